This is an optimization exercise on Yosys and OpenROAD, whose aim is small area, a short achievable clock period and few clock cycles, not a production implementation. Function was checked by simulation only, so behaviour that the tests miss may differ from the original. The runs stand in the order in which they began. Some may have run side by side, so a run need not build on the results above it, and the first need not be the original design. Some runs may be left out. An edit can pass the tests and still lose a function that they never use.

==> design.v <==
module MM(
  input wire clk,
  input wire [31:0] in_temp_key,
  input wire [31:0] in_text,
  input wire [31:0] in_answer,
  input wire [31:0] in_N,
  output reg [31:0] MM_temp_key,
  output reg [31:0] MM_text,
  output reg [31:0] MM_answer
);
wire [31:0] op_b = (in_temp_key % 2 == 0) ? in_text : in_answer;
wire [63:0] prod = in_text * op_b;
reg  [32:0] rem;
reg  [33:0] diff;
reg  [31:0] red;
integer k;
always@* begin
  rem = 33'd0;
  for(k = 63; k >= 0; k = k - 1) begin
    rem  = {rem[31:0], prod[k]};
    diff = {1'b0, rem} - {2'b00, in_N};
    if(!diff[33])
      rem = diff[32:0];
  end
  red = rem[31:0];
end
always@ (posedge clk) begin
  if(in_temp_key % 2 == 0) begin
    MM_text <= red;
    MM_answer <= in_answer;
    MM_temp_key <= in_temp_key/2;
  end
  else begin
    MM_text   <= in_text;
    MM_answer <= red;
    MM_temp_key <= in_temp_key-1;
  end
end
endmodule
module SBPRSA (
  input wire clk,
  input wire rst_n,
  input wire exe,
  input wire [31:0]data,
  input wire [31:0] MM_temp_key,
  input wire [31:0] MM_text,
  input wire [31:0] MM_answer,
  output reg en,
  output reg [7:0] addr,
  output reg [31:0]result,
  output reg [1:0]status,
  output reg o_en,
  output reg [31:0] in_temp_key,
  output reg [31:0] in_text,
  output reg [31:0] in_answer,
  output reg [31:0] in_N
);
  reg       [ 3:0] state, state_next;
  parameter [ 3:0] IDLE       = 4'b0000;
  parameter [ 3:0] LOAD_KEY   = 4'b0001;
  parameter [ 3:0] CATCH_KEY  = 4'b0010;
  parameter [ 3:0] GET_KEY    = 4'b0011;
  parameter [ 3:0] LOAD_DATA  = 4'b0100;
  parameter [ 3:0] CATCH_DATA = 4'b0101;
  parameter [ 3:0] CALC       = 4'b0110;
  parameter [ 3:0] CALC2      = 4'b1010;
  parameter [ 3:0] OUT        = 4'b0111;
  parameter [ 3:0] OUT2       = 4'b1000;
  parameter [ 3:0] FINISH     = 4'b1001;
  reg [7:0] i,i_next;
  reg [31:0] kkk,kkk_next;
  reg [31:0] nnn,nnn_next;
  reg [31:0] text,text_next;
  reg [31:0] answer,answer_next;
  reg [31:0] key,key_next;
  reg [31:0] temp_key,temp_key_next;
  reg [31:0] N,N_next;
always@ (posedge clk or negedge rst_n) begin
  if(!rst_n)begin
    state <= IDLE;
    en    <= 1'b0;
  end
  else begin
    state <= state_next;
    en    <= 1'b1;
  end
end
always@ (posedge clk) begin
    i     <= i_next;
    key   <= key_next;
    N     <= N_next;
    kkk   <= kkk_next;
    nnn   <= nnn_next;
    text   <= text_next;
    answer <= answer_next;
    temp_key <= temp_key_next;
end
always@* begin
  case(state)
      IDLE:begin
        if(exe)
          state_next = LOAD_KEY;
        else
          state_next = IDLE;
      end
      LOAD_KEY:begin
          state_next = CATCH_KEY;
      end
      CATCH_KEY:begin
          state_next = GET_KEY;
      end
      GET_KEY:begin
        if(i != 191)
            state_next = LOAD_KEY;
        else
            state_next = LOAD_DATA;
      end
      LOAD_DATA:begin
          state_next = CATCH_DATA;
      end
      CATCH_DATA:begin
          state_next = CALC;
      end
      CALC:begin
          state_next = CALC2;
      end
      CALC2:begin
        if(temp_key > 0)
          state_next = CALC;
        else
          state_next = OUT;
      end
      OUT :begin
          state_next = OUT2;
      end
      OUT2:begin
        if(i<63)
          state_next = LOAD_DATA;
        else
          state_next = FINISH;
      end
      FINISH:begin
          state_next = FINISH;
      end
      default:begin
        state_next = IDLE;
      end
  endcase
end
always@* begin
  status        = 2'b01;
  addr          = i;
  i_next        = i;
  key_next      = key;
  temp_key_next = key;
  N_next        = N;
  o_en          = 1'b0;
  kkk_next      = 32'd0;
  nnn_next      = 32'd0;
  text_next     = 32'd0;
  answer_next   = 32'd1;
  result        = 32'd0;
  in_text       = 32'd0;
  in_N          = 32'd0;
  in_answer     = 32'd0;
  in_temp_key   = 32'd0;
  case(state)
      IDLE:begin
        status   = 2'b00;
        addr     = 8'd0;
        i_next   = 8'd127;
        key_next = 32'd0;
        temp_key_next = 32'd0;
        N_next   = 32'd0;
      end
      LOAD_KEY:begin
        temp_key_next = 32'd0;
      end
      CATCH_KEY:begin
        temp_key_next = 32'd0;
        if(i == 127)  begin
          kkk_next = data;
          nnn_next = 32'd0;
        end
        else begin
          kkk_next = 32'd0;
          nnn_next = data;
        end
      end
      GET_KEY:begin
        kkk_next = kkk;
        temp_key_next = 32'd0;
        nnn_next = nnn;
        if(i != 191)
          i_next = 8'd191;
        else
          i_next = 8'd0;
        if(i == 127)
          key_next = kkk;
        else
          N_next   = nnn;
      end
      LOAD_DATA:begin
      end
      CATCH_DATA:begin
        text_next = data;
      end
      CALC:begin
        in_text = text;
        in_N    = N;
        in_answer = answer;
        in_temp_key = temp_key;
        text_next = text;
        answer_next = answer;
        temp_key_next = temp_key;
      end
      CALC2:begin
        in_text = text;
        in_N    = N;
        in_answer = answer;
        in_temp_key = temp_key;
        text_next = MM_text;
        answer_next = MM_answer;
        temp_key_next = MM_temp_key;
      end
      OUT:begin
        o_en     = 1'b1;
        answer_next = answer;
        result   = answer;
      end
      OUT2:begin
        i_next   = i+8'd1;
        answer_next   = answer;
      end
      FINISH:begin
        status   = 2'b11;
        addr     = 8'd0;
        i_next   = 8'd127;
        key_next = 32'd0;
        temp_key_next = 32'd0;
        N_next   = 32'd0;
      end
      default:begin
        status   = 2'b00;
        addr     = 8'd0;
        i_next   = 8'd127;
        key_next = 32'd0;
        temp_key_next = 32'd0;
        N_next   = 32'd0;
      end
  endcase
end
endmodule
module RSA (
  input  wire        clk,
  input  wire        rst_n,
  input  wire        exe,
  input  wire [31:0] data,
  output wire        en,
  output wire [7:0]  addr,
  output wire [31:0] result,
  output wire [1:0]  status,
  output wire        o_en
);
  wire [31:0] MM_temp_key;
  wire [31:0] MM_text;
  wire [31:0] MM_answer;
  wire [31:0] in_temp_key;
  wire [31:0] in_text;
  wire [31:0] in_answer;
  wire [31:0] in_N;
  SBPRSA sbprsa
  (
    .clk(clk),
    .rst_n(rst_n),
    .exe(exe),
    .data(data),
    .en(en),
    .addr(addr),
    .result(result),
    .status(status),
    .o_en(o_en),
    .MM_temp_key(MM_temp_key),
    .MM_text(MM_text),
    .MM_answer(MM_answer),
    .in_temp_key(in_temp_key),
    .in_text(in_text),
    .in_answer(in_answer),
    .in_N(in_N)
  );
  MM mm
  (
    .clk(clk),
    .MM_temp_key(MM_temp_key),
    .MM_text(MM_text),
    .MM_answer(MM_answer),
    .in_temp_key(in_temp_key),
    .in_text(in_text),
    .in_answer(in_answer),
    .in_N(in_N)
  );
endmodule
==> run.sh <==
#!/bin/bash
# synth_recipe.tcl (not shown) runs the flow's synth.tcl, then flattens the netlist and writes it again
# the make line also repeats each setting of config.mk as NAME=value (left out here)
make -C /OpenROAD-flow-scripts/flow DESIGN_CONFIG=/design/flow/config.mk WORK_HOME=/design/flow/orfs CLKGATE_MAP_FILE= SYNTH_SCRIPT=/design/flow/synth_recipe.tcl finish
==> config.mk <==
export PLATFORM = sky130hd
export DESIGN_NAME = RSA
export DESIGN_NICKNAME = RSA
export VERILOG_FILES = /design/flow/design.v
export SDC_FILE = /design/flow/constraint.sdc
export NUM_CORES = 4
export LEC_CHECK = 0
export CAP_MARGIN = 20
export CORE_MARGIN = 2
export CORE_UTILIZATION = 40
export SLEW_MARGIN = 20
==> constraint.sdc <==
create_clock -name core_clock -period 400.0 [get_ports {clk}]
set_input_delay 80.0000 -clock core_clock [delete_from_list [all_inputs] [get_ports {clk}]]
set_output_delay 80.0000 -clock core_clock [all_outputs]
set_load 0.01 [all_outputs]
==> flow_summary.ini, run 1 <==
[run_status]
status = no timing/DRC/antenna violations

[die]
core_area_sq_mm = 0.383
ios = 79
start_util_pct = 40.2
die_y_um = 624
dieArea_sq_mm = 0.390
rows = 227
die_w_um = 624

[sta]
min_period_ns = 366.29
setup_viol = 0
timing.final.crit_share_pct = 91.6
skew_ns = 0.0565
tns_ns = 0
worst_hold_slack_ns = 0.499
drv_slew = 0
fmax_ghz = 0.00273
hold_viol = 0
setup_slack_ns = 33.71
slew_headroom_pct = 10.9

[global_routing]
gr-usage-all-layers_pct = 27.9
grt_max_degree = 166
grt_pass1_wl_um = 835000
grt_pass1_vias = 133756
grt-ovfl-total = 0
antenna_found_initial = 21

[clock_tree]
clk_pin_slew_worst_paths_ns = 0.06
htreeDepth = 2
tritoncts = done
holdBufCountCts = 0
insertion_delay_ns = 0.64
root_buffer = clkbuf_16
numCtsBuffers = 38
cts_buffer_depth = 3
cts.sinks = 333

[worst_setup_path]
critPathLaunchType = register
cp_slowest_stage_delay_ns = 0.58
startpoint = sbprsa.state[2]$_DFF_PN0_
required_ns = 400.46
critical_path_class = reg2reg
end_kind = register
critPathCapture = mm.MM_text[6]$_DFF_P_
crit_family = compound AO/OA/AOI/OAI gates
crit_arrival_ns = 366.75
cp_slowest_cell = fa_1
worstPathMaxFanout = 50
critPathBufInv = 36
critPathMostFrequentCell = a21boi_0
crit_cells = 699

[layout]
regArea_sq_mm = 0.00902
final_common_cell = ha_1
final_layout_size_suffix_gt1_share_pct = 11.9
multi_input_area_sq_mm = 0.136
area_growth_pct = 7.84
mostFrequentLayoutCells = 2,281 x ha_1, 2,089 x inv_1, 1,721 x nor2_1
finalNonFillerCells = 24627
fillers = 38529
final_nets = 22820

[placed_design]
dp_cells = 24425
port_buffers = 78
hpwl_um = 450000
dp_slack_ns = 1.84
gp_congestion = 0.978

[drt]
ant_nets = 0
via_count = 141751
route.detailed.drc = 0
first_pass_iters = 8
vias_per_cell = 5.76
wirelength_um = 572000
first_iter_violations = 10914
post_drt_wl_per_cell_um = 23.2

[flow_run]
drv_cap = 0

[yosys]
ys_ff_latch = 333
seq_area_frac_synth_pct = 5.85
ys_warn_count = 2
synth.avg_cell_area_sq_um = 7.91
synth_edf_count = 232
async_reset_ff_share_pct = 1.50
syn_inst = 19467
synthFlopType = edfxtp_1
ys_types = 154
synthesis.area_sq_mm = 0.154

[worst_hold_path]
hold_path_depth = 1
hp-class = reg2reg
worstHoldStart = sbprsa.nnn[4]$_SDFFCE_PP0N_
whs_endpoint = sbprsa.N[4]$_SDFFCE_PN0P_
-- layer usage --
layer,GRT usage [%],share of wire (%)
met4,13.0,5.6
met5,0,0.0045
met3,4.55,7.8
met1,36.1,42
met2,45.4,45
-- per-stage QoR --
stage / utilization (%) / cell area, sq um
final: 43.4 / 166000
after global routing: 43.4 / 166000
after CTS: 42.7 / 163000
after detailed placement: 42.3 / 162000
after global placement: 42.3 / 162000
after floorplan: - / 154000
-- area by class of cell --
cell class | count | share of cell area (%)
Multi-Input combinational cell | 16467 | 82.1
Tap cell | 5038 | 3.80
Clock buffer | 52 | 0.635
Antenna cell | 16 | 0.0241
Timing Repair Buffer | 612 | 3.15
Clock inverter | 17 | 0.129
Sequential cell | 333 | 5.43
Inverter | 2092 | 4.73
-- cell families after synthesis --
group | synth area share, %
AO/OA/AOI/OAI | 20.4
multiplexers | 12.6
AND/OR/NAND/NOR | 14.1
adder cells (fa/ha/maj) | 31.0
other | 0.00488
buffers and inverters | 6.94
XOR/XNOR | 9.09
flip-flops | 5.85
-- cell usage after synthesis (30+ instances only) --
library cell,count,share of area [%]
a211oi_1,102,0.50
a21boi_0,236,1.2
a21o_1,770,3.8
a21oi_1,1412,4.6
a22o_1,71,0.40
a31oi_1,72,0.29
and2_1,356,1.4
and3_1,110,0.45
buf_1,63,0.15
buf_2,78,0.25
buf_4,40,0.20
buf_6,30,0.22
clkbuf_1,370,0.90
dfxtp_1,96,1.2
edfxtp_1,232,4.5
fa_1,959,12
ha_1,2282,19
inv_1,2091,5.1
mux2_1,30,0.22
mux2_2,1173,8.6
mux2_4,60,0.59
mux2i_1,476,3.1
nand2_1,1714,4.2
nand2b_1,192,0.78
nand3_1,138,0.45
nor2_1,1735,4.2
nor2b_1,164,0.67
nor3_1,179,0.58
o211ai_1,60,0.29
o21a_1,153,0.75
o21ai_0,1402,4.6
o21bai_1,175,0.85
o31ai_1,42,0.20
or3_1,65,0.26
xnor2_1,868,4.9
xor2_1,729,4.1
-- sequential cells by signal, indices dropped and copies added (netlist names) --
signal,cells
sbprsa.temp_key,32
sbprsa.text,32
sbprsa.answer,32
sbprsa.i,8
mm.MM_temp_key,32
sbprsa.state,4
sbprsa.N,32
sbprsa.en,1
sbprsa.kkk,32
sbprsa.nnn,32
mm.MM_answer,32
sbprsa.key,32
mm.MM_text,32
-- timing repair --
| item | CTS | global route |
|---|---|---|
| gates cloned | 0 | 15 |
| endpoints found under the hold margin | 0 | 0 |
| setup buffers | 0 | 102 |
| endpoints found under the setup margin | 61 | 64 |
| pin swaps | 0 | 43 |
| resized for setup | 2 | 586 |
Testbench counts, summed over its fixed seeds: cycles 126,504.
Power of run 1 is not shown: the default activity estimate is doubtful for this run.
==> run 2: changes to the inputs <==
==> design.v (replaced) <==
module MM (
  input  wire [31:0] A,
  input  wire [31:0] B,
  input  wire [31:0] N,
  input  wire        force_sub,
  output wire [31:0] res
);
  wire [32:0] BN = {1'b0, B} + {1'b0, N};
  wire [32:0] Bx = {1'b0, B};
  wire [32:0] Nx = {1'b0, N[31:1], 1'b1};
  wire [31:0] S [0:32];
  wire [32:0] C [0:32];
  assign S[0] = 32'd0;
  assign C[0] = 33'd0;
  genvar i;
  generate
    for (i = 0; i < 32; i = i + 1) begin : row
      wire        q    = S[i][0] ^ C[i][0] ^ (A[i] & B[0]);
      wire        s_bn = A[i] & q;
      wire        s_b  = A[i] & ~q;
      wire        s_n  = ~A[i] & q;
      wire [32:0] sel  = ({33{s_bn}} & BN) | ({33{s_b}} & Bx) | ({33{s_n}} & Nx);
      wire [32:0] s3   = {1'b0, S[i]};
      wire [32:0] sum  = s3 ^ C[i] ^ sel;
      wire [32:0] cy   = (s3 & C[i]) | (s3 & sel) | (C[i] & sel);
      assign S[i+1] = sum[32:1];
      assign C[i+1] = {cy[32:1], s3[0] | C[i][0] | sel[0]};
    end
  endgenerate
  wire [32:0] T = {1'b0, S[32]} + C[32];
  wire [33:0] D = {1'b0, T} - {2'b00, N};
  assign res = (force_sub | ~D[33]) ? D[31:0] : T[31:0];
endmodule
module RSA (
  input  wire        clk,
  input  wire        rst_n,
  input  wire        exe,
  input  wire [31:0] data,
  output reg         en,
  output reg  [7:0]  addr,
  output wire [31:0] result,
  output reg  [1:0]  status,
  output reg         o_en
);
  localparam [3:0] IDLE = 4'd0,  LDN  = 4'd1,  LDK   = 4'd2,  FSUB = 4'd3,
                   SNI  = 4'd4,  DBL  = 4'd5,  SQR2  = 4'd6,  CIN  = 4'd7,
                   SQ   = 4'd8,  MUL  = 4'd9,  COUT  = 4'd10, LAST = 4'd11,
                   DONE = 4'd12;
  reg [3:0]  state;
  reg [5:0]  cnt;       
  reg [31:0] N;
  reg [31:0] key;
  reg [31:0] R2;        
  reg [31:0] base;      
  reg [31:0] acc;
  assign result = acc;
  reg [4:0] msb;
  integer k;
  always @* begin
    msb = 5'd0;
    for (k = 1; k < 32; k = k + 1)
      if (key[k]) msb = k[4:0];
  end
  wire key0 = (key == 32'd0);
  wire kbit = key[cnt[4:0]];
  reg  [31:0] opA;
  reg  [31:0] opB;
  always @* begin
    case (state)
      CIN:     opA = key0 ? 32'd1 : base;
      MUL:     opA = base;
      COUT:    opA = 32'd1;
      DBL:     opA = {acc[30:0], 1'b0};
      FSUB:    opA = 32'd0;
      default: opA = acc;
    endcase
    opB = (state == CIN) ? R2 : acc;
  end
  wire [31:0] mres;
  MM mm (.A(opA), .B(opB), .N(N), .force_sub(state == FSUB), .res(mres));
  always @(posedge clk or negedge rst_n) begin
    if (!rst_n) begin
      state  <= IDLE;
      en     <= 1'b0;
      addr   <= 8'd191;
      status <= 2'b00;
      o_en   <= 1'b0;
    end else begin
      en   <= 1'b1;
      o_en <= (state == COUT);
      case (state)
        IDLE: if (exe) begin state <= LDN; status <= 2'b01; end
        LDN:  begin state <= LDK; addr <= 8'd127; end
        LDK:  begin state <= FSUB; addr <= 8'd0; end
        FSUB: state <= N[31] ? DBL : SNI;
        SNI:  if (cnt == 6'd0) state <= DBL;
        DBL:  state <= SQR2;
        SQR2: if (cnt == 6'd0) begin state <= CIN; addr <= addr + 8'd1; end
        CIN:  state <= (msb == 5'd0) ? COUT : SQ;
        SQ:   if (kbit) state <= MUL;
              else if (cnt == 6'd0) state <= COUT;
        MUL:  state <= (cnt == 6'd0) ? COUT : SQ;
        COUT: begin
                addr  <= addr + 8'd1;
                state <= (addr == 8'd64) ? LAST : CIN;
              end
        LAST: begin state <= DONE; status <= 2'b11; end
        default: ;
      endcase
    end
  end
  always @(posedge clk) begin
    case (state)
      LDK:  N   <= data;
      FSUB: begin key <= data; cnt <= 6'd39; end
      SNI:  cnt <= cnt - 6'd1;
      DBL:  cnt <= 6'd4;
      SQR2: cnt <= cnt - 6'd1;
      CIN:  cnt <= {1'b0, msb - 5'd1};
      SQ:   if (!kbit) cnt <= cnt - 6'd1;
      MUL:  cnt <= cnt - 6'd1;
      default: ;
    endcase
    if (state == FSUB || state == SNI || state == DBL || state == SQR2 ||
        state == CIN || state == SQ || state == MUL || state == COUT)
      acc <= mres;
    if (state == SQR2)
      R2 <= mres;
    if (state == CIN)
      base <= mres;
    else if ((state == SQR2 && cnt == 6'd0) || state == COUT)
      base <= data;
  end
endmodule
==> run 2 against run 1 <==
Against the previous run:
- worst hold slack got worse by 0.012 ns
- wire length is 62% lower
- utilization is 1.2 points lower
- largest cell class unchanged
- via count is 64% lower
- setup slack better by 280 ns
- global-route usage increased by 2.7 points
- final cell count down 67%
- first-iteration DRC count down 42%
- sequential share of layout area up 3.9 points
- fmax rose to 4.5 times the previous value
- flip-flop and latch count shrank 151
- critical path type is now reg2out
- count of clock-buffer cells in the layout decreased by 34
==> flow_summary.ini, run 2 <==
[yosys]
synth_area_leaders = fa_1 34%, a21oi_1 11%, edfxtp_1 9.0%, a22oi_1 5.6%, o21ai_0 5.1%
syn_inst = 6680
ys_warn_count = 2
yosysMostFrequentCell = a21oi_1
async_reset_ff_share_pct = 8.79
ys_ff_latch = 182
synth_top_area_cell = fa_1
yosys-top-cells-count = 1,235 x a21oi_1, 933 x fa_1, 629 x clkbuf_1
ys_types = 94
synth_edf_count = 166
yosysTopAreaCellShare_pct = 33.9
synthesis.area_sq_mm = 0.0552
seq_area_frac_synth_pct = 9.78
synth.avg_cell_area_sq_um = 8.26
synthFlopType = edfxtp_1

[worst_setup_path]
worstPathMaxFanout = 4
required_ns = 320.00
critPathLaunchType = register
cp_slowest_stage_delay_ns = 0.67
critPathBufInv = 1
end_kind = primary output
critical_path_class = reg2out
rrSetupSlack_ns = 334.58
cp_slowest_cell = clkdlybuf4s50_1
path_cells = clkdlybuf4s50_1
crit_arrival_ns = 1.64
crit_family = buffers and inverters

[global_routing]
grt-ovfl-total = 0
grt_max_degree = 72
antenna_found_initial = 5
gr-usage-all-layers_pct = 30.6
grt_pass1_vias = 50514
grt_pass1_wl_um = 332000

[clock_tree]
cts_setup_buffers = 0
tritoncts = done
cts_buffer_depth = 2
cts_resized = 0
clk_pin_slew_worst_paths_ns = 0.07
htreeDepth = 4
insertion_delay_ns = 0.45
cts.sinks = 182
numCtsBuffers = 17
root_buffer = clkbuf_16
holdBufCountCts = 0

[die]
core_area_sq_mm = 0.137
start_util_pct = 40.2
ios = 79
rows = 136
die_y_um = 375
dieArea_sq_mm = 0.141
die_w_um = 375

[sta]
drv_slew = 0
tightest_slew_ns = 1.17
timing.final.crit_share_pct = 20.4
setup_viol = 0
skew_ns = 0.0102
min_period_ns = 81.64
rsz0062_at_grt = false
fmax_ghz = 0.0122
slew_headroom_pct = 21.7
hold_viol = 0
tns_ns = 0

[drt]
ant_nets = 0
first_pass_iters = 8
first_iter_violations = 6297
post_drt_wl_per_cell_um = 27.1
route.detailed.drc = 0
wirelength_um = 218000
via_count = 51308
vias_per_cell = 6.38

[layout]
fillers = 13615
final_layout_size_suffix_gt1_share_pct = 8.71
mostFrequentLayoutCells = 1,225 x a21oi_1, 933 x fa_1, 581 x nor2_1
area_growth_pct = 4.78
final_common_cell = a21oi_1
final_nets = 7367

[placed_design]
port_buffers = 78
gp_congestion = 0.975
hpwl_um = 168000

[run_status]
status = no timing/DRC/antenna violations

[worst_hold_path]
hp-class = reg2reg

[flow_run]
drv_cap = 0
## run 2: metal layers
metal | vias to the layer above | global-route usage [%] | wire, um
met5 | - | 0.789 | 207
met4 | 10 | 11.9 | 9990
met3 | 472 | 5.86 | 21300
met2 | 2855 | 49.0 | 99600
met1 | 25496 | 40.7 | 86500
li1 | 22475 | - | -
## run 2: cells by family (layout without fill, tap and decap cells)
kind of cell,count (synthesis),after routing,synth area share (%)
other,1,4,0.00680
and+or+nand+nor,1469,1469,11.3
adders and majority gates,1100,1100,37.6
xor gates and xnor gates,120,120,1.91
AOI/OAI and AO/OA,2577,2577,27.2
muxes,220,220,4.87
buffers and inverters,1011,576,7.27
DFF,182,182,9.78
## run 2: cell type report
cell class | instances | area [sq um] | area share (%)
inverters | 230 | 866 | 1.50
flip-flops and latches | 182 | 5390 | 9.33
diodes | 3 | 7.51 | 0.0130
repair buffers | 314 | 2560 | 4.44
multi-input cells | 5487 | 46100 | 79.8
clock inverters | 14 | 171 | 0.297
clock buffers | 18 | 429 | 0.743
well taps | 1794 | 2240 | 3.88
## run 2: tightest hold or removal path, stage by stage, from the launching register on
cell and delay, ns:
dfstp_2 0.39, nand2_1 0.06, nand2_1 0.04
## run 2: worst paths after layout
kind                                           start                   end  cells after the start
worst min-delay path             addr[7]$_DFFE_PN1P_   addr[7]$_DFFE_PN1P_                      2
min in group asynchronous                      rst_n  state[0]$_DFFE_PN0P_                      1
worst max register to register  state[3]$_DFFE_PN0P_    base[30]$_DFFE_PP_                    232
max in group asynchronous                      rst_n   addr[6]$_DFFE_PN0P_                      1
worst min register to register   addr[7]$_DFFE_PN1P_   addr[7]$_DFFE_PN1P_                      2
worst max-delay path                acc[0]$_DFFE_PP_             result[0]                      1
## run 2: through the flow
| stage | cells | hold WS (ns) | worst slack (ns) | utilization, % | cell area [sq um] |
|---|---|---|---|---|---|
| finish | 8042 | 0.487 | 318.36 | 42.1 | 57800 |
| CTS | 8039 | 0.493 | 318.35 | 42.1 | 57800 |
| floorplan | 6680 | 0.470 | 319.28 | - | 55200 |
| detailed placement | 8007 | 0.480 | 318.63 | 41.7 | 57200 |
| global placement | 8007 | 0.466 | 318.64 | 41.7 | 57200 |
| global route | 8039 | 0.503 | 318.31 | 42.1 | 57800 |
Testbench counts for the RTL of run 2, summed over its fixed seeds: cycles 60,360.
Power of run 2 is not shown: default switching activity piles up to over one toggle a cycle in this logic, so the estimate is an artifact.
==> run 3: changes to the inputs <==
--- a/design.v
+++ b/design.v
@@ -43,9 +43,10 @@
   output reg         o_en
 );
-  localparam [3:0] IDLE = 4'd0,  LDN  = 4'd1,  LDK   = 4'd2,  FSUB = 4'd3,
-                   SNI  = 4'd4,  DBL  = 4'd5,  SQR2  = 4'd6,  CIN  = 4'd7,
-                   SQ   = 4'd8,  MUL  = 4'd9,  COUT  = 4'd10, LAST = 4'd11,
-                   DONE = 4'd12;
+  localparam [3:0] IDLE = 4'd0,  LDN  = 4'd1,  LDK  = 4'd2,  FSUB = 4'd3,
+                   SNI  = 4'd4,  DBL  = 4'd5,  SQR2 = 4'd6,  CIN  = 4'd7,
+                   PSQ  = 4'd8,  PMUL = 4'd9,  SQ   = 4'd10, SQ2  = 4'd11,
+                   MULB = 4'd12, MUL3 = 4'd13, COUT = 4'd14, LAST = 4'd15;
   reg [3:0]  state;
+  reg        done;
   reg [5:0]  cnt;       
   reg [31:0] N;
@@ -53,4 +54,5 @@
   reg [31:0] R2;        
   reg [31:0] base;      
+  reg [31:0] b3;        
   reg [31:0] acc;
   assign result = acc;
@@ -62,16 +64,19 @@
       if (key[k]) msb = k[4:0];
   end
-  wire key0 = (key == 32'd0);
-  wire kbit = key[cnt[4:0]];
+  wire key0  = (key == 32'd0);
+  wire kbit  = key[cnt[4:0]];
+  wire kbit1 = key[cnt[4:0] - 5'd1];
+  wire last  = (cnt == 6'd0);
   reg  [31:0] opA;
   reg  [31:0] opB;
   always @* begin
     case (state)
-      CIN:     opA = key0 ? 32'd1 : base;
-      MUL:     opA = base;
-      COUT:    opA = 32'd1;
-      DBL:     opA = {acc[30:0], 1'b0};
-      FSUB:    opA = 32'd0;
-      default: opA = acc;
+      CIN:       opA = key0 ? 32'd1 : base;
+      PMUL, MULB: opA = base;
+      MUL3:      opA = b3;
+      COUT:      opA = 32'd1;
+      DBL:       opA = {acc[30:0], 1'b0};
+      FSUB:      opA = 32'd0;
+      default:   opA = acc;
     endcase
     opB = (state == CIN) ? R2 : acc;
@@ -82,4 +87,5 @@
     if (!rst_n) begin
       state  <= IDLE;
+      done   <= 1'b0;
       en     <= 1'b0;
       addr   <= 8'd191;
@@ -90,20 +96,23 @@
       o_en <= (state == COUT);
       case (state)
-        IDLE: if (exe) begin state <= LDN; status <= 2'b01; end
+        IDLE: if (exe && !done) begin state <= LDN; status <= 2'b01; end
         LDN:  begin state <= LDK; addr <= 8'd127; end
         LDK:  begin state <= FSUB; addr <= 8'd0; end
         FSUB: state <= N[31] ? DBL : SNI;
-        SNI:  if (cnt == 6'd0) state <= DBL;
+        SNI:  if (last) state <= DBL;
         DBL:  state <= SQR2;
-        SQR2: if (cnt == 6'd0) begin state <= CIN; addr <= addr + 8'd1; end
-        CIN:  state <= (msb == 5'd0) ? COUT : SQ;
-        SQ:   if (kbit) state <= MUL;
-              else if (cnt == 6'd0) state <= COUT;
-        MUL:  state <= (cnt == 6'd0) ? COUT : SQ;
+        SQR2: if (last) begin state <= CIN; addr <= addr + 8'd1; end
+        CIN:  state <= (msb == 5'd0) ? COUT : PSQ;
+        PSQ:  state <= PMUL;
+        PMUL: state <= last ? COUT : SQ;
+        SQ:   if (kbit) state <= (!last && kbit1) ? SQ2 : MULB;
+              else if (last) state <= COUT;
+        SQ2:  state <= MUL3;
+        MULB, MUL3: state <= last ? COUT : SQ;
         COUT: begin
                 addr  <= addr + 8'd1;
                 state <= (addr == 8'd64) ? LAST : CIN;
               end
-        LAST: begin state <= DONE; status <= 2'b11; end
+        LAST: begin state <= IDLE; done <= 1'b1; status <= 2'b11; end
         default: ;
       endcase
@@ -114,20 +123,19 @@
       LDK:  N   <= data;
       FSUB: begin key <= data; cnt <= 6'd39; end
-      SNI:  cnt <= cnt - 6'd1;
       DBL:  cnt <= 6'd4;
-      SQR2: cnt <= cnt - 6'd1;
       CIN:  cnt <= {1'b0, msb - 5'd1};
-      SQ:   if (!kbit) cnt <= cnt - 6'd1;
-      MUL:  cnt <= cnt - 6'd1;
+      SNI, SQR2, PMUL, MULB, MUL3: cnt <= cnt - 6'd1;
+      SQ:   if (!kbit || (!last && kbit1)) cnt <= cnt - 6'd1;
       default: ;
     endcase
-    if (state == FSUB || state == SNI || state == DBL || state == SQR2 ||
-        state == CIN || state == SQ || state == MUL || state == COUT)
+    if (!(state == PMUL && !kbit))
       acc <= mres;
     if (state == SQR2)
       R2 <= mres;
+    if (state == PMUL)
+      b3 <= mres;
     if (state == CIN)
       base <= mres;
-    else if ((state == SQR2 && cnt == 6'd0) || state == COUT)
+    else if ((state == SQR2 && last) || state == COUT)
       base <= data;
   end
--- a/config.mk
+++ b/config.mk
@@ -6,4 +6,5 @@
 export NUM_CORES = 4
 export LEC_CHECK = 0
+export ABC_AREA = 1
 export CAP_MARGIN = 20
 export CORE_MARGIN = 2
==> run 3 against run 2 <==
Against the previous run:
- sequential share of layout area is 2.6 points higher
- wire length decreased by 12%
- synthesized cell count shrank 13%
- critical path type unchanged
- register-to-register slack worse by 3.1 ns
- still clean on timing, DRC and antenna
- die area down 8.3%
- setup slack worse by 0.0090 ns
- highest routed layer is now met4
- cell area decreased by 7.7%
- utilization increased by 0.34 points
- global-route usage shrank 1.3 points
- worst hold slack lost 0.016 ns
- largest cell class unchanged
==> flow_summary.ini, run 3 <==
[run_status]
status = no timing/DRC/antenna violations

[die]
die_w_um = 359
rows = 130
ios = 79
die_y_um = 359
core_area_sq_mm = 0.126
start_util_pct = 40.3
dieArea_sq_mm = 0.129

[sta]
setup_viol = 0
slew_headroom_pct = 21.8
drv_slew = 0
min_period_ns = 81.65
tns_ns = 0
fmax_ghz = 0.0122
hold_viol = 0
skew_ns = 0.0403
rsz0062_at_grt = false
timing.final.crit_share_pct = 20.4
tightest_slew_ns = 1.16

[worst_setup_path]
path_cells = clkdlybuf4s50_1
critPathBufInv = 1
critical_path_class = reg2out
crit_arrival_ns = 1.65
rrSetupSlack_ns = 331.49
critPathLaunchType = register
reg2reg_to = base[23]$_DFFE_PP_
cp_slowest_stage_delay_ns = 0.56
worstPathMaxFanout = 4
worstRegToRegCells = 286
end_kind = primary output
r2r_start = state[1]$_DFFE_PN0P_
required_ns = 320.00
crit_family = flip-flops
cp_slowest_cell = dfstp_2

[global_routing]
grt_util_met3_pct = 7.04
use_met1_pct = 40.0
antenna_found_initial = 2
grt_pass1_vias = 47642
grt-ovfl-total = 0
grt_pass1_wl_um = 300000
grt_max_degree = 65
grt.busiest_layer = met2
met2_usage_pct = 45.4
gr-usage-all-layers_pct = 29.3

[clock_tree]
cts_setup_buffers = 0
cts_resized = 0
tritoncts = done
root_buffer = clkbuf_16
numCtsBuffers = 24
clk_pin_slew_worst_paths_ns = 0.06
holdBufCountCts = 0
insertion_delay_ns = 0.56
htreeDepth = 1
cts_buffer_depth = 3
cts.sinks = 215

[drt]
wirelength_um = 191000
route.detailed.drc = 0
first_iter_violations = 5760
post_drt_wl_per_cell_um = 26.5
ant_nets = 0
via_count = 47195
vias_per_cell = 6.56
first_pass_iters = 7

[placed_design]
gp_congestion = 0.947
dpl_cell_area_sq_mm = 0.0525
hpwl_um = 148000
port_buffers = 78

[flow_run]
drv_cap = 0

[yosys]
synth_adder_area_share_pct = 41.0
synth_top_family_by_area = adder cells
yosys-top-cells-count = 1,068 x a21oi_1, 933 x fa_1, 910 x o22ai_1
synth_area_leaders = fa_1 37%, edfxtp_1 12%, o22ai_1 11%, a21oi_1 11%, nand2_1 4.5%
synthSimpleGateAreaFrac_pct = 8.30
ys_warn_count = 2
ys_types = 65
synthesis.area_sq_mm = 0.0505
syn_inst = 5836
synthFlopType = edfxtp_1
yosys.area_share.xor_xnor_pct = 1.64
yosysTopAreaCellShare_pct = 37.0
synth_edf_count = 198
seq_area_frac_synth_pct = 12.6
yosysMostFrequentCell = a21oi_1
synth-compound-area-share_pct = 27.6
synthMuxAreaShare_pct = 0
ys_ff_latch = 215
async_reset_ff_share_pct = 7.91
synth_top_area_cell = fa_1
synth.avg_cell_area_sq_um = 8.66

[layout]
final_common_cell = a21oi_1
fillers = 12421
area_growth_pct = 5.54
final_nets = 6657
mostFrequentLayoutCells = 1,068 x a21oi_1, 933 x fa_1, 910 x o22ai_1
final_area_sq_mm = 0.0533
final_layout_size_suffix_gt1_share_pct = 8.42

[worst_hold_path]
hold_path_depth = 1
whs_endpoint = done$_DFFE_PN0P_
worstHoldStart = done$_DFFE_PN0P_
hp-class = reg2reg
## run 3: changes by cell type in the layout (fill, tap and decap cells not counted), moves of 57 or more
cell / delta
nand3_1: +60
mux2i_1: -57
inv_1: +163
o22ai_1: +903
a21oi_1: -157
o221ai_1: +60
nand2_1: +162
nor2_1: -466
xnor2_1: -59
nor3_1: -208
o21ai_0: -446
a22oi_1: -408
mux2_2: -104
a21o_1: -58
## run 3: cell families (layout without fill, tap and decap cells)
logic type	Yosys count	in the layout
compound gates	2365	2365
fa+ha+maj	1095	1095
buf+inv	1076	785
simple gates	993	993
flops	215	215
xor+xnor	91	91
other cells	1	2
## run 3: worst max path at each step
stage                        startpoint      end  slack, ns  cells after the start
floorplan           addr[2]$_DFFE_PN1P_  addr[2]     319.45                      0
global placement    addr[2]$_DFFE_PN1P_  addr[2]     318.93                      1
detailed placement  addr[2]$_DFFE_PN1P_  addr[2]     318.93                      1
CTS                 addr[2]$_DFFE_PN1P_  addr[2]     318.33                      1
global route        addr[0]$_DFFE_PN1P_  addr[0]     318.31                      1
finish              addr[2]$_DFFE_PN1P_  addr[2]     318.35                      1
## run 3: layout make-up
cell class	instances	area, sq um	share of cell area [%]
multi-input cells	4545	39900	74.9
flip-flops and latches	215	6380	12.0
repair buffers	309	2560	4.79
well taps	1650	2060	3.87
inverters	432	1620	3.04
clock buffers	33	644	1.21
clock inverters	11	124	0.232
diodes	1	2.50	0.00469
## run 3: stage by stage
| stage | hold WS [ns] | std cells | util [%] | setup WS [ns] |
|---|---|---|---|---|
| floorplan | 0.440 | 5836 | - | 319.45 |
| global placement | 0.457 | 7147 | 41.8 | 318.93 |
| detailed placement | 0.458 | 7149 | 41.8 | 318.93 |
| CTS | 0.480 | 7193 | 42.5 | 318.33 |
| global route | 0.499 | 7195 | 42.5 | 318.31 |
| finish | 0.471 | 7196 | 42.5 | 318.35 |
## run 3: layer usage
metal / share of wire [%] / vias up
li1: - / 20078
met1: 40 / 23892
met2: 44 / 2820
met3: 11 / 405
met4: 4.1 / 0
met5: 0 / -
Testbench counts for the RTL of run 3, summed over its fixed seeds: cycles 55,688.
Power of run 3 is left out for the same reason.
==> run 4: changes to the inputs <==
--- a/design.v
+++ b/design.v
@@ -1,2 +1,17 @@
+function [33:0] rca33;
+  input [32:0] a;
+  input [32:0] b;
+  input        cin;
+  integer      n;
+  reg          c;
+  begin
+    c = cin;
+    for (n = 0; n < 33; n = n + 1) begin
+      rca33[n] = a[n] ^ b[n] ^ c;
+      c        = (a[n] & b[n]) | (a[n] & c) | (b[n] & c);
+    end
+    rca33[33] = c;
+  end
+endfunction
 module MM (
   input  wire [31:0] A,
@@ -6,29 +21,84 @@
   output wire [31:0] res
 );
-  wire [32:0] BN = {1'b0, B} + {1'b0, N};
+  wire [33:0] bn_s = rca33({1'b0, B}, {1'b0, N}, 1'b0);
+  wire [32:0] BN = bn_s[32:0];
   wire [32:0] Bx = {1'b0, B};
   wire [32:0] Nx = {1'b0, N[31:1], 1'b1};
-  wire [31:0] S [0:32];
-  wire [32:0] C [0:32];
-  assign S[0] = 32'd0;
-  assign C[0] = 33'd0;
-  genvar i;
+  wire        q0   = A[0] & B[0];
+  wire [32:0] sel0 = ({33{A[0] & q0}} & BN) | ({33{A[0] & ~q0}} & Bx) | ({33{~A[0] & q0}} & Nx);
+  wire [31:0] S1   = sel0[32:1];
+  wire        q1   = S1[0] ^ (A[1] & B[0]);
+  wire [32:0] sel1 = ({33{A[1] & q1}} & BN) | ({33{A[1] & ~q1}} & Bx) | ({33{~A[1] & q1}} & Nx);
+  wire [32:0] sum1 = {1'b0, S1} ^ sel1;
+  wire [32:0] cy1  = {1'b0, S1} & sel1;
+  wire [31:0] nS [2:32];
+  wire [32:0] nC [2:32];
+  assign nS[2] = ~sum1[32:1];
+  assign nC[2] = ~{cy1[32:1], S1[0] | sel1[0]};
+  genvar i, j;
   generate
-    for (i = 0; i < 32; i = i + 1) begin : row
-      wire        q    = S[i][0] ^ C[i][0] ^ (A[i] & B[0]);
-      wire        s_bn = A[i] & q;
-      wire        s_b  = A[i] & ~q;
-      wire        s_n  = ~A[i] & q;
-      wire [32:0] sel  = ({33{s_bn}} & BN) | ({33{s_b}} & Bx) | ({33{s_n}} & Nx);
-      wire [32:0] s3   = {1'b0, S[i]};
-      wire [32:0] sum  = s3 ^ C[i] ^ sel;
-      wire [32:0] cy   = (s3 & C[i]) | (s3 & sel) | (C[i] & sel);
-      assign S[i+1] = sum[32:1];
-      assign C[i+1] = {cy[32:1], s3[0] | C[i][0] | sel[0]};
+    for (i = 2; i < 32; i = i + 1) begin : row
+      wire        q    = nS[i][0] ^ nC[i][0] ^ (A[i] & B[0]);
+      wire        l_bn, l_b, l_n, s_bn, s_b, s_n;
+      MMdec dl (.a(A[i]), .q(q), .s_bn(l_bn), .s_b(l_b), .s_n(l_n));
+      MMdec dh (.a(A[i]), .q(q), .s_bn(s_bn), .s_b(s_b), .s_n(s_n));
+      wire        nsel0 = ~((l_bn & BN[0]) | (l_b & B[0]) | l_n);
+      wire [32:0] nsum;
+      wire [32:0] ncy;
+      assign ncy[0] = nS[i][0] & nC[i][0] & nsel0;
+      for (j = 1; j < 32; j = j + 1) begin : col
+        wire nsel;
+        if (j == 1) begin : lo
+          MMsel us (.s_bn(l_bn), .s_b(l_b), .s_n(l_n), .bn(BN[j]), .b(B[j]), .n(N[j]),
+                    .nsel(nsel));
+        end else begin : hi
+          MMsel us (.s_bn(s_bn), .s_b(s_b), .s_n(s_n), .bn(BN[j]), .b(B[j]), .n(N[j]),
+                    .nsel(nsel));
+        end
+        MMfa  uf (.a(nS[i][j]), .b(nC[i][j]), .c(nsel), .sum(nsum[j]), .cy(ncy[j]));
+      end
+      wire nsel32 = ~(s_bn & BN[32]);
+      assign nsum[32] = ~(nC[i][32] ^ nsel32);
+      assign ncy[32]  = nC[i][32] | nsel32;
+      assign nsum[0]  = 1'b1;
+      assign nS[i+1] = nsum[32:1];
+      assign nC[i+1] = ncy;
     end
   endgenerate
-  wire [32:0] T = {1'b0, S[32]} + C[32];
+  wire [32:0] T = ~({1'b1, nS[32]} + nC[32] + 33'd1);
   wire [33:0] D = {1'b0, T} - {2'b00, N};
   assign res = (force_sub | ~D[33]) ? D[31:0] : T[31:0];
+endmodule
+module MMdec (
+  input  wire a,
+  input  wire q,
+  output wire s_bn,
+  output wire s_b,
+  output wire s_n
+);
+  assign s_bn = a & q;
+  assign s_b  = a & ~q;
+  assign s_n  = ~a & q;
+endmodule
+module MMsel (
+  input  wire s_bn,
+  input  wire s_b,
+  input  wire s_n,
+  input  wire bn,
+  input  wire b,
+  input  wire n,
+  output wire nsel
+);
+  assign nsel = ~((s_bn & bn) | (s_b & b) | (s_n & n));
+endmodule
+module MMfa (
+  input  wire a,
+  input  wire b,
+  input  wire c,
+  output wire sum,
+  output wire cy
+);
+  assign sum = a ^ b ^ c;
+  assign cy  = (a & b) | (a & c) | (b & c);
 endmodule
 module RSA (
--- a/config.mk
+++ b/config.mk
@@ -6,7 +6,8 @@
 export NUM_CORES = 4
 export LEC_CHECK = 0
-export ABC_AREA = 1
 export CAP_MARGIN = 20
 export CORE_MARGIN = 2
 export CORE_UTILIZATION = 40
 export SLEW_MARGIN = 20
+export SYNTH_HIERARCHICAL = 1
+export SYNTH_MINIMUM_KEEP_SIZE = 0
==> run 4 against run 3 <==
Against the previous run:
- wire length down 12%
- sequential share of layout area up 0.48 points
- flip-flop and latch count unchanged
- final cell count down 21%
- die area down 6.6%
- fmax about the same
- global-route usage down 2.0 points
- count of clock-buffer cells in the layout down 8
- area after synthesis down 6.7%
- critical endpoint is now addr[3]
==> flow_summary.ini, run 4 <==
[run_status]
status = no timing/DRC/antenna violations

[placed_design]
gp_congestion = 0.906
dp_slack_ns = 318.49
port_buffers = 78
dpl_cell_area_sq_mm = 0.0507
hpwl_um = 128000

[flow_run]
drv_cap = 0

[yosys]
syn_inst = 3990
synthMuxAreaShare_pct = 2.28
yosys-top-cells-count = 963 x fa_1, 930 x a222oi_1, 358 x nand2_1
synthesis.area_sq_mm = 0.0472
synth_top_area_cell = fa_1
yosysTopAreaCellShare_pct = 40.9
synth_area_leaders = fa_1 41%, a222oi_1 20%, edfxtp_1 13%, ha_1 3.4%, nand2_1 2.8%
synth-compound-area-share_pct = 26.7
ys_types = 95
async_reset_ff_share_pct = 7.91
synth.avg_cell_area_sq_um = 11.8
yosys.area_share.xor_xnor_pct = 1.58
synthFlopType = edfxtp_1
synth_edf_count = 198
synth_adder_area_share_pct = 44.3
ys_warn_count = 8
yosysMostFrequentCell = fa_1
synth_top_family_by_area = adder cells
seq_area_frac_synth_pct = 13.5
ys_ff_latch = 215
synthSimpleGateAreaFrac_pct = 9.17

[worst_setup_path]
crit_family = flip-flops
critPathLaunchType = register
end_kind = primary output
cp_slowest_stage_delay_ns = 0.60
cp_slowest_cell = dfstp_2
critical_path_class = reg2out
crit_arrival_ns = 1.66
path_cells = clkdlybuf4s50_1
critPathBufInv = 1
worstPathMaxFanout = 7
required_ns = 320.00

[die]
dieArea_sq_mm = 0.121
rows = 125
ios = 79
start_util_pct = 40.5
core_area_sq_mm = 0.117
die_w_um = 347
die_y_um = 347

[sta]
min_period_ns = 81.65
fmax_ghz = 0.0122
hold_viol = 0
tns_ns = 0
rsz0062_at_grt = false
skew_ns = 0.0181
timing.final.crit_share_pct = 20.4
slew_headroom_pct = 25.8
tightest_slew_ns = 1.11
setup_slack_ns = 318.35
drv_slew = 0
setup_viol = 0

[layout]
fillers = 10921
final_common_cell = fa_1
utilization_pct = 44.0
final_area_sq_mm = 0.0513
final_nets = 5269
final_layout_size_suffix_gt1_share_pct = 9.66
n_antenna_cell = 0
area_growth_pct = 8.68
mostFrequentLayoutCells = 963 x fa_1, 930 x a222oi_1, 357 x nand2_1

[clock_tree]
htreeDepth = 1
numCtsBuffers = 18
cts_setup_buffers = 0
tritoncts = done
root_buffer = clkbuf_16
clk_pin_slew_worst_paths_ns = 0.07
cts.sinks = 215
holdBufCountCts = 0
cts_buffer_depth = 3
cts_resized = 0
insertion_delay_ns = 0.51

[global_routing]
grt_max_degree = 65
grt_pass1_vias = 43708
gr-usage-all-layers_pct = 27.3
grt_pass1_wl_um = 262000
grt-ovfl-total = 0
antenna_found_initial = 1

[drt]
wirelength_um = 168000
post_drt_wl_per_cell_um = 29.6
via_count = 42005
vias_per_cell = 7.40
ant_nets = 0
route.detailed.drc = 0
first_pass_iters = 17
first_iter_violations = 10407

[worst_hold_path]
hp-class = reg2reg
[run 4: changes by cell type after synthesis, sizes merged, moves of 235 or more]
| cell | before | now |
|---|---|---|
| nand2 | 622 | 358 |
| clkbuf | 324 | 63 |
| o22ai | 910 | 5 |
| a21oi | 1079 | 90 |
| buf | 320 | 30 |
| a222oi | 0 | 930 |
| inv | 432 | 197 |
[run 4: kinds of logic after synthesis]
logic type	after synthesis
multiplexers	87
AND/OR/NAND/NOR	833
flip-flops	215
XOR/XNOR	84
buffers and inverters	290
adder cells (fa/ha/maj)	1093
other	1
AO/OA/AOI/OAI	1387
[run 4: metrics by stage]
step | hold WS [ns] | cells
finish | 0.482 | 5677
detailed placement | 0.467 | 5644
global placement | 0.459 | 5644
floorplan | 0.444 | 3990
CTS | 0.486 | 5676
global route | 0.498 | 5677
[run 4: final timing paths]
| kind | to | startpoint | slack (ns) | depth (start not counted) |
|---|---|---|---|---|
| setup / recovery | addr[3] | addr[3]$_DFFE_PN1P_ | 318.35 | 1 |
| hold / removal | status[0]$_DFFE_PN0P_ | status[0]$_DFFE_PN0P_ | 0.48 | 1 |
| setup reg to reg | base[0]$_DFFE_PP_ | state[2]$_DFFE_PN0P_ | 336.86 | 186 |
| hold reg to reg | status[0]$_DFFE_PN0P_ | status[0]$_DFFE_PN0P_ | 0.48 | 1 |
| max in group asynchronous | status[1]$_DFFE_PN0P_ | rst_n | 319.48 | 1 |
| min in group asynchronous | state[3]$_DFFE_PN0P_ | rst_n | 79.98 | 1 |
[run 4: Yosys stat by module, one instance, submodules excluded]
module  area [sq um]  times used  flops+latches  cells
MMdec           22.5          60              0      3
MM              8100           1              0   1145
RSA             9800           1            215    805
MMsel           10.0         930              0      1
MMfa            20.0         930              0      1
[run 4: cell type report]
class | count | area (sq um) | share of cell area (%)
Multi-Input combinational cell | 3485 | 39800 | 77.7
Sequential cell | 215 | 6380 | 12.4
Tap cell | 1524 | 1910 | 3.72
Timing Repair Buffer | 224 | 1890 | 3.68
Inverter | 197 | 739 | 1.44
Clock buffer | 25 | 498 | 0.971
Clock inverter | 7 | 41.3 | 0.0805
[run 4: routing by layer]
metal / up-vias / GRT usage (%) / routed length, um
met5: - / 0 / 0
met2: 2636 / 46.2 / 82100
met4: 0 / 6.81 / 4080
li1: 17126 / - / -
met3: 233 / 3.36 / 16700
met1: 22010 / 37.2 / 65100
Testbench counts for the RTL of run 4, summed over its fixed seeds: cycles 55,688.
Power of run 4 is left out for the same reason.
==> run 5: changes to the inputs <==
--- a/design.v
+++ b/design.v
@@ -1,17 +1,2 @@
-function [33:0] rca33;
-  input [32:0] a;
-  input [32:0] b;
-  input        cin;
-  integer      n;
-  reg          c;
-  begin
-    c = cin;
-    for (n = 0; n < 33; n = n + 1) begin
-      rca33[n] = a[n] ^ b[n] ^ c;
-      c        = (a[n] & b[n]) | (a[n] & c) | (b[n] & c);
-    end
-    rca33[33] = c;
-  end
-endfunction
 module MM (
   input  wire [31:0] A,
@@ -21,6 +6,14 @@
   output wire [31:0] res
 );
-  wire [33:0] bn_s = rca33({1'b0, B}, {1'b0, N}, 1'b0);
-  wire [32:0] BN = bn_s[32:0];
+  wire [32:0] BN;
+  wire [32:0] bnc;
+  assign bnc[0] = 1'b0;
+  genvar k;
+  generate
+    for (k = 0; k < 32; k = k + 1) begin : bn_add
+      MMfa f (.a(B[k]), .b(N[k]), .c(bnc[k]), .sum(BN[k]), .cy(bnc[k+1]));
+    end
+  endgenerate
+  assign BN[32] = bnc[32];
   wire [32:0] Bx = {1'b0, B};
   wire [32:0] Nx = {1'b0, N[31:1], 1'b1};
@@ -66,7 +59,23 @@
     end
   endgenerate
-  wire [32:0] T = ~({1'b1, nS[32]} + nC[32] + 33'd1);
-  wire [33:0] D = {1'b0, T} - {2'b00, N};
-  assign res = (force_sub | ~D[33]) ? D[31:0] : T[31:0];
+  wire [32:0] tS;
+  wire [32:0] tc;
+  assign tc[0] = 1'b1;
+  generate
+    for (k = 0; k < 32; k = k + 1) begin : t_add
+      MMfa f (.a(nS[32][k]), .b(nC[32][k]), .c(tc[k]), .sum(tS[k]), .cy(tc[k+1]));
+    end
+  endgenerate
+  assign tS[32] = ~(nC[32][32] ^ tc[32]);
+  wire [31:0] y;
+  wire [32:0] yc;
+  assign yc[0] = 1'b0;
+  generate
+    for (k = 0; k < 32; k = k + 1) begin : d_add
+      MMfa f (.a(tS[k]), .b(N[k]), .c(yc[k]), .sum(y[k]), .cy(yc[k+1]));
+    end
+  endgenerate
+  wire ge = ~(tS[32] & yc[32]);
+  assign res = (force_sub | ge) ? ~y : ~tS[31:0];
 endmodule
 module MMdec (
@@ -138,4 +147,6 @@
   wire kbit1 = key[cnt[4:0] - 5'd1];
   wire last  = (cnt == 6'd0);
+  wire one   = (cnt == 6'd1);
+  wire kshort = (msb == 5'd0);    
   reg  [31:0] opA;
   reg  [31:0] opB;
@@ -164,5 +175,5 @@
     end else begin
       en   <= 1'b1;
-      o_en <= (state == COUT);
+      o_en <= (state == COUT) || (state == MULB && last);
       case (state)
         IDLE: if (exe && !done) begin state <= LDN; status <= 2'b01; end
@@ -172,16 +183,30 @@
         SNI:  if (last) state <= DBL;
         DBL:  state <= SQR2;
-        SQR2: if (last) begin state <= CIN; addr <= addr + 8'd1; end
-        CIN:  state <= (msb == 5'd0) ? COUT : PSQ;
+        SQR2: if (last) state <= CIN;
+        CIN:  begin
+                state <= PSQ;
+                if (msb[4:1] == 4'd0) addr <= addr + 8'd1;
+              end
         PSQ:  state <= PMUL;
-        PMUL: state <= last ? COUT : SQ;
-        SQ:   if (kbit) state <= (!last && kbit1) ? SQ2 : MULB;
-              else if (last) state <= COUT;
+        PMUL: begin
+                state <= last ? COUT : SQ;
+                if (one) addr <= addr + 8'd1;
+              end
+        SQ:   begin
+                if (kbit) state <= (!last && kbit1) ? SQ2 : MULB;
+                else if (last) state <= COUT;
+                if (one && (!kbit || kbit1)) addr <= addr + 8'd1;
+              end
         SQ2:  state <= MUL3;
-        MULB, MUL3: state <= last ? COUT : SQ;
-        COUT: begin
-                addr  <= addr + 8'd1;
-                state <= (addr == 8'd64) ? LAST : CIN;
-              end
+        MUL3: begin
+                state <= last ? COUT : SQ;
+                if (one) addr <= addr + 8'd1;
+              end
+        MULB: begin
+                if (last) state <= (addr == 8'd64) ? LAST : CIN;
+                else      state <= SQ;
+                if (one) addr <= addr + 8'd1;
+              end
+        COUT: state <= (addr == 8'd64) ? LAST : CIN;
         LAST: begin state <= IDLE; done <= 1'b1; status <= 2'b11; end
         default: ;
@@ -194,10 +219,10 @@
       FSUB: begin key <= data; cnt <= 6'd39; end
       DBL:  cnt <= 6'd4;
-      CIN:  cnt <= {1'b0, msb - 5'd1};
+      CIN:  cnt <= kshort ? 6'd0 : {1'b0, msb - 5'd1};
       SNI, SQR2, PMUL, MULB, MUL3: cnt <= cnt - 6'd1;
       SQ:   if (!kbit || (!last && kbit1)) cnt <= cnt - 6'd1;
       default: ;
     endcase
-    if (!(state == PMUL && !kbit))
+    if (!(state == PMUL && !kbit) && !((state == PSQ || state == PMUL) && kshort))
       acc <= mres;
     if (state == SQR2)
@@ -207,5 +232,6 @@
     if (state == CIN)
       base <= mres;
-    else if ((state == SQR2 && last) || state == COUT)
+    else if ((state == SQR2 && last) || state == COUT || (state == MULB && last) ||
+             (state == SQ && last && kbit))
       base <= data;
   end
==> run 5 against run 4 <==
Against the previous run:
- still clean
- via count shrank 7.7%
- flip-flop and latch count did not move
- utilization rose by 0.41 points
- synthesized cell count fell by 12%
- sequential share of layout area increased by 0.48 points
- register-to-register slack lost 7.8 ns
- critical path type unchanged
==> flow_summary.ini, run 5 <==
[run_status]
status = no timing/DRC/antenna violations

[worst_setup_path]
worstRegToRegCells = 199
critPathLaunchType = register
reg2reg_to = base[0]$_DFFE_PP_
path_cells = clkdlybuf4s50_1
critPathCapture = addr[4]
end_kind = primary output
crit_arrival_ns = 1.67
critPathBufInv = 1
worstPathMaxFanout = 7
rrSetupSlack_ns = 329.03
critical_path_class = reg2out
required_ns = 320.00
cp_slowest_stage_delay_ns = 0.61
crit_cells = 1
startpoint = addr[4]$_DFFE_PN1P_
cp_slowest_cell = dfstp_2
crit_family = flip-flops
r2r_start = state[2]$_DFFE_PN0P_

[clock_tree]
numCtsBuffers = 19
holdBufCountCts = 0
cts_buffer_depth = 3
clk_pin_slew_worst_paths_ns = 0.08
root_buffer = clkbuf_16
cts.sinks = 215
cts_setup_buffers = 0
insertion_delay_ns = 0.51
tritoncts = done
cts_resized = 0
htreeDepth = 1

[die]
ios = 79
rows = 122
dieArea_sq_mm = 0.115
die_w_um = 339
core_area_sq_mm = 0.111
die_y_um = 339
start_util_pct = 40.4

[placed_design]
dp_slack_ns = 318.66
port_buffers = 78
dp_cells = 5177
gp_congestion = 0.925
hpwl_um = 122000

[drt]
first_pass_iters = 17
ant_nets = 0
post_drt_wl_per_cell_um = 29.8
route.detailed.drc = 0
wirelength_um = 155000
vias_per_cell = 7.44
via_count = 38784
first_iter_violations = 9613

[sta]
skew_ns = 0.0217
setup_slack_ns = 318.33
fmax_ghz = 0.0122
slew_headroom_pct = 34.9
hold_viol = 0
rsz0062_at_grt = false
drv_slew = 0
tns_ns = 0
setup_viol = 0
tightest_slew_ns = 0.977
timing.final.crit_share_pct = 20.4
min_period_ns = 81.67

[worst_hold_path]
hp-class = reg2reg

[yosys]
ys_warn_count = 8
yosys-top-cells-count = 1,026 x fa_1, 961 x a222oi_1, 374 x nand2_1
syn_inst = 3519
synth_top_area_cell = fa_1
ys_types = 72
ys_ff_latch = 215
synth.avg_cell_area_sq_um = 12.8
synthFlopType = edfxtp_1
synthesis.area_sq_mm = 0.0450
yosysTopAreaCellShare_pct = 45.7
async_reset_ff_share_pct = 7.91
synth_area_leaders = fa_1 46%, a222oi_1 21%, edfxtp_1 13%, nand2_1 3.1%, ha_1 1.9%
synth_edf_count = 198
seq_area_frac_synth_pct = 14.2
yosysMostFrequentCell = fa_1

[global_routing]
grt_max_degree = 66
gr-usage-all-layers_pct = 26.3
grt_pass1_wl_um = 243000
grt-ovfl-total = 0
antenna_found_initial = 0
grt_pass1_vias = 39952

[layout]
fillers = 10501
final_nets = 4840
area_growth_pct = 9.81
regArea_sq_mm = 0.00638
final_layout_size_suffix_gt1_share_pct = 11.7
n_antenna_cell = 0
multi_input_area_sq_mm = 0.0379
mostFrequentLayoutCells = 1,026 x fa_1, 961 x a222oi_1, 373 x nand2_1
final_common_cell = fa_1
finalNonFillerCells = 5212

[flow_run]
drv_cap = 0
run 5: cell count changes after synthesis, sizes merged, moves of 30 or more:
cell	delta
fa	+63
a21oi	-60
a21o	-31
a221o	-32
o221ai	+32
o21ai	-67
inv	-89
a22o	-37
nand2b	-30
a222oi	+31
nor2	-53
ha	-63
run 5: cells by family (layout without fill, tap and decap cells):
family                     count (synthesis)  count (layout)  share of synthesized area, %
buffers and inverters                    195             399                          1.77
and+or+nand+nor                          758             758                          8.80
muxes                                     91              91                          2.31
xor gates and xnor gates                  41              41                         0.799
other                                      3               4                        0.0250
AOI/OAI and AO/OA                       1123            1123                          24.5
DFF                                      215             215                          14.2
adders and majority gates               1093            1093                          47.6
run 5: stage by stage:
| step | hold slack, ns | area, sq um | util, % |
|---|---|---|---|
| floorplan | 0.437 | 45000 | - |
| global placement | 0.462 | 48700 | 43.8 |
| detailed placement | 0.473 | 48700 | 43.8 |
| CTS | 0.488 | 49300 | 44.4 |
| global route | 0.532 | 49400 | 44.4 |
| finish | 0.487 | 49400 | 44.4 |
run 5: per-layer routing:
layer / share of wire [%] / up-vias / track usage (%) / wire, um
li1: - / 15530 / - / -
met5: 0 / - / 0 / 0
met4: 4.2 / 0 / 9.64 / 6570
met2: 48 / 2451 / 44.1 / 75100
met3: 9.6 / 290 / 3.19 / 14800
met1: 38 / 20513 / 35.1 / 58600
run 5: worst min-delay path by stage:
| stage | start | to | slack, ns | depth (start not counted) |
|---|---|---|---|---|
| floorplan | done$_DFFE_PN0P_ | done$_DFFE_PN0P_ | 0.44 | 2 |
| global placement | status[0]$_DFFE_PN0P_ | status[0]$_DFFE_PN0P_ | 0.46 | 2 |
| detailed placement | status[0]$_DFFE_PN0P_ | status[0]$_DFFE_PN0P_ | 0.47 | 2 |
| CTS | status[0]$_DFFE_PN0P_ | status[0]$_DFFE_PN0P_ | 0.49 | 2 |
| global route | addr[7]$_DFFE_PN1P_ | addr[7]$_DFFE_PN1P_ | 0.53 | 2 |
| finish | status[0]$_DFFE_PN0P_ | status[0]$_DFFE_PN0P_ | 0.49 | 2 |
run 5: layout make-up:
class / instances / area share, %
clock buffer: 21 / 0.999
clock inverter: 12 / 0.241
inverter: 108 / 0.821
multi-input combinational: 3110 / 76.8
sequential: 215 / 12.9
tap: 1488 / 3.77
timing repair buffer: 258 / 4.40
run 5: Yosys stat by module (local to each module, per instance):
module	flip-flops and latches	area, sq um	times used
MMsel	0	10.0	930
MMdec	0	22.5	60
MMfa	0	20.0	1026
RSA	215	9830	1
MM	0	3930	1
Testbench counts for the RTL of run 5, summed over its fixed seeds: cycles 54,984.
Power of run 5 is left out for the same reason.
==> run 6: changes to the inputs <==
--- a/config.mk
+++ b/config.mk
@@ -9,4 +9,5 @@
 export CORE_MARGIN = 2
 export CORE_UTILIZATION = 40
+export GPL_TIMING_DRIVEN = 0
 export SLEW_MARGIN = 20
 export SYNTH_HIERARCHICAL = 1
==> run 6 against run 5 <==
Against the previous run:
- still clean on timing, DRC and antenna
- critical path type unchanged
- cell area is essentially flat
- highest routed layer unchanged
- clock skew grew 0.011 ns
- flip-flop and latch count is the same
==> flow_summary.ini, run 6 <==
[run_status]
status = no timing/DRC/antenna violations

[sta]
slew_headroom_pct = 24.6
min_period_ns = 81.70
drv_slew = 0
fmax_ghz = 0.0122
timing.final.crit_share_pct = 20.4
skew_ns = 0.0328
hold_viol = 0
tns_ns = 0
tightest_slew_ns = 1.13
setup_slack_ns = 318.30
rsz0062_at_grt = false
setup_viol = 0

[placed_design]
dp_slack_ns = 318.72
port_buffers = 78
gp_congestion = 0.877
hpwl_um = 116000

[yosys]
yosys-top-cells-count = 1,026 x fa_1, 961 x a222oi_1, 374 x nand2_1
yosysMostFrequentCell = fa_1
synthesis.area_sq_mm = 0.0450
ys_warn_count = 8
yosysTopAreaCellShare_pct = 45.7
synthFlopType = edfxtp_1
ys_types = 72
ys_ff_latch = 215
seq_area_frac_synth_pct = 14.2
async_reset_ff_share_pct = 7.91
syn_inst = 3519
synth_area_leaders = fa_1 46%, a222oi_1 21%, edfxtp_1 13%, nand2_1 3.1%, ha_1 1.9%
synth_top_area_cell = fa_1
synth.avg_cell_area_sq_um = 12.8
synth_edf_count = 198

[clock_tree]
cts_resized = 0
cts.sinks = 215
cts_setup_buffers = 0
numCtsBuffers = 21
cts_buffer_depth = 3
root_buffer = clkbuf_16
holdBufCountCts = 0
tritoncts = done
clk_pin_slew_worst_paths_ns = 0.06
insertion_delay_ns = 0.53
htreeDepth = 1

[worst_setup_path]
end_kind = primary output
crit_arrival_ns = 1.70
crit_family = flip-flops
critical_path_class = reg2out
critPathLaunchType = register
worstPathMaxFanout = 7
critPathBufInv = 1
cp_slowest_cell = dfstp_2
required_ns = 320.00
path_cells = clkdlybuf4s50_1
cp_slowest_stage_delay_ns = 0.61

[global_routing]
grt_pass1_vias = 39010
gr-usage-all-layers_pct = 22.9
grt_pass1_wl_um = 218000
grt-ovfl-total = 0
grt_max_degree = 35
antenna_found_initial = 1

[die]
rows = 122
dieArea_sq_mm = 0.115
core_area_sq_mm = 0.111
die_y_um = 339
ios = 79
start_util_pct = 40.4
die_w_um = 339

[drt]
route.detailed.drc = 0
vias_per_cell = 7.08
first_iter_violations = 7160
via_count = 36594
first_pass_iters = 13
ant_nets = 0
post_drt_wl_per_cell_um = 26.5
wirelength_um = 137000

[layout]
final_common_cell = fa_1
mostFrequentLayoutCells = 1,000 x fa_1, 961 x a222oi_1, 345 x nand2_1
final_nets = 4796
area_growth_pct = 9.88
final_layout_size_suffix_gt1_share_pct = 10.4

[worst_hold_path]
hp-class = reg2reg

[flow_run]
drv_cap = 0
-- run 6: cell count changes in the layout (fill, tap and decap cells not counted), moves of 13 or more --
cell and change:
nor2b_2 -30, buf_4 -162, nor2b_4 +30, buf_8 +34
clkbuf_1 +58, fa_1 -26, nand2_2 +28, nand2_1 -28
fa_2 +26, buf_2 +13
-- run 6: path summary, 6_finish.rpt --
path / startpoint / end / slack [ns] / cells past startpoint
max in group asynchronous: rst_n / addr[6]$_DFFE_PN0P_ / 319.52 / 1
max: addr[4]$_DFFE_PN1P_ / addr[4] / 318.30 / 1
max reg2reg: state[1]$_DFFE_PN0P_ / base[6]$_DFFE_PP_ / 326.51 / 201
min: addr[7]$_DFFE_PN1P_ / addr[7]$_DFFE_PN1P_ / 0.50 / 2
min in group asynchronous: rst_n / state[3]$_DFFE_PN0P_ / 79.96 / 1
min reg2reg: addr[7]$_DFFE_PN1P_ / addr[7]$_DFFE_PN1P_ / 0.50 / 2
-- run 6: logic make-up after synthesis --
| kind of cell | synth area share [%] |
|---|---|
| AOI/OAI and AO/OA | 24.5 |
| adders and majority gates | 47.6 |
| xor gates and xnor gates | 0.799 |
| muxes | 2.31 |
| buffers and inverters | 1.77 |
| DFF | 14.2 |
| and+or+nand+nor | 8.80 |
| other | 0.0250 |
-- run 6: Yosys stat by module, one instance, submodules excluded --
module  cells inside  area (sq um)  copies in the design
RSA              840          9830                     1
MM               543          3930                     1
MMdec              3          22.5                    60
MMfa               1          20.0                  1026
MMsel              1          10.0                   930
-- run 6: routing by layer --
| layer | vias to the layer above | GRT usage, % | routed length [um] |
|---|---|---|---|
| met5 | - | 0 | 0 |
| met4 | 0 | 3.56 | 2020 |
| met3 | 70 | 2.48 | 9470 |
| met2 | 1378 | 38.5 | 66100 |
| met1 | 19696 | 32.5 | 59200 |
| li1 | 15450 | - | - |
-- run 6: through the flow --
stage | cell area, sq um | hold WS [ns] | instances | util (%)
after floorplan | 45000 | 0.437 | 3520 | -
after global placement | 47600 | 0.484 | 5086 | 42.8
after detailed placement | 48300 | 0.484 | 5112 | 43.4
after CTS | 49000 | 0.499 | 5150 | 44.1
after global routing | 49400 | 0.525 | 5171 | 44.4
final | 49400 | 0.500 | 5172 | 44.4
-- run 6: layout make-up --
cell class | instances | area [sq um]
multi-input cells | 3110 | 38200
clock buffers | 23 | 533
flip-flops and latches | 215 | 6380
diodes | 1 | 2.50
repair buffers | 125 | 1480
fillers | 10546 | 61700
well taps | 1488 | 1860
clock inverters | 15 | 161
plain buffers | 87 | 392
inverters | 108 | 405
Power of run 6 is left out for the same reason.
==> run 7: changes to the inputs <==
--- a/design.v
+++ b/design.v
@@ -33,16 +33,13 @@
     for (i = 2; i < 32; i = i + 1) begin : row
       wire        q    = nS[i][0] ^ nC[i][0] ^ (A[i] & B[0]);
-      wire        l_bn, l_b, l_n, s_bn, s_b, s_n;
-      MMdec dl (.a(A[i]), .q(q), .s_bn(l_bn), .s_b(l_b), .s_n(l_n));
+      wire        s_bn, s_b, s_n;
       MMdec dh (.a(A[i]), .q(q), .s_bn(s_bn), .s_b(s_b), .s_n(s_n));
-      wire        nsel0 = ~((l_bn & BN[0]) | (l_b & B[0]) | l_n);
       wire [32:0] nsum;
       wire [32:0] ncy;
-      assign ncy[0] = nS[i][0] & nC[i][0] & nsel0;
+      assign ncy[0] = nS[i][0] & nC[i][0];
       for (j = 1; j < 32; j = j + 1) begin : col
         wire nsel;
         if (j == 1) begin : lo
-          MMsel us (.s_bn(l_bn), .s_b(l_b), .s_n(l_n), .bn(BN[j]), .b(B[j]), .n(N[j]),
-                    .nsel(nsel));
+          MMsel1 us (.a(A[i]), .q(q), .bn(BN[j]), .b(B[j]), .n(N[j]), .nsel(nsel));
         end else begin : hi
           MMsel us (.s_bn(s_bn), .s_b(s_b), .s_n(s_n), .bn(BN[j]), .b(B[j]), .n(N[j]),
@@ -89,4 +86,14 @@
   assign s_b  = a & ~q;
   assign s_n  = ~a & q;
+endmodule
+module MMsel1 (
+  input  wire a,
+  input  wire q,
+  input  wire bn,
+  input  wire b,
+  input  wire n,
+  output wire nsel
+);
+  assign nsel = ~((q & a & bn) | (q & ~a & n) | (~q & a & b));
 endmodule
 module MMsel (
--- a/config.mk
+++ b/config.mk
@@ -9,5 +9,4 @@
 export CORE_MARGIN = 2
 export CORE_UTILIZATION = 40
-export GPL_TIMING_DRIVEN = 0
 export SLEW_MARGIN = 20
 export SYNTH_HIERARCHICAL = 1
==> run 7 against run 6 <==
Against the previous run:
- register-to-register slack gained 7.4 ns
- via count grew 3.5%
- flip-flop and latch count is the same
- clock skew shrank 0.016 ns
- setup slack gained 0.026 ns
- first-iteration DRC count grew 26%
- worst hold slack lost 0.015 ns
- global-route usage grew 4.3 points
==> flow_summary.ini, run 7 <==
[clock_tree]
holdBufCountCts = 0
cts.sinks = 215
tritoncts = done
cts_buffer_depth = 3
insertion_delay_ns = 0.51
clk_pin_slew_worst_paths_ns = 0.07
cts_resized = 0
cts_setup_buffers = 0
numCtsBuffers = 20
htreeDepth = 1
root_buffer = clkbuf_16

[yosys]
ys_ff_latch = 215
synth.avg_cell_area_sq_um = 13.0
synth_edf_count = 198
synth_top_area_cell = fa_1
ys_types = 73
synthesis.area_sq_mm = 0.0444
yosysMostFrequentCell = fa_1
ys_warn_count = 8
synthFlopType = edfxtp_1
yosysTopAreaCellShare_pct = 46.3
async_reset_ff_share_pct = 7.91
synth_area_leaders = fa_1 46%, a222oi_1 21%, edfxtp_1 13%, nand2_1 3.4%, mux2i_1 2.3%
seq_area_frac_synth_pct = 14.4
syn_inst = 3423
yosys-top-cells-count = 1,026 x fa_1, 931 x a222oi_1, 404 x nand2_1

[sta]
skew_ns = 0.0165
min_period_ns = 81.67
timing.final.crit_share_pct = 20.4
hold_viol = 0
worst_hold_slack_ns = 0.485
tightest_slew_ns = 1.09
slew_headroom_pct = 27.3
drv_slew = 0
fmax_ghz = 0.0122
tns_ns = 0
setup_viol = 0
rsz0062_at_grt = false

[run_status]
status = no timing/DRC/antenna violations

[placed_design]
dpl_cell_area_sq_mm = 0.0480
hpwl_um = 120000
gp_congestion = 0.916
port_buffers = 78

[die]
start_util_pct = 40.2
ios = 79
die_y_um = 337
die_w_um = 337
dieArea_sq_mm = 0.114
rows = 122
core_area_sq_mm = 0.110

[worst_setup_path]
critPathLaunchType = register
critPathCapture = addr[4]
worstRegToRegCells = 199
cp_slowest_stage_delay_ns = 0.60
end_kind = primary output
path_cells = clkdlybuf4s50_1
rrSetupSlack_ns = 333.87
required_ns = 320.00
critical_path_class = reg2out
reg2reg_to = base[0]$_DFFE_PP_
r2r_start = state[1]$_DFFE_PN0P_
crit_cells = 1
worstPathMaxFanout = 7
startpoint = addr[4]$_DFFE_PN1P_
crit_family = flip-flops
critPathBufInv = 1
crit_arrival_ns = 1.67
cp_slowest_cell = dfstp_2

[drt]
via_count = 37869
first_pass_iters = 17
post_drt_wl_per_cell_um = 30.3
first_iter_violations = 8999
vias_per_cell = 7.42
route.detailed.drc = 0
ant_nets = 0
wirelength_um = 155000

[global_routing]
grt_pass1_vias = 39528
gr-usage-all-layers_pct = 27.1
antenna_found_initial = 2
grt-ovfl-total = 0
grt_pass1_wl_um = 243000
grt_max_degree = 66

[layout]
mostFrequentLayoutCells = 1,024 x fa_1, 931 x a222oi_1, 403 x nand2_1
final_area_sq_mm = 0.0487
area_growth_pct = 9.69
final_layout_size_suffix_gt1_share_pct = 10.8
final_common_cell = fa_1
final_nets = 4732

[worst_hold_path]
hold_path_depth = 2
hp-class = reg2reg

[flow_run]
drv_cap = 0
[run 7: changes by cell type after synthesis, moves of 3 or more]
cell,delta
a221oi_1,-30
a222oi_1,-30
and2_2,-30
and2b_2,-30
buf_1,+5
buf_2,+3
buf_4,-9
buf_6,+3
clkbuf_1,-8
mux2_4,+30
mux2i_1,+30
nand2_1,+30
nand2b_1,-30
nor2b_1,-30
[run 7: cell families (layout without fill, tap and decap cells)]
logic type      Yosys count  count (layout)  share of synthesized area [%]
buf+inv                 189             381                           1.73
xor+xnor                 41              41                          0.810
fa+ha+maj              1093            1093                           48.2
mux                     151             151                           4.04
compound gates         1063            1063                           23.6
simple gates            668             668                           7.22
flops                   215             215                           14.4
other cells               3               6                         0.0254
[run 7: worst min path at each step]
| stage | slack (ns) | startpoint | endpoint |
|---|---|---|---|
| 2_1_floorplan | 0.44 | done$_DFFE_PN0P_ | done$_DFFE_PN0P_ |
| 3_5_place_dp | 0.48 | status[0]$_DFFE_PN0P_ | status[0]$_DFFE_PN0P_ |
| 5_1_grt | 0.50 | status[0]$_DFFE_PN0P_ | status[0]$_DFFE_PN0P_ |
| 3_3_place_gp | 0.46 | status[0]$_DFFE_PN0P_ | status[0]$_DFFE_PN0P_ |
| 4_1_cts | 0.49 | status[0]$_DFFE_PN0P_ | status[0]$_DFFE_PN0P_ |
| 6_report | 0.49 | status[0]$_DFFE_PN0P_ | status[0]$_DFFE_PN0P_ |
[run 7: area by class of cell]
type,count,area [sq um]
flip-flops and latches,215,6380
clock buffers,27,548
inverters,108,405
repair buffers,239,1990
well taps,1488,1860
clock inverters,7,90.1
diodes,2,5.00
fillers,10303,61700
multi-input cells,3020,37400
[run 7: modules after synthesis (local to each module, per instance)]
module | times used | cell area (sq um)
MMsel1 | 30 | 28.8
RSA | 1 | 9830
MM | 1 | 3440
MMsel | 900 | 10.0
MMdec | 30 | 22.5
MMfa | 1026 | 20.0
[run 7: per-layer routing]
layer	part of all wire (%)	track usage [%]
met5	0	0
met4	4.2	10.3
met3	9.5	2.99
met2	48	45.4
met1	38	36.3
[run 7: through the flow]
stage	util, %	worst slack (ns)	std cells
2_1_floorplan	-	319.27	3424
3_5_place_dp	43.5	318.66	5070
6_report	44.1	318.33	5106
5_1_grt	44.1	318.30	5106
3_3_place_gp	43.5	318.69	5070
4_1_cts	44.1	318.32	5104
[run 7: worst reg2reg max path, delay by kind of cell (launching register included)]
kind            cells  cell delay [ns]
mux                60            13.25
xor+xnor           30            11.12
simple gates        7             2.05
compound gates      2             0.36
fa+ha+maj          96            37.11
flops               1             0.96
buf+inv             4             1.15
Testbench counts for the RTL of run 7, summed over its fixed seeds: cycles 54,984.
Power of run 7 is left out for the same reason.
==> run 8: changes to the inputs <==
--- a/config.mk
+++ b/config.mk
@@ -6,8 +6,9 @@
 export NUM_CORES = 4
 export LEC_CHECK = 0
-export CAP_MARGIN = 20
+export CAP_MARGIN = 10
 export CORE_MARGIN = 2
 export CORE_UTILIZATION = 40
-export SLEW_MARGIN = 20
+export CTS_BUF_LIST = sky130_fd_sc_hd__clkbuf_8
+export SLEW_MARGIN = 10
 export SYNTH_HIERARCHICAL = 1
 export SYNTH_MINIMUM_KEEP_SIZE = 0
==> run 8 against run 7 <==
Against the previous run:
- register-to-register slack better by 0.04 ns
- fmax down 0.10%
- setup slack worse by 0.082 ns
- sequential share of layout area about the same
- die area unchanged
- clock skew up 0.0086 ns
- critical path depth unchanged
- global-route usage about the same
- cell area about the same
- via count down 0.20%
- flip-flop and latch count unchanged
- largest cell class unchanged
- highest routed layer unchanged
==> flow_summary.ini, run 8 <==
[yosys]
ys_types = 73
synth.avg_cell_area_sq_um = 13.0
synth_adder_area_share_pct = 48.2
synthesis.area_sq_mm = 0.0444
yosys-top-cells-count = 1,026 x fa_1, 931 x a222oi_1, 404 x nand2_1
yosysTopAreaCellShare_pct = 46.3
syn_inst = 3423
ys_ff_latch = 215
synthFlopType = edfxtp_1
synth_edf_count = 198
yosysMostFrequentCell = fa_1
seq_area_frac_synth_pct = 14.4
synth_area_leaders = fa_1 46%, a222oi_1 21%, edfxtp_1 13%, nand2_1 3.4%, mux2i_1 2.3%
yosys.area_share.xor_xnor_pct = 0.810
synth_top_area_cell = fa_1
synthMuxAreaShare_pct = 4.04
synth-compound-area-share_pct = 23.6
synth_top_family_by_area = adder cells
synthSimpleGateAreaFrac_pct = 7.22
ys_warn_count = 8
async_reset_ff_share_pct = 7.91

[global_routing]
gr-usage-all-layers_pct = 27.2
antenna_found_initial = 1
grt_max_degree = 66
grt-ovfl-total = 0
grt_pass1_wl_um = 243000
grt_pass1_vias = 39612

[run_status]
status = no timing/DRC/antenna violations

[worst_setup_path]
worstPathMaxFanout = 7
crit_family = flip-flops
cp_slowest_cell = dfstp_2
rrSetupSlack_ns = 333.91
startpoint = addr[2]$_DFFE_PN1P_
critPathLaunchType = register
required_ns = 320.00
critPathBufInv = 1
end_kind = primary output
path_cells = clkdlybuf4s50_1
r2r_start = state[1]$_DFFE_PN0P_
critPathCapture = addr[2]
crit_cells = 1
crit_arrival_ns = 1.75
cp_slowest_stage_delay_ns = 0.60
critical_path_class = reg2out
worstRegToRegCells = 196
reg2reg_to = base[0]$_DFFE_PP_

[clock_tree]
numCtsBuffers = 29
clk_pin_slew_worst_paths_ns = 0.08
htreeDepth = 1
insertion_delay_ns = 0.60
tritoncts = done
root_buffer = clkbuf_8
cts_setup_buffers = 0
cts.sinks = 215
cts_resized = 0
holdBufCountCts = 0
cts_buffer_depth = 3

[layout]
area_growth_pct = 9.62
final_nets = 4741
multi_input_area_sq_mm = 0.0374
final_common_cell = fa_1
mostFrequentLayoutCells = 1,025 x fa_1, 931 x a222oi_1, 403 x nand2_1
final_layout_size_suffix_gt1_share_pct = 11.0
regArea_sq_mm = 0.00638
fillers = 10315

[die]
dieArea_sq_mm = 0.114
core_area_sq_mm = 0.110
die_w_um = 337
start_util_pct = 40.2
ios = 79
die_y_um = 337
rows = 122

[sta]
hold_viol = 0
tns_ns = 0
setup_viol = 0
slew_headroom_pct = 24.5
skew_ns = 0.0251
fmax_ghz = 0.0122
timing.final.crit_share_pct = 20.4
drv_slew = 0
tightest_slew_ns = 1.13
rsz0062_at_grt = false
min_period_ns = 81.75

[placed_design]
port_buffers = 78
hpwl_um = 120000
gp_congestion = 0.916

[drt]
first_iter_violations = 9034
vias_per_cell = 7.38
route.detailed.drc = 0
post_drt_wl_per_cell_um = 30.2
ant_nets = 0
wirelength_um = 155000
via_count = 37794
first_pass_iters = 17

[flow_run]
drv_cap = 0

[worst_hold_path]
hp-class = reg2reg
[run 8: stage by stage]
stage | instances | util, % | hold slack (ns) | setup slack (ns) | area (sq um)
5_1_grt | 5124 | 44.1 | 0.505 | 318.21 | 48600
6_report | 5124 | 44.1 | 0.488 | 318.25 | 48600
3_5_place_dp | 5070 | 43.5 | 0.476 | 318.66 | 48000
2_1_floorplan | 3424 | - | 0.437 | 319.27 | 44400
3_3_place_gp | 5070 | 43.5 | 0.459 | 318.69 | 48000
4_1_cts | 5123 | 44.1 | 0.493 | 318.23 | 48600
[run 8: cell families after synthesis]
family          after synthesis
fa+ha+maj                  1093
compound gates             1063
simple gates                668
flops                       215
buf+inv                     189
mux                         151
xor+xnor                     41
other cells                   3
[run 8: layer usage]
metal / part of all wire [%] / routed length, um / global-route usage, %
met1: 38 / 58400 / 36.4
met4: 4.4 / 6810 / 10.6
met5: 0 / 0 / 0
met2: 48 / 74900 / 45.4
met3: 9.5 / 14600 / 2.95
[run 8: area by class of cell]
class                           instances  area share, %
Antenna cell                            1        0.00515
Tap cell                             1488           3.83
Multi-Input combinational cell       3020           76.9
Clock inverter                         24          0.435
Timing Repair Buffer                  239           4.09
Sequential cell                       215           13.1
Clock buffer                           29          0.821
Inverter                              108          0.834
[run 8: worst register-to-register path: cells and delay by family, from the launching register on]
| kind | cells | cell delay [ns] |
|---|---|---|
| adder cells (fa/ha/maj) | 94 | 36.76 |
| multiplexers | 57 | 12.67 |
| XOR/XNOR | 29 | 10.72 |
| AND/OR/NAND/NOR | 7 | 2.54 |
| buffers and inverters | 5 | 1.56 |
| flip-flops | 1 | 0.96 |
| AO/OA/AOI/OAI | 4 | 0.79 |
[run 8: modules after synthesis, one instance, submodules excluded]
| module | flops+latches | times used | cell area [sq um] | cells |
|---|---|---|---|---|
| MMdec | 0 | 30 | 22.5 | 3 |
| MMsel | 0 | 900 | 10.0 | 1 |
| MMfa | 0 | 1026 | 20.0 | 1 |
| MMsel1 | 0 | 30 | 28.8 | 3 |
| RSA | 215 | 1 | 9830 | 840 |
| MM | 0 | 1 | 3440 | 477 |
[run 8: worst min-delay path by stage]
stage | start | endpoint | slack (ns) | cells after the start
5_1_grt | status[0]$_DFFE_PN0P_ | status[0]$_DFFE_PN0P_ | 0.50 | 2
6_report | status[0]$_DFFE_PN0P_ | status[0]$_DFFE_PN0P_ | 0.49 | 2
4_1_cts | status[0]$_DFFE_PN0P_ | status[0]$_DFFE_PN0P_ | 0.49 | 2
2_1_floorplan | done$_DFFE_PN0P_ | done$_DFFE_PN0P_ | 0.44 | 2
3_3_place_gp | status[0]$_DFFE_PN0P_ | status[0]$_DFFE_PN0P_ | 0.46 | 2
3_5_place_dp | status[0]$_DFFE_PN0P_ | status[0]$_DFFE_PN0P_ | 0.48 | 2
Power of run 8 is left out for the same reason.

-- what the ideal ports hide --
The flow's constraints put no driver on any port. The routed layouts listed below were extracted and timed again, unchanged, in two steps.
Step 1: set_driving_cell puts a clkbuf_16 on clk and a buf_2 on each other input, an assumption about the parent block.
Step 2, shift: input delay + t, output delay - t, t = (earliest + latest rising clock arrival at the registers) / 2. This alone moves slack from input paths to output paths.
Slacks: ideal / step 1 / step 2; pairs: ideal / step 1.
run	t (ns)	slack for setup (ns)	worst slew at a driven data input, ns
run 1	0.668	33.713 / 33.713 / 33.713	0.05
run 2	0.483	318.360 / 318.320 / 318.622	0.07
run 3	0.592	318.351 / 318.302 / 318.894	0.06
run 4	0.550	318.345 / 318.299 / 318.456	0.07
run 5	0.544	318.332 / 318.290 / 318.623	0.07
run 6	0.554	318.303 / 318.261 / 318.679	0.06
run 7	0.550	318.329 / 318.283 / 318.638	0.08
run 8	0.626	318.247 / 318.206 / 318.628	0.08
After both steps every run listed still meets setup and hold.
